Context: an optimization exercise on an open-source flow, tuned for small area. The choices shown serve that exercise and are no tape-out recipe.
Function was checked by simulation only, so behaviour that the tests miss may differ from the original.
Order is by start time. A run may have started before the one above it ended, and the first run may already hold edits.
Some runs may be left out. An edit can pass the tests and still lose a function that they never use.
The clock port is modelled as an ideal driver, which makes a skipped or thinned clock tree look cheaper than it is; a real chip needs a root buffer or a tree.
Power figures rest on the tool's default switching activity, not on a simulated workload.

==> config.mk <==
export PLATFORM = sky130hd
export DESIGN_NAME = AXI_FIFO
export DESIGN_NICKNAME = AXI_FIFO
export VERILOG_FILES = /design/flow/design.v
export SDC_FILE = /design/flow/constraint.sdc
export NUM_CORES = 4
export LEC_CHECK = 0
export CAP_MARGIN = 20
export CORE_MARGIN = 2
export CORE_UTILIZATION = 40
export SLEW_MARGIN = 20
==> constraint.sdc <==
create_clock -name core_clock -period 5.0 [get_ports {Aclk}]
set_input_delay 1.0000 -clock core_clock [delete_from_list [all_inputs] [get_ports {Aclk}]]
set_output_delay 1.0000 -clock core_clock [all_outputs]
set_load 0.01 [all_outputs]
==> design.v <==
module AXI_FIFO(
	input wire Aclk,
	input wire Areset_n,
	input wire s_axis_tvalid,
	input wire s_axis_tlast,
	input wire [7:0] s_axis_tdata,
	input wire [1:0] s_axis_tkeep,
	output wire s_axis_tready,  
	input wire m_axis_tready,  
	output wire m_axis_tvalid,
	output wire m_axis_tlast,
	output wire [1:0] m_axis_tkeep,
	output wire [7:0] m_axis_tdata
);
reg mem_l[16];
reg [1:0] mem_k[16];
reg [7:0] mem_d[16];
reg [3:0] w_ptr;
reg [3:0] r_ptr;
reg [4:0] count;
wire full,empty;
wire wr_en,rd_en;
assign full = (count==5'd16) ? 1'b1 : 1'b0;
assign empty = (count==5'd0) ? 1'b1 : 1'b0;
assign s_axis_tready = !full;
assign wr_en = s_axis_tvalid && !full;
assign rd_en = m_axis_tready && !empty;
always_ff @(posedge Aclk or negedge Areset_n)
begin
	if(!Areset_n) begin
		w_ptr <= 4'd0;
		r_ptr <= 4'd0;
		count <= 5'd0;
		for(int i=0 ; i<16; i++) begin
				mem_d[i] <= 8'h00;
				mem_l[i] <= 1'b0;
				mem_k[i] <= 2'b00;
		end
	end
	else begin
		if (wr_en) begin
			mem_d[w_ptr] <= s_axis_tdata;
			mem_k[w_ptr] <= s_axis_tkeep;
			mem_l[w_ptr] <= s_axis_tlast;
			w_ptr <= w_ptr + 4'h1;
		end
		if (rd_en) begin 		 
			r_ptr <= r_ptr + 4'h1;	 
		end				 
		if (wr_en && !rd_en)
			count <= count + 5'h1;
		else if (rd_en && !wr_en)
			count <= count - 5'h1;
	end
end
assign m_axis_tdata = (m_axis_tvalid) ? mem_d[r_ptr] : 8'h00;
assign m_axis_tlast = (m_axis_tvalid) ? mem_l[r_ptr] : 1'b0;
assign m_axis_tkeep = (m_axis_tvalid) ? mem_k[r_ptr] : 2'b00;
assign m_axis_tvalid = (count > 0) ? 1'b1 : 1'b0;
endmodule
==> run.sh <==
#!/bin/bash
# synth_recipe.tcl (not shown) runs the flow's synth.tcl, then flattens the netlist and writes it again
# the make line also repeats each setting of config.mk as NAME=value (left out here)
make -C /OpenROAD-flow-scripts/flow DESIGN_CONFIG=/design/flow/config.mk WORK_HOME=/design/flow/orfs CLKGATE_MAP_FILE= SYNTH_SCRIPT=/design/flow/synth_recipe.tcl finish
==> reports/results.tsv, run 1 <==
metric	value	unit
outcome	timing/DRC/antenna clean	
drt_first_iter_violations	431	
cts_setup_buffers	0	
final.fill_count	1933	
timing.final.ws_setup	0.4935	ns
port_buffers	27	
drc	0	
drive_above_1_share	27.49	%
max-slew-margin-rel	34.19	%
die_h	154.1	um
synth_area	9015	sq um
pwr_density_cell	708.3	nW/um^2
critPathMaxFanout	30	
critPathKind	reg -> out	
setup_tns	0	ns
clock_skew	0.008864	ns
placed_cells_incl_taps	933	
report.final.setup_viol	0	
num_vias	5692	
timing_hold_violations_final	0	
power_frac_clock	19.7	%
seqPwrFrac	39.5	%
cts_made_buffers	17	
ys_ff_latch	189	
critical-path-slowest-cell	sky130_fd_sc_hd__a2111o_1	
max-clock-path-buffers	2	
antennaDiodeCount	0	
synth_sequential_area_ratio	52.46	%
preCtsSetupSlack	1.068	ns
antenna_left	0	
design.portCount	28	
antenna_found_initial	0	
finalMaxSlewViolations	0	
cp_data_arrival_time	3.51	ns
critical_path.cell_chain	inv_1 > ha_2 > a2111o_1 > o21ai_0 > a31oi_1 > clkdlybuf4s50_1	
finish.utilization	45.49	%
timing.critical_path.required	4.00	ns
wirelength	22560	um
htree_levels	4	
layout.nets	700	
drt_pre_antenna_iters	6	
yosysWarnings	4	
ir_drop	0.2883	mV
area.growth.synth_to_final	10.80	%
hold_path.class	reg -> reg	
rsz0062_at_grt	no	
timing.hold.ws	0.4879	ns
floorplan.initialDensity	41.05	%
first_pass_grt_wire_length	35940	um
dieArea	23750	sq um
synth-main-ff-cell	sky130_fd_sc_hd__dfrtp_1	
place_congestion	0.7885	
ys_types	48	
grt_remaining_overflow	0	
p_leak	4.286	nW
cts_tree	done	
count_of_flip_flops_with_a_built_in_enable_after_synthesis	0	
dp_hpwl	13940	um
holdBufCountCts	0	
intPower	4.543	mW
critical_path.endpoint_type	output port	
via_count_of_the_first_global_routing_pass	6043	
worst_setup_path_start_kind	flop	
clkSinkCount	189	
routed_via_count_divided_by_cell_count	5.905	
switching_pwr	2.532	mW
max_slew.worst_pin.slew	0.9871	ns
final_cell_count_no_fill	964	
rows	54	
cts.clk_slew.worst_paths	0.07	ns
die_w	154.1	um
layout_min_cycle_time	4.506	ns
design.core.area	21960	sq um
cp_slowest_stage_delay	0.76	ns
post-route-period-util	90.13	%
gr-usage-all-layers	19.99	%
combPwrFrac	40.8	%
synthesis.instances	673	
synthesis.area_per_instance	13.40	sq um
cts.root.buffer_cell	sky130_fd_sc_hd__clkbuf_16	
clkLatencyLatePin	0.42	ns
max_freq	221.9	MHz
async_s_r_ff_share_synth	100.0	%
max-cap-violations	0	
netSwitchingFraction	35.78	%
postCtsResizedCells	0	
postSynthNetCount	701	
largest_net_degree_at_the_start_of_global_routing	98	
post_drt_wl_per_cell	23.40	um
==> worst max-delay path: cells and delay by family, from the launching register on <==
| family | cells | cell delay, ns |
|---|---|---|
| buffers and inverters | 2 | 0.68 |
| AO/OA/AOI/OAI | 3 | 1.23 |
| adder cells (fa/ha/maj) | 1 | 0.74 |
| flip-flops | 1 | 0.41 |
==> final cells by class <==
cell class | count | area (sq um) | area share, %
Clock buffer | 21 | 460.4 | 4.610
Clock inverter | 10 | 137.6 | 1.378
Inverter | 7 | 26.28 | 0.2631
Multi-Input combinational cell | 414 | 3891 | 38.96
Sequential cell | 189 | 4731 | 47.36
Tap cell | 280 | 350.3 | 3.507
Timing Repair Buffer | 43 | 391.6 | 3.921
==> sequential cells by signal, indices dropped and copies added, names as in the netlist <==
register	count
mem_k	32
count	5
r_ptr	4
w_ptr	4
mem_l	16
mem_d	128
==> metal layers <==
metal	share of wire (%)	track usage (%)
met1	46	27.56
met2	48	31.95
met3	5.0	4.002
met4	1.7	6.231
met5	0	0
==> cell usage after synthesis, types with 2 or more instances <==
cell / instances / share of area (%)
sky130_fd_sc_hd__dfrtp_1: 189 / 52
sky130_fd_sc_hd__mux2_2: 101 / 13
sky130_fd_sc_hd__mux2_1: 60 / 7.5
sky130_fd_sc_hd__a22oi_1: 28 / 2.3
sky130_fd_sc_hd__nand2_1: 27 / 1.1
sky130_fd_sc_hd__a221oi_1: 24 / 2.3
sky130_fd_sc_hd__clkbuf_1: 23 / 0.96
sky130_fd_sc_hd__mux2_4: 20 / 3.3
sky130_fd_sc_hd__a21oi_1: 19 / 1.1
sky130_fd_sc_hd__a31oi_1: 15 / 1.0
sky130_fd_sc_hd__buf_2: 13 / 0.72
sky130_fd_sc_hd__ha_1: 12 / 1.7
sky130_fd_sc_hd__nand3_2: 12 / 1.3
sky130_fd_sc_hd__buf_6: 11 / 1.4
sky130_fd_sc_hd__o21ai_0: 11 / 0.61
sky130_fd_sc_hd__a22o_1: 9 / 0.87
sky130_fd_sc_hd__a311oi_1: 9 / 0.87
sky130_fd_sc_hd__buf_4: 9 / 0.75
sky130_fd_sc_hd__xnor2_1: 9 / 0.87
sky130_fd_sc_hd__inv_1: 7 / 0.29
sky130_fd_sc_hd__a32o_1: 6 / 0.67
sky130_fd_sc_hd__buf_1: 6 / 0.25
sky130_fd_sc_hd__nor2b_1: 5 / 0.35
sky130_fd_sc_hd__a211oi_1: 4 / 0.33
sky130_fd_sc_hd__nand3_1: 4 / 0.22
sky130_fd_sc_hd__nor2_1: 4 / 0.17
sky130_fd_sc_hd__o21ai_1: 4 / 0.22
sky130_fd_sc_hd__a222oi_1: 3 / 0.33
sky130_fd_sc_hd__nand4_1: 3 / 0.21
sky130_fd_sc_hd__nor3_1: 3 / 0.17
sky130_fd_sc_hd__a211o_1: 2 / 0.19
sky130_fd_sc_hd__a21o_1: 2 / 0.17
sky130_fd_sc_hd__a32oi_1: 2 / 0.19
sky130_fd_sc_hd__mux2i_1: 2 / 0.22
sky130_fd_sc_hd__nand4_2: 2 / 0.28
==> layout by cell type, fill, tap and decap left out, drive strengths merged, types with 3 or more instances in the layout <==
master	n
nand2	27
nor2	4
mux2	181
clkbuf	21
ha	12
a221oi	24
nor2b	5
nand3	16
a22o	9
clkinv	3
a22oi	28
a32o	6
buf	17
a311oi	9
a222oi	3
bufinv	3
inv	9
a211oi	4
nand4	5
o21ai	15
nor3	3
a21oi	19
a31oi	15
xnor2	9
dfrtp	189
clkdlybuf4s50	26
==> kinds of logic after synthesis <==
kind of cell               Yosys count  synth area share, %
DFF                                189                52.46
muxes                              184                23.91
AOI/OAI and AO/OA                  143                12.05
buffers and inverters               70                4.400
and+or+nand+nor                     64                4.317
adders and majority gates           13                1.888
xor gates and xnor gates            10               0.9716
==> power groups by stage <==
stage | registers [mW] | clock network [mW] | logic [mW]
after floorplan | 2.60 | 0 | 2.11
after global placement | 2.77 | 0 | 2.80
after detailed placement | 2.81 | 0 | 2.88
after CTS | 2.79 | 1.42 | 2.90
after global routing | 2.90 | 1.49 | 3.12
final | 2.79 | 1.39 | 2.89
==> worst paths after layout <==
check	start	endpoint	slack, ns	cells past startpoint
worst max-delay path	r_ptr[1]	m_axis_tdata[2]	0.49	6
worst min-delay path	mem_l[0]	mem_l[0]	0.49	1
min in group asynchronous	Areset_n	mem_d[14][2]	0.66	1
worst min register to register	mem_l[0]	mem_l[0]	0.49	1
worst max register to register	count[0]	count[4]	1.55	10
max in group asynchronous	Areset_n	mem_d[9][7]	3.28	2
==> metrics by stage <==
stage,total power [mW],instance area [sq um]
detailed placement,5.688,9390
global route,7.509,9988
global placement,5.569,9390
floorplan,4.713,9015
CTS,7.104,9988
finish,7.075,9988
==> run 2, diff against run 1 <==
==> design.v (replaced) <==
module AXI_FIFO(
	input wire Aclk,
	input wire Areset_n,
	input wire s_axis_tvalid,
	input wire s_axis_tlast,
	input wire [7:0] s_axis_tdata,
	input wire [1:0] s_axis_tkeep,
	output wire s_axis_tready,
	input wire m_axis_tready,
	output wire m_axis_tvalid,
	output wire m_axis_tlast,
	output wire [1:0] m_axis_tkeep,
	output wire [7:0] m_axis_tdata
);
reg [10:0] mem [0:15];
reg [4:0] p;             
wire empty = p[4];
wire full  = !p[4] && (p[3:0] == 4'hf);
wire wr_en = s_axis_tvalid && !full;
wire rd_en = m_axis_tready && !empty;
assign s_axis_tready = !full;
assign m_axis_tvalid = !empty;
always @(posedge Aclk) begin
	if (wr_en) begin
		mem[0] <= {s_axis_tlast, s_axis_tkeep, s_axis_tdata};
		for (int i = 1; i < 16; i++)
			mem[i] <= mem[i-1];
	end
end
always @(posedge Aclk or negedge Areset_n) begin
	if (!Areset_n)
		p <= 5'b11111;
	else if (wr_en && !rd_en)
		p <= p + 5'd1;
	else if (rd_en && !wr_en)
		p <= p - 5'd1;
end
wire [10:0] head = mem[p[3:0]];
assign {m_axis_tlast, m_axis_tkeep, m_axis_tdata} = head;
endmodule
==> reports/results.tsv, run 2 <==
metric	value	unit	change
cp_data_arrival_time	3.30	ns	-0.21 ns
synth.most_common_cell	sky130_fd_sc_hd__edfxtp_1		
timing_hold_violations_final	0		unchanged
largest_net_degree_at_the_start_of_global_routing	177		+81%
max-cap-violations	0		unchanged
rsz0062_at_grt	no		
ir_drop	0.3046	mV	+5.7%
design.core.area	17960	sq um	-18%
critPathMaxFanout	34		+13%
cts_made_buffers	17		unchanged
seq_area	5416	sq um	+14%
antennaDiodeCount	0		unchanged
rr_endpoint	p[4]		
worst_setup_path_start_kind	flop		
hold_path.class	reg -> reg		
cts_setup_buffers	0		unchanged
floorplan.initialDensity	40.69	%	-0.36 points
cts.root.buffer_cell	sky130_fd_sc_hd__clkbuf_16		
clkLatencyLatePin	0.43	ns	about the same
ff2ff_setup_slack	1.61	ns	+0.06 ns
clock_skew	0.008033	ns	-0.0008311 ns
first_pass_grt_wire_length	25370	um	-29%
drt_first_iter_violations	841		+95%
wirelength	16330	um	-28%
die_w	139.2	um	-9.7%
r2r_start	p[1]		
postSynthNetCount	478		-32%
timing.hold.worst.start	mem[10][6]		
synth_area_leaders	sky130_fd_sc_hd__edfxtp_1 72%, sky130_fd_sc_hd__mux2i_1 2.1%, sky130_fd_sc_hd__dfstp_2 1.8%, sky130_fd_sc_hd__a22oi_1 1.6%, sky130_fd_sc_hd__nand3_1 1.4%		
synthesis.instances	458		-32%
post_drt_wl_per_cell	22.43	um	-4.2%
max-clock-path-buffers	2		unchanged
setup_tns	0	ns	unchanged
postCtsResizedCells	0		unchanged
max_slew.worst_pin.slew	0.9733	ns	-0.01377 ns
num_vias	4286		-25%
gr-usage-all-layers	17.28	%	-2.7 points
synth_area	7310	sq um	-19%
final_cell_count_no_fill	728		-24%
placed_cells_incl_taps	696		-25%
synth_common_cells	176 x sky130_fd_sc_hd__edfxtp_1, 20 x sky130_fd_sc_hd__nand3_1, 19 x sky130_fd_sc_hd__a21oi_1, 19 x sky130_fd_sc_hd__nand2_1		
routed_via_count_divided_by_cell_count	5.887		-0.29%
layout_min_cycle_time	4.299	ns	-0.2076 ns
synthesis.area_per_instance	15.96	sq um	+19%
layout.nets	506		-28%
p_leak	2.813	nW	-34%
place_congestion	0.8968		+14%
outcome	timing/DRC/antenna clean		
critical_path.cell_chain	buf_4 > mux2_2 > a221o_1 > nand3_1 > a41oi_1 > clkdlybuf4s50_1		
dieArea	19370	sq um	-18%
yosys.area.top_type_share	72.30	%	+20 points
report.final.setup_viol	0		unchanged
antenna_found_initial	0		unchanged
postLayoutCellArea	8392	sq um	-16%
ys_types	52		+8.3%
area_of_combinational_cells_with_multiple_inputs	1710	sq um	-56%
synth_sequential_area_ratio	74.10	%	+22 points
dp_hpwl	10030	um	-28%
critical-path-slowest-cell	sky130_fd_sc_hd__dfstp_2		
rows	49		-9.3%
clkSinkCount	181		-4.2%
cp_slowest_stage_delay	1.00	ns	+0.24 ns
critical_path.endpoint_type	output port		
min_path_cells	0		-1
drc	0		unchanged
rr_worst_depth	12		+2
cts_tree	done		
crit_buf_inv	2		unchanged
top_regs	mem (176), p (5)		
registers.top_by_ff_count	mem		
holdBufCountCts	0		unchanged
drt_pre_antenna_iters	5		-1
preCtsSetupSlack	1.180	ns	+0.1120 ns
via_count_of_the_first_global_routing_pass	4086		-32%
most_frequent_standard_cell_in_the_layout_excluding_fill_and_tap_cells	sky130_fd_sc_hd__edfxtp_1		
async_s_r_ff_share_synth	2.762	%	-97 points
finish.utilization	46.72	%	+1.2 points
holdPathEnd	mem[11][6]		
cts.clk_slew.worst_paths	0.07	ns	about the same
critical-path-top-delay-family	flip-flops		
htree_levels	4		unchanged
ys_ff_latch	181		-4.2%
synth-main-ff-cell	sky130_fd_sc_hd__edfxtp_1		
final.fill_count	1523		-21%
antenna_left	0		unchanged
max_freq	232.6	MHz	+4.8%
drive_above_1_share	11.02	%	-16 points
count_of_flip_flops_with_a_built_in_enable_after_synthesis	176		+176
design.portCount	28		unchanged
port_buffers	27		unchanged
max-slew-margin-rel	35.11	%	+0.92 points
area.growth.synth_to_final	14.81	%	
finalMaxSlewViolations	0		unchanged
timing.hold.ws	0.4484	ns	-0.03946 ns
timing.final.ws_setup	0.7011	ns	+0.2076 ns
placedInstanceArea	7802	sq um	-17%
largest_register_ff_count	176		+38%
timing.critical_path.required	4.00	ns	about the same
die_h	139.2	um	-9.7%
pwr_density_cell	618.7	nW/um^2	-13%
leading_area_contributor_after_synthesis	sky130_fd_sc_hd__edfxtp_1		
yosysWarnings	2		-2
critPathKind	reg -> out		
top_library_cells_by_usage_in_the_layout_fill_and_taps_aside	176 x sky130_fd_sc_hd__edfxtp_1, 27 x sky130_fd_sc_hd__clkdlybuf4s50_1, 20 x sky130_fd_sc_hd__nand3_1, 19 x sky130_fd_sc_hd__nand2_1, 19 x sky130_fd_sc_hd__a21oi_1		
post-route-period-util	85.98	%	-4.2 points
grt_remaining_overflow	0		unchanged
totalPowerFinal	5.192	mW	-27%
[run 2: cell types whose count changed in the layout (fill, tap and decap cells not counted), moves of 16 or more]
cell                       delta
sky130_fd_sc_hd__mux2_4      -20
sky130_fd_sc_hd__a221oi_1    -20
sky130_fd_sc_hd__edfxtp_1   +176
sky130_fd_sc_hd__mux2_1      -60
sky130_fd_sc_hd__nand3_1     +16
sky130_fd_sc_hd__dfrtp_1    -188
sky130_fd_sc_hd__mux2_2      -93
[run 2: metal layers]
metal  up-vias  wire length, um  global-route usage [%]
met5         -                0                       0
met4         0              223                   6.114
met3        20             1102                   3.833
met2       218             7397                   24.55
met1      2166             7606                   26.21
li1       1882                -                       -
[run 2: area by class of cell]
type                    count  share of cell area [%]
flip-flops and latches    181                   64.54
clock inverters            14                   1.908
inverters                   5                  0.2236
clock buffers              18                   5.114
multi-input cells         244                   20.38
well taps                 229                   3.414
repair buffers             37                   4.413
[run 2: how the worst max path moves through the flow]
stage                              from  cells past startpoint               to  slack (ns)
after floorplan           s_axis_tvalid                      9             p[4]        0.18
after global placement             p[1]                      6  m_axis_tkeep[1]        1.20
after detailed placement           p[1]                      6  m_axis_tdata[5]        1.18
after CTS                          p[1]                      6  m_axis_tdata[5]        0.71
after global routing               p[1]                      6  m_axis_tdata[5]        0.51
final                              p[1]                      6  m_axis_tkeep[1]        0.70
[run 2: cell families (layout without fill, tap and decap cells)]
logic type	Yosys count	count (layout)	share of synthesized area, %
compound gates	107	107	10.42
fa+ha+maj	5	5	0.9586
xor+xnor	5	5	0.5991
buf+inv	33	74	2.533
flops	181	181	74.10
simple gates	101	101	7.172
mux	26	26	4.211
[run 2: where the power goes]
part / internal, mW / total, mW / switching, mW
Combinational: 0.757 / 1.68 / 0.927
Sequential: 1.92 / 2.16 / 0.243
Clock: 0.782 / 1.35 / 0.565
Total: 3.46 / 5.19 / 1.74
[run 2: worst register-to-register path: cells and delay by family (launching register included)]
kind | cells | cell delay [ns]
fa+ha+maj | 2 | 0.51
buf+inv | 2 | 0.50
xor+xnor | 2 | 0.28
simple gates | 4 | 0.68
flops | 1 | 1.00
compound gates | 2 | 0.36
==> run 3, diff against run 2 <==
==> design.v (replaced) <==
module AXI_FIFO(
	input wire Aclk,
	input wire Areset_n,
	input wire s_axis_tvalid,
	input wire s_axis_tlast,
	input wire [7:0] s_axis_tdata,
	input wire [1:0] s_axis_tkeep,
	output wire s_axis_tready,
	input wire m_axis_tready,
	output wire m_axis_tvalid,
	output wire m_axis_tlast,
	output wire [1:0] m_axis_tkeep,
	output wire [7:0] m_axis_tdata
);
reg [10:0] mem [0:15];
reg [4:0] c;
wire [4:0] c_nxt;
wire wr_en;
wire [15:0] sel;
fifo_ctrl u_ctrl (
	.c(c), .s_valid(s_axis_tvalid), .m_ready(m_axis_tready),
	.s_ready(s_axis_tready), .wr_en(wr_en), .c_nxt(c_nxt), .sel(sel));
assign m_axis_tvalid = c[4];
always @(posedge Aclk) begin
	if (wr_en) begin
		mem[0] <= {s_axis_tlast, s_axis_tkeep, s_axis_tdata};
		for (int i = 1; i < 16; i++)
			mem[i] <= mem[i-1];
	end
end
always @(posedge Aclk or negedge Areset_n) begin
	if (!Areset_n)
		c <= 5'd0;
	else
		c <= c_nxt;
end
wire [10:0] head;
genvar b;
generate
	for (b = 0; b < 11; b++) begin : g_mux
		wire [15:0] col;
		for (genvar i = 0; i < 16; i++) begin : g_col
			assign col[i] = mem[i][b];
		end
		fifo_mux16 u_mux (.d(col), .s(sel), .y(head[b]));
	end
endgenerate
assign {m_axis_tlast, m_axis_tkeep, m_axis_tdata} = head;
endmodule
module fifo_ctrl(
	input wire [4:0] c,
	input wire s_valid,
	input wire m_ready,
	output wire s_ready,
	output wire wr_en,
	output wire [4:0] c_nxt,
	output wire [15:0] sel
);
wire z, rd_en, en;
fifo_nor4  g_z   (.a(c[3:0]), .y(z));                  
fifo_nand2 g_rdy (.a(c[4]), .b(z), .y(s_ready));       
fifo_and2  g_wr  (.a(s_valid), .b(s_ready), .y(wr_en));
fifo_and2  g_rd  (.a(m_ready), .b(c[4]), .y(rd_en));
fifo_xor2  g_en  (.a(wr_en), .b(rd_en), .y(en));       
wire y0, y1n, y2, y3n, n1, t2, n3, t4;
fifo_xor2  g_y0  (.a(c[0]), .b(wr_en), .y(y0));
fifo_xnor2 g_y1  (.a(c[1]), .b(wr_en), .y(y1n));
fifo_xor2  g_y2  (.a(c[2]), .b(wr_en), .y(y2));
fifo_xnor2 g_y3  (.a(c[3]), .b(wr_en), .y(y3n));
fifo_nand2 g_n1  (.a(en), .b(y0), .y(n1));
fifo_nor2  g_t2  (.a(n1), .b(y1n), .y(t2));
fifo_nand2 g_n3  (.a(t2), .b(y2), .y(n3));
fifo_nor2  g_t4  (.a(n3), .b(y3n), .y(t4));
fifo_xor2  g_c0  (.a(c[0]), .b(en), .y(c_nxt[0]));
fifo_xnor2 g_c1  (.a(c[1]), .b(n1), .y(c_nxt[1]));
fifo_xor2  g_c2  (.a(c[2]), .b(t2), .y(c_nxt[2]));
fifo_xnor2 g_c3  (.a(c[3]), .b(n3), .y(c_nxt[3]));
fifo_xor2  g_c4  (.a(c[4]), .b(t4), .y(c_nxt[4]));
wire [3:0] ci;
wire [3:0] lo_n, hi_n;
genvar j;
generate
	for (j = 0; j < 4; j++) begin : g_inv
		fifo_inv g (.a(c[j]), .y(ci[j]));
	end
	for (j = 0; j < 4; j++) begin : g_pre
		fifo_nand2 gl (.a(j[1] ? c[1] : ci[1]), .b(j[0] ? c[0] : ci[0]), .y(lo_n[j]));
		fifo_nand2 gh (.a(j[1] ? c[3] : ci[3]), .b(j[0] ? c[2] : ci[2]), .y(hi_n[j]));
	end
	for (j = 0; j < 16; j++) begin : g_sel
		fifo_nor2 g (.a(lo_n[3 - (j % 4)]), .b(hi_n[3 - (j / 4)]), .y(sel[j]));
	end
endgenerate
endmodule
module fifo_mux16(input wire [15:0] d, input wire [15:0] s, output wire y);
wire [5:0] n;
wire m0, m1;
fifo_aoi222 g0 (.a(d[1:0]), .b(s[1:0]), .c(d[2]), .e(s[2]), .y(n[0]));
fifo_aoi222 g1 (.a(d[4:3]), .b(s[4:3]), .c(d[5]), .e(s[5]), .y(n[1]));
fifo_aoi222 g2 (.a(d[7:6]), .b(s[7:6]), .c(d[8]), .e(s[8]), .y(n[2]));
fifo_aoi222 g3 (.a(d[10:9]), .b(s[10:9]), .c(d[11]), .e(s[11]), .y(n[3]));
fifo_aoi222 g4 (.a(d[13:12]), .b(s[13:12]), .c(d[14]), .e(s[14]), .y(n[4]));
fifo_nand2  g5 (.a(d[15]), .b(s[15]), .y(n[5]));
fifo_nand3  g6 (.a(n[2:0]), .y(m0));
fifo_nand3  g7 (.a(n[5:3]), .y(m1));
fifo_or2    g8 (.a(m0), .b(m1), .y(y));
endmodule
module fifo_aoi222(input wire [1:0] a, input wire [1:0] b, input wire c, input wire e, output wire y);
assign y = !((a[0] & b[0]) | (a[1] & b[1]) | (c & e));
endmodule
module fifo_inv(input wire a, output wire y);
assign y = !a;
endmodule
module fifo_and2(input wire a, input wire b, output wire y);
assign y = a & b;
endmodule
module fifo_or2(input wire a, input wire b, output wire y);
assign y = a | b;
endmodule
module fifo_nand2(input wire a, input wire b, output wire y);
assign y = !(a & b);
endmodule
module fifo_nor2(input wire a, input wire b, output wire y);
assign y = !(a | b);
endmodule
module fifo_xor2(input wire a, input wire b, output wire y);
assign y = a ^ b;
endmodule
module fifo_xnor2(input wire a, input wire b, output wire y);
assign y = !(a ^ b);
endmodule
module fifo_nand3(input wire [2:0] a, output wire y);
assign y = !(&a);
endmodule
module fifo_nor4(input wire [3:0] a, output wire y);
assign y = !(|a);
endmodule
==> flow/run.sh (new file) <==
#!/bin/bash
set -euo pipefail
here=$(pwd)
export BUFFER_PORTS_ARGS="-buffer_cell sky130_fd_sc_hd__buf_1"
export CTS_ARGS="-sink_clustering_enable -repair_clock_nets -dont_use_dummy_load -buf_list sky130_fd_sc_hd__clkbuf_4"
export POST_CTS_TCL="$here/flow/post_cts.tcl"
export CLK_SLEW_SWAP_NS=0.105
bash standard.sh > flow_make.log 2>&1
==> flow/post_cts.tcl (new file) <==
estimate_parasitics -placement
set swapped 0
foreach inst [get_cells -hierarchical *] {
  if { [get_property $inst ref_name] ne "sky130_fd_sc_hd__clkbuf_4" } { continue }
  set worst 0.0
  set out [get_pins -of_objects $inst -filter "direction == output"]
  foreach p [get_pins -of_objects [get_nets -of_objects $out] -filter "direction == input"] {
    set s [get_property $p slew_max]
    if { $s > $worst } { set worst $s }
  }
  if { $worst > $::env(CLK_SLEW_SWAP_NS) } {
    puts "post_cts: [get_full_name $inst] worst sink slew $worst ns -> clkbuf_8"
    replace_cell $inst sky130_fd_sc_hd__clkbuf_8
    incr swapped
  }
}
puts "post_cts: swapped $swapped clock buffers"
if { $swapped > 0 } {
  detailed_placement
  check_placement -verbose
  estimate_parasitics -placement
}
==> standard.sh (new file) <==
#!/bin/bash
# synth_recipe.tcl (not shown) runs the flow's synth.tcl, then flattens the netlist and writes it again
# the make line also repeats each setting of config.mk as NAME=value (left out here)
make -C /OpenROAD-flow-scripts/flow DESIGN_CONFIG=/design/flow/config.mk WORK_HOME=/design/flow/orfs CLKGATE_MAP_FILE= SYNTH_SCRIPT=/design/flow/synth_recipe.tcl "${@:-finish}"
--- a/config.mk
+++ b/config.mk
@@ -8,4 +8,7 @@
 export CAP_MARGIN = 20
 export CORE_MARGIN = 2
-export CORE_UTILIZATION = 40
+export CORE_UTILIZATION = 60
+export CTS_BUF_LIST = sky130_fd_sc_hd__clkbuf_4
 export SLEW_MARGIN = 20
+export SYNTH_HIERARCHICAL = 1
+export SYNTH_MINIMUM_KEEP_SIZE = 0
removed: run.sh
==> reports/results.tsv, run 3 <==
metric	value	unit	change
placed_cells_incl_taps	491		-29%
intPower	2.481	mW	-28%
max_slew.worst_pin.slew	1.018	ns	+0.04442 ns
yosysWarnings	8		+6
gr-usage-all-layers	20.51	%	+3.2 points
final_cell_count_no_fill	508		-30%
seqPwrFrac	57.6	%	+16 points
gr-usage-met2	28.75	%	+4.2 points
max-slew-margin-rel	32.15	%	-3.0 points
design.portCount	28		unchanged
dieArea	11540	sq um	-40%
critPathMaxFanout	11		-68%
design.core.area	10370	sq um	-42%
pwr_density_cell	516.6	nW/um^2	-17%
critPathKind	reg -> out		
wirelength	11130	um	-32%
clkSinkCount	181		unchanged
registers.top_by_ff_count	mem		
place_congestion	0.7780		-13%
yosys.area.top_type_share	82.36	%	+10 points
combPwrFrac	24.0	%	-8.4 points
antenna_left	0		unchanged
largest_register_ff_count	176		unchanged
rsz0062_at_grt	no		
totalPowerFinal	3.566	mW	-31%
area.growth.synth_to_final	7.565	%	
finish.utilization	66.57	%	+20 points
ys_types	12		-77%
top_regs	mem (176), c (5)		
outcome	timing/DRC/antenna clean		
timing_hold_violations_final	0		unchanged
grt_use_met1	31.02	%	+4.8 points
synth.most_common_cell	sky130_fd_sc_hd__edfxtp_1		
num_vias	3337		-22%
post_drt_wl_per_cell	21.91	um	-2.3%
most_frequent_standard_cell_in_the_layout_excluding_fill_and_tap_cells	sky130_fd_sc_hd__edfxtp_1		
drc	0		unchanged
critical_path.endpoint_type	output port		
synth-main-ff-cell	sky130_fd_sc_hd__edfxtp_1		
hold_path.class	in -> async		
cp_data_arrival_time	2.58	ns	-0.72 ns
grt_most_used_layer	met1		
largest_net_degree_at_the_start_of_global_routing	84		-53%
max_freq	279.4	MHz	+20%
layout_min_cycle_time	3.579	ns	-0.7200 ns
setup_tns	0	ns	unchanged
clkLatencyLatePin	0.44	ns	about the same
leading_area_contributor_after_synthesis	sky130_fd_sc_hd__edfxtp_1		
routed_via_count_divided_by_cell_count	6.569		+12%
port_buffers	27		unchanged
final.fill_count	720		-53%
netSwitchingFraction	30.41	%	-3.0 points
die_h	107.4	um	-23%
post-route-period-util	71.58	%	-14 points
synthesis.instances	326		-29%
cts_tree	done		
first_pass_grt_wire_length	16910	um	-33%
power_frac_clock	18.5	%	-7.4 points
layout.nets	389		-23%
ir_drop	0.3050	mV	+0.12%
top_library_cells_by_usage_in_the_layout_fill_and_taps_aside	176 x sky130_fd_sc_hd__edfxtp_1, 55 x sky130_fd_sc_hd__a222oi_1, 27 x sky130_fd_sc_hd__buf_1, 22 x sky130_fd_sc_hd__nand2_1, 22 x sky130_fd_sc_hd__nand3_1		
synth_sequential_area_ratio	84.30	%	+10 points
count_of_flip_flops_with_a_built_in_enable_after_synthesis	176		unchanged
p_leak	2.297	nW	-18%
synth_common_cells	176 x sky130_fd_sc_hd__edfxtp_1, 55 x sky130_fd_sc_hd__a222oi_1, 22 x sky130_fd_sc_hd__nand2_1, 22 x sky130_fd_sc_hd__nand3_1, 18 x sky130_fd_sc_hd__nor2_1		
ys_ff_latch	181		unchanged
antenna_found_initial	0		unchanged
drive_above_1_share	5.645	%	-5.4 points
synth_area	6417	sq um	-12%
postSynthNetCount	341		-29%
async_s_r_ff_share_synth	2.762	%	unchanged
drt_first_iter_violations	591		-30%
groute.layer.met3.usage	5.145	%	+1.3 points
timing.critical_path.required	4.00	ns	about the same
drt_pre_antenna_iters	7		+2
report.final.setup_viol	0		unchanged
antennaDiodeCount	0		unchanged
dp_hpwl	6878	um	-31%
clock_skew	0.02949	ns	+0.02146 ns
rows	37		-24%
die_w	107.4	um	-23%
synth_area_leaders	sky130_fd_sc_hd__edfxtp_1 82%, sky130_fd_sc_hd__a222oi_1 8.6%, sky130_fd_sc_hd__dfrtp_1 1.9%, sky130_fd_sc_hd__nand3_1 1.7%, sky130_fd_sc_hd__nand2_1 1.3%		
finalMaxSlewViolations	0		unchanged
synthesis.area_per_instance	19.69	sq um	+23%
switching_pwr	1.085	mW	-38%
cts.clk_slew.worst_paths	0.09	ns	+0.02 ns
floorplan.initialDensity	61.88	%	+21 points
via_count_of_the_first_global_routing_pass	3109		-24%
worst_setup_path_start_kind	flop		
grt_remaining_overflow	0		unchanged
max-cap-violations	0		unchanged
==> run 3: path summary, 6_finish.rpt <==
kind,from,to,slack [ns],depth (start not counted)
max,c[3],m_axis_tdata[6],1.42,6
min,Areset_n,c[3],0.42,1
max reg2reg,c[3],mem[11][7],2.80,4
min reg2reg,mem[10][0],mem[11][0],0.43,0
max in group asynchronous,Areset_n,c[2],4.34,1
min in group core_clock,mem[10][0],mem[11][0],0.43,0
==> run 3: worst max-delay path, stage by stage, from the launching register on <==
cell and delay, ns:
sky130_fd_sc_hd__dfrtp_1 0.48, sky130_fd_sc_hd__nand2_1 0.15, sky130_fd_sc_hd__nor2_1 0.71, sky130_fd_sc_hd__a222oi_1 0.30, sky130_fd_sc_hd__nand3_1 0.23, sky130_fd_sc_hd__or2_1 0.13, sky130_fd_sc_hd__buf_1 0.15
==> run 3: final cells by class <==
class / instances / area (sq um) / area share [%]
Sequential cell: 181 / 5410 / 78.38
Clock buffer: 17 / 196.4 / 2.846
Inverter: 4 / 15.01 / 0.2175
Multi-Input combinational cell: 141 / 994.7 / 14.41
Tap cell: 136 / 170.2 / 2.465
Timing Repair Buffer: 29 / 116.4 / 1.686
==> run 3: logic make-up (layout without fill, tap and decap cells) <==
group	after synthesis	in the layout	share of synthesized area, %
and+or+nand+nor	76	76	5.518
AOI/OAI and AO/OA	55	55	8.579
DFF	181	181	84.30
xor gates and xnor gates	10	10	1.365
buffers and inverters	4	50	0.2339
==> run 3: power by group through the flow <==
stage	clock [mW]	sequential, mW	combinational, mW
after floorplan	0	2.05	0.569
after global placement	0	2.07	0.846
after detailed placement	0	2.08	0.854
after global routing	0.734	2.08	0.943
final	0.658	2.05	0.856
==> run 3: per-module statistics from Yosys, one instance, submodules excluded, a selection <==
| module | times used | cell area [sq um] |
|---|---|---|
| fifo_nor4 | 1 | 12.51 |
| fifo_inv | 4 | 3.754 |
| fifo_nand2 | 22 | 3.754 |
| fifo_xor2 | 6 | 8.758 |
| fifo_xnor2 | 4 | 8.758 |
| fifo_nor2 | 18 | 3.754 |
| fifo_aoi222 | 55 | 10.01 |
| fifo_and2 | 2 | 6.256 |
| AXI_FIFO | 1 | 5410 |
| fifo_nand3 | 22 | 5.005 |
==> run 3: per-layer routing <==
metal  routed length (um)  part of all wire, %
met5                    0                    0
met4                  137                  1.2
met3                  742                  6.7
met2                 5190                   47
met1                 5062                   45
==> run 3: per-stage QoR <==
step           setup WS (ns)  hold slack (ns)  cell area (sq um)
2_1_floorplan         0.7278           0.4260               6419
3_3_place_gp           1.929           0.4299               6706
3_5_place_dp           1.880           0.4341               6706
5_1_grt                1.192           0.4026               6903
6_report               1.421           0.4186               6903
==> run 4, diff against run 3 <==
==> run.sh (new file) <==
#!/bin/bash
# synth_recipe.tcl (not shown) runs the flow's synth.tcl, then flattens the netlist and writes it again
# the make line also repeats each setting of config.mk as NAME=value (left out here)
make -C /OpenROAD-flow-scripts/flow DESIGN_CONFIG=/design/flow/config.mk WORK_HOME=/design/flow/orfs CLKGATE_MAP_FILE= SYNTH_SCRIPT=/design/flow/synth_recipe.tcl finish
--- a/config.mk
+++ b/config.mk
@@ -9,5 +9,5 @@
 export CORE_MARGIN = 2
 export CORE_UTILIZATION = 60
-export CTS_BUF_LIST = sky130_fd_sc_hd__clkbuf_4
+export CTS_BUF_LIST = sky130_fd_sc_hd__clkbuf_8
 export SLEW_MARGIN = 20
 export SYNTH_HIERARCHICAL = 1
removed: flow/run.sh
removed: flow/post_cts.tcl
removed: standard.sh
==> reports/results.tsv, run 4 <==
metric	value	unit	change
combPwrFrac	25.6	%	+1.6 points
ys_types	12		unchanged
intPower	2.872	mW	+16%
clkSinkCount	181		unchanged
critical-path-top-delay-family	simple AND/OR/NAND/NOR gates		
outcome	timing/DRC/antenna clean		
worst_setup_path_start_kind	flop		
die_w	107.4	um	unchanged
synth.most_common_cell	sky130_fd_sc_hd__edfxtp_1		
largest_net_degree_at_the_start_of_global_routing	149		+77%
antennaDiodeCount	0		unchanged
max_slew.worst_pin.slew	1.052	ns	+0.03454 ns
max-slew-margin-rel	29.59	%	-2.6 points
finalMaxSlewViolations	0		unchanged
max-cap-violations	0		unchanged
pwr_density_cell	555.4	nW/um^2	+7.5%
dieArea	11540	sq um	unchanged
rows	37		unchanged
async_s_r_ff_share_synth	2.762	%	unchanged
cp_slowest_stage_delay	0.78	ns	+0.07 ns
seqPwrFrac	50.8	%	-6.8 points
clkLatencyLatePin	0.45	ns	about the same
critical_path.endpoint_type	output port		
cts_made_buffers	17		
power_frac_clock	23.6	%	+5.1 points
antenna_left	0		unchanged
critPathKind	reg -> out		
critPathMaxFanout	11		unchanged
hold_path.class	reg -> reg		
dp_hpwl	6663	um	-3.1%
synth-main-ff-cell	sky130_fd_sc_hd__edfxtp_1		
antenna_found_initial	0		unchanged
post-route-period-util	81.59	%	+10 points
most_frequent_standard_cell_in_the_layout_excluding_fill_and_tap_cells	sky130_fd_sc_hd__edfxtp_1		
p_leak	2.462	nW	+7.2%
critical-path-slowest-cell	sky130_fd_sc_hd__nor2_1		
leading_area_contributor_after_synthesis	sky130_fd_sc_hd__edfxtp_1		
yosysWarnings	8		unchanged
max_freq	245.1	MHz	-12%
top_regs	mem (176), c (5)		
cts_tree	done		
synthesis.instances	326		unchanged
cp_data_arrival_time	3.08	ns	+0.50 ns
htree_levels	4		
design.core.area	10370	sq um	unchanged
postLayoutCellArea	7263	sq um	+5.2%
netSwitchingFraction	28.81	%	-1.6 points
ys_ff_latch	181		unchanged
grt_remaining_overflow	0		unchanged
cts.root.buffer_cell	sky130_fd_sc_hd__clkbuf_8		
via_count_of_the_first_global_routing_pass	3236		+4.1%
count_of_flip_flops_with_a_built_in_enable_after_synthesis	176		unchanged
post_drt_wl_per_cell	21.88	um	-0.16%
num_vias	3403		+2.0%
crit_buf_inv	2		+1
placed_cells_incl_taps	490		-0.20%
timing.critical_path.required	4.00	ns	about the same
setup_tns	0	ns	unchanged
postSynthNetCount	341		unchanged
wirelength	11420	um	+2.6%
cts.clk_slew.worst_paths	0.08	ns	about the same
largest_register_ff_count	176		unchanged
drt_first_iter_violations	511		-14%
final_cell_count_no_fill	522		+2.8%
gr-usage-all-layers	21.41	%	+0.90 points
floorplan.initialDensity	61.88	%	unchanged
placedInstanceArea	6880	sq um	+2.6%
rsz0062_at_grt	no		
cts_setup_buffers	0		
timing_hold_violations_final	0		unchanged
synth_sequential_area_ratio	84.30	%	unchanged
place_congestion	0.8662		+11%
max-clock-path-buffers	2		
synth_area_leaders	sky130_fd_sc_hd__edfxtp_1 82%, sky130_fd_sc_hd__a222oi_1 8.6%, sky130_fd_sc_hd__dfrtp_1 1.9%, sky130_fd_sc_hd__nand3_1 1.7%, sky130_fd_sc_hd__nand2_1 1.3%		
die_h	107.4	um	unchanged
report.final.setup_viol	0		unchanged
design.portCount	28		unchanged
synth_area	6417	sq um	unchanged
postCtsResizedCells	0		
holdBufCountCts	0		
port_buffers	27		unchanged
registers.top_by_ff_count	mem		
synth_common_cells	176 x sky130_fd_sc_hd__edfxtp_1, 55 x sky130_fd_sc_hd__a222oi_1, 22 x sky130_fd_sc_hd__nand2_1, 22 x sky130_fd_sc_hd__nand3_1, 18 x sky130_fd_sc_hd__nor2_1		
switching_pwr	1.162	mW	+7.2%
first_pass_grt_wire_length	17620	um	+4.2%
drc	0		unchanged
ir_drop	0.2812	mV	-7.8%
critical_path.cell_chain	inv_1 > nand2_1 > nor2_1 > a222oi_1 > nand3_1 > or2_1 > clkdlybuf4s50_1		
timing.hold.ws	0.4544	ns	+0.03579 ns
layout_min_cycle_time	4.080	ns	+0.5007 ns
drt_pre_antenna_iters	12		+5
top_library_cells_by_usage_in_the_layout_fill_and_taps_aside	176 x sky130_fd_sc_hd__edfxtp_1, 55 x sky130_fd_sc_hd__a222oi_1, 27 x sky130_fd_sc_hd__clkdlybuf4s50_1, 22 x sky130_fd_sc_hd__nand2_1, 22 x sky130_fd_sc_hd__nand3_1		
layout.nets	388		-0.26%
clock_skew	0.008802	ns	-0.02069 ns
synthesis.area_per_instance	19.69	sq um	unchanged
routed_via_count_divided_by_cell_count	6.519		-0.76%
drive_above_1_share	7.254	%	+1.6 points
area.growth.synth_to_final	13.18	%	
yosys.area.top_type_share	82.36	%	unchanged
## run 4: cell counts after synthesis
No cell type changed its count.
## run 4: power groups by stage
stage	clock network, mW	logic, mW	registers (mW)
finish	0.954	1.03	2.05
global route	1.03	1.12	2.08
CTS	0.978	1.03	2.05
detailed placement	0	1.03	2.08
global placement	0	1.02	2.07
floorplan	0	0.569	2.05
## run 4: cell type report
type | instances | area [sq um]
clock buffer | 17 | 234.0
clock inverter | 15 | 148.9
fill | 688 | 3107
inverter | 4 | 15.01
multi-input combinational | 141 | 994.7
sequential | 181 | 5410
tap | 136 | 170.2
timing repair buffer | 28 | 290.3
## run 4: per-stage QoR
| stage | util [%] | power (mW) | setup slack [ns] |
|---|---|---|---|
| after detailed placement | 66.35 | 3.109 | 1.423 |
| after global routing | 70.04 | 4.224 | 0.7482 |
| after floorplan | - | 2.621 | 0.7278 |
| final | 70.04 | 4.034 | 0.9204 |
| after CTS | 70.04 | 4.061 | 0.8969 |
| after global placement | 66.35 | 3.091 | 1.467 |
## run 4: path summary, 6_finish.rpt
kind	from	endpoint	slack, ns	cells after the start
setup / recovery	c[1]	m_axis_tdata[6]	0.92	7
hold / removal	mem[2][3]	mem[3][3]	0.45	0
setup reg to reg	c[3]	mem[6][5]	2.78	4
hold reg to reg	mem[2][3]	mem[3][3]	0.45	0
max in group asynchronous	Areset_n	c[2]	4.04	1
min in group asynchronous	Areset_n	c[3]	0.77	1
## run 4: cell families (layout without fill, tap and decap cells)
kind of cell / after synthesis / after routing / share of synthesized area (%)
compound gates: 55 / 55 / 8.579
xor+xnor: 10 / 10 / 1.365
buf+inv: 4 / 64 / 0.2339
flops: 181 / 181 / 84.30
simple gates: 76 / 76 / 5.518
## run 4: modules after synthesis (local to each module, per instance), excerpt
module / cell area [sq um] / flops+latches
fifo_nor4: 12.51 / 0
fifo_nand3: 5.005 / 0
fifo_xnor2: 8.758 / 0
fifo_aoi222: 10.01 / 0
fifo_nor2: 3.754 / 0
fifo_and2: 6.256 / 0
AXI_FIFO: 5410 / 181
## run 4: layer usage
layer | vias up | share of wire, % | GRT usage (%)
li1 | 1506 | - | -
met1 | 1698 | 44 | 32.88
met2 | 185 | 46 | 28.62
met3 | 14 | 9.2 | 5.448
met4 | 0 | 1.3 | 10.99
met5 | - | 0 | 0
==> run 5, diff against run 4 <==
--- a/design.v
+++ b/design.v
@@ -57,7 +57,6 @@
 	output wire [15:0] sel
 );
-wire z, rd_en, en;
-fifo_nor4  g_z   (.a(c[3:0]), .y(z));                  
-fifo_nand2 g_rdy (.a(c[4]), .b(z), .y(s_ready));       
+wire rd_en, en;
+fifo_nand2 g_rdy (.a(c[4]), .b(sel[15]), .y(s_ready));  
 fifo_and2  g_wr  (.a(s_valid), .b(s_ready), .y(wr_en));
 fifo_and2  g_rd  (.a(m_ready), .b(c[4]), .y(rd_en));
@@ -94,5 +93,5 @@
 endmodule
 module fifo_mux16(input wire [15:0] d, input wire [15:0] s, output wire y);
-wire [5:0] n;
+wire [4:0] n;
 wire m0, m1;
 fifo_aoi222 g0 (.a(d[1:0]), .b(s[1:0]), .c(d[2]), .e(s[2]), .y(n[0]));
@@ -101,8 +100,10 @@
 fifo_aoi222 g3 (.a(d[10:9]), .b(s[10:9]), .c(d[11]), .e(s[11]), .y(n[3]));
 fifo_aoi222 g4 (.a(d[13:12]), .b(s[13:12]), .c(d[14]), .e(s[14]), .y(n[4]));
-fifo_nand2  g5 (.a(d[15]), .b(s[15]), .y(n[5]));
-fifo_nand3  g6 (.a(n[2:0]), .y(m0));
-fifo_nand3  g7 (.a(n[5:3]), .y(m1));
-fifo_or2    g8 (.a(m0), .b(m1), .y(y));
+fifo_nand3  g5 (.a(n[2:0]), .y(m0));
+fifo_nand2  g6 (.a(n[3]), .b(n[4]), .y(m1));
+fifo_ao211  g7 (.a(d[15]), .b(s[15]), .c(m0), .e(m1), .y(y));
+endmodule
+module fifo_ao211(input wire a, input wire b, input wire c, input wire e, output wire y);
+assign y = (a & b) | c | e;
 endmodule
 module fifo_aoi222(input wire [1:0] a, input wire [1:0] b, input wire c, input wire e, output wire y);
@@ -114,7 +115,4 @@
 module fifo_and2(input wire a, input wire b, output wire y);
 assign y = a & b;
-endmodule
-module fifo_or2(input wire a, input wire b, output wire y);
-assign y = a | b;
 endmodule
 module fifo_nand2(input wire a, input wire b, output wire y);
@@ -133,5 +131,2 @@
 assign y = !(&a);
 endmodule
-module fifo_nor4(input wire [3:0] a, output wire y);
-assign y = !(|a);
-endmodule
==> flow/run.sh (new file) <==
#!/bin/bash
set -euo pipefail
here=$(pwd)
export BUFFER_PORTS_ARGS="-buffer_cell sky130_fd_sc_hd__buf_1"
export CTS_ARGS="-sink_clustering_enable -repair_clock_nets -dont_use_dummy_load -buf_list sky130_fd_sc_hd__clkbuf_4"
export POST_CTS_TCL="$here/flow/post_cts.tcl"
export CLK_SLEW_SWAP_NS=0.115
bash standard.sh > flow_make.log 2>&1
==> flow/post_cts.tcl (new file) <==
estimate_parasitics -placement
set swapped 0
foreach inst [get_cells -hierarchical *] {
  if { [get_property $inst ref_name] ne "sky130_fd_sc_hd__clkbuf_4" } { continue }
  set worst 0.0
  set out [get_pins -of_objects $inst -filter "direction == output"]
  foreach p [get_pins -of_objects [get_nets -of_objects $out] -filter "direction == input"] {
    set s [get_property $p slew_max]
    if { $s > $worst } { set worst $s }
  }
  if { $worst > $::env(CLK_SLEW_SWAP_NS) } {
    puts "post_cts: [get_full_name $inst] worst sink slew $worst ns -> clkbuf_8"
    replace_cell $inst sky130_fd_sc_hd__clkbuf_8
    incr swapped
  }
}
puts "post_cts: swapped $swapped clock buffers"
if { $swapped > 0 } {
  detailed_placement
  check_placement -verbose
  estimate_parasitics -placement
}
==> standard.sh (new file) <==
#!/bin/bash
# synth_recipe.tcl (not shown) runs the flow's synth.tcl, then flattens the netlist and writes it again
# the make line also repeats each setting of config.mk as NAME=value (left out here)
make -C /OpenROAD-flow-scripts/flow DESIGN_CONFIG=/design/flow/config.mk WORK_HOME=/design/flow/orfs CLKGATE_MAP_FILE= SYNTH_SCRIPT=/design/flow/synth_recipe.tcl "${@:-finish}"
--- a/config.mk
+++ b/config.mk
@@ -9,5 +9,5 @@
 export CORE_MARGIN = 2
 export CORE_UTILIZATION = 60
-export CTS_BUF_LIST = sky130_fd_sc_hd__clkbuf_8
+export CTS_BUF_LIST = sky130_fd_sc_hd__clkbuf_4
 export SLEW_MARGIN = 20
 export SYNTH_HIERARCHICAL = 1
removed: run.sh
==> reports/results.tsv, run 5 <==
metric	value	unit	change
outcome	timing/DRC/antenna clean		
post_drt_wl_per_cell	21.74	um	-0.63%
largest_register_ff_count	176		unchanged
top_library_cells_by_usage_in_the_layout_fill_and_taps_aside	176 x sky130_fd_sc_hd__edfxtp_1, 55 x sky130_fd_sc_hd__a222oi_1, 27 x sky130_fd_sc_hd__buf_1, 22 x sky130_fd_sc_hd__nand2_1, 18 x sky130_fd_sc_hd__nor2_1		
die_w	107.1	um	-0.30%
wirelength	10760	um	-5.8%
synth_area_leaders	sky130_fd_sc_hd__edfxtp_1 83%, sky130_fd_sc_hd__a222oi_1 8.6%, sky130_fd_sc_hd__dfrtp_1 2.0%, sky130_fd_sc_hd__a211o_1 1.5%, sky130_fd_sc_hd__nand2_1 1.3%		
critical_path.cell_chain	inv_1 > nand2_1 > nor2_1 > a222oi_1 > nand3_1 > a211o_1 > buf_1		
die_h	107.1	um	-0.30%
registers.top_by_ff_count	mem		
setup_tns	0	ns	unchanged
hold_path.class	in -> async		
pwr_density_cell	522.2	nW/um^2	-6.0%
critical-path-slowest-cell	sky130_fd_sc_hd__nor2_1		
cts_tree	done		
clkSinkCount	181		unchanged
synth_common_cells	176 x sky130_fd_sc_hd__edfxtp_1, 55 x sky130_fd_sc_hd__a222oi_1, 22 x sky130_fd_sc_hd__nand2_1		
dieArea	11470	sq um	-0.60%
met3WireLength	853	um	-18%
sum_of_routed_wire_segments_on_met1	5079	um	+1.1%
async_s_r_ff_share_synth	2.762	%	unchanged
ys_ff_latch	181		unchanged
largest_net_degree_at_the_start_of_global_routing	162		+8.7%
ys_types	11		-1
layout.nets	376		-3.1%
count_of_flip_flops_with_a_built_in_enable_after_synthesis	176		unchanged
critPathKind	reg -> out		
clkLatencyLatePin	0.44	ns	about the same
report.final.setup_viol	0		unchanged
leading_area_contributor_after_synthesis	sky130_fd_sc_hd__edfxtp_1		
antenna_left	0		unchanged
layout_min_cycle_time	3.559	ns	-0.5202 ns
rsz0062_at_grt	no		
max-slew-margin-rel	26.74	%	-2.8 points
cts.clk_slew.worst_paths	0.10	ns	+0.02 ns
rr_worst_depth	11		+7
met2RoutedLength	4724	um	-9.2%
placed_cells_incl_taps	478		-2.4%
timing.hold.ws	0.4058	ns	-0.04863 ns
yosys.area.top_type_share	82.87	%	+0.52 points
timing_hold_violations_final	0		unchanged
post-route-period-util	71.19	%	-10 points
most_frequent_standard_cell_in_the_layout_excluding_fill_and_tap_cells	sky130_fd_sc_hd__edfxtp_1		
top_regs	mem (176), c (5)		
max_slew.worst_pin.slew	1.095	ns	+0.04251 ns
antenna_found_initial	0		unchanged
routed_via_count_divided_by_cell_count	6.598		+1.2%
gr-usage-all-layers	19.99	%	-1.4 points
via_count_of_the_first_global_routing_pass	3096		-4.3%
drc	0		unchanged
antennaDiodeCount	0		unchanged
synth.most_common_cell	sky130_fd_sc_hd__edfxtp_1		
postSynthNetCount	329		-3.5%
critPathMaxFanout	11		unchanged
grt_remaining_overflow	0		unchanged
dp_hpwl	6620	um	-0.65%
rows	37		unchanged
totalPowerFinal	3.573	mW	-11%
final.fill_count	701		+1.9%
r2r_start	c[0]		
synth_sequential_area_ratio	84.83	%	+0.53 points
area_of_combinational_cells_with_multiple_inputs	954.7	sq um	-4.0%
design.core.area	10320	sq um	-0.45%
first_pass_grt_wire_length	16730	um	-5.1%
floorplan.initialDensity	61.77	%	-0.11 points
timing.critical_path.required	4.00	ns	about the same
num_vias	3266		-4.0%
critical_path.endpoint_type	output port		
max_freq	280.9	MHz	+15%
synthesis.area_per_instance	20.31	sq um	+3.2%
synth-main-ff-cell	sky130_fd_sc_hd__edfxtp_1		
rr_endpoint	c[4]		
drt_first_iter_violations	575		+13%
worst_setup_path_start_kind	flop		
finalMaxSlewViolations	0		unchanged
synthesis.instances	314		-3.7%
ir_drop	0.2841	mV	+1.0%
seq_area	5410	sq um	unchanged
p_leak	2.330	nW	-5.4%
max-cap-violations	0		unchanged
cp_data_arrival_time	2.56	ns	-0.52 ns
highest_routing_layer_actually_used	met4		
drive_above_1_share	5.292	%	-2.0 points
clock_skew	0.03683	ns	+0.02803 ns
design.portCount	28		unchanged
place_congestion	0.8352		-3.6%
area.growth.synth_to_final	7.298	%	
yosysWarnings	8		unchanged
finish.utilization	66.28	%	-3.8 points
final_cell_count_no_fill	495		-5.2%
ff2ff_setup_slack	2.00	ns	-0.78 ns
synth_area	6377	sq um	-0.62%
port_buffers	27		unchanged
drt_pre_antenna_iters	10		-2
cp_slowest_stage_delay	0.69	ns	-0.09 ns
==> run 5: cell count changes in the layout (fill, tap and decap cells not counted), sizes merged <==
cell	before	now
or2	11	0
clkdlybuf4s50	27	0
nand3	22	11
a211o	0	11
clkinvlp	3	0
nor4	1	0
buf	1	28
bufinv	3	0
inv	8	4
clkinv	5	0
==> run 5: per-layer routing <==
| metal | vias up | global-route usage (%) |
|---|---|---|
| met5 | - | 0 |
| met4 | 0 | 8.720 |
| met3 | 9 | 5.471 |
| met2 | 161 | 26.54 |
| met1 | 1629 | 31.25 |
| li1 | 1467 | - |
==> run 5: Yosys stat by module, one instance, submodules excluded, excerpt <==
module | copies in the design | flip-flops and latches | cells | cell area [sq um]
AXI_FIFO | 1 | 181 | 181 | 5410
fifo_and2 | 2 | 0 | 1 | 6.256
fifo_inv | 4 | 0 | 1 | 3.754
fifo_nand2 | 22 | 0 | 1 | 3.754
fifo_nand3 | 11 | 0 | 1 | 5.005
fifo_xnor2 | 4 | 0 | 1 | 8.758
==> run 5: worst max-delay path by stage <==
stage                              from               to  slack [ns]  cells after the start
after floorplan           s_axis_tvalid             c[4]        0.73                      7
after global placement             c[1]     m_axis_tlast        2.00                      7
after detailed placement           c[1]  m_axis_tdata[6]        1.96                      7
after global routing               c[1]  m_axis_tdata[6]        1.30                      7
final                              c[1]  m_axis_tdata[6]        1.44                      7
==> run 5: critical path, delay by kind of cell, from the launching register on <==
family,cells,cell delay (ns)
compound gates,2,0.37
buf+inv,2,0.24
simple gates,3,1.06
flops,1,0.45
==> run 5: metrics by stage <==
stage	area [sq um]	setup WS, ns
2_1_floorplan	6379	0.7278
3_3_place_gp	6671	1.999
3_5_place_dp	6671	1.959
5_1_grt	6843	1.298
6_report	6843	1.441
==> run 5: area by class of cell <==
class,count,share of cell area [%]
multi-input cells,129,13.95
inverters,4,0.2194
well taps,136,2.487
flip-flops and latches,181,79.06
repair buffers,28,1.774
clock buffers,17,2.505
==> run 5: power breakdown <==
part           switching [mW]  internal (mW)  leakage, nW
logic                   0.570          0.315        0.456
clock network           0.409          0.218       0.0963
registers               0.121           1.94         1.78
==> run 5: logic make-up after synthesis <==
kind of cell    Yosys count  share of synthesized area [%]
buf+inv                   4                         0.2354
flops                   181                          84.83
xor+xnor                 10                          1.373
simple gates             53                          3.414
compound gates           66                          10.14
==> run 6, diff against run 5 <==
--- a/flow/run.sh
+++ b/flow/run.sh
@@ -1,3 +1,8 @@
 #!/bin/bash
+# The standard layout, with three changes to what the layout adds around the design:
+# the port buffers are buf_1 cells; CTS builds its tree from clkbuf_4 cells without
+# dummy loads; and after CTS, flow/post_cts.tcl regroups the flip-flops under
+# 12 leaf buffers by position and sizes each leaf to keep clock-pin slew in margin.
+# Each step's full log is in orfs/logs; make's own output is in flow_make.log here.
 set -euo pipefail
 here=$(pwd)
@@ -6,3 +11,5 @@
 export POST_CTS_TCL="$here/flow/post_cts.tcl"
 export CLK_SLEW_SWAP_NS=0.115
+export CLK_GROUPS=12
+export CLK_SIZES="4 8 16"
 bash standard.sh > flow_make.log 2>&1
==> flow/post_cts.tcl (replaced) <==
# After CTS: rebuild the leaf level of the clock tree and size its buffers.
#
# 1. The flip-flops are split into CLK_GROUPS groups by k-means on their
#    positions. Each group is driven by one of CTS's leaf buffers, moved to the
#    group's centroid and fed by the same root buffer as before; the leaf
#    buffers left over are removed.
# 2. Each leaf buffer gets the smallest of CLK_SIZES (clkbuf_N) whose
#    flip-flop clock pins stay under CLK_SLEW_SWAP_NS (placement estimate).
# The placement is then legalized again. If the tree is not a root buffer
# feeding leaf buffers, step 1 is skipped.
set block [ord::get_db_block]
set ngroups $::env(CLK_GROUPS)

proc is_clkbuf { inst } {
  return [string match "sky130_fd_sc_hd__clkbuf_*" [[$inst getMaster] getName]]
}
proc drives_flops { inst } {
  foreach s [[[$inst findITerm X] getNet] getITerms] {
    if { [[$s getMTerm] getName] eq "CLK" } { return 1 }
  }
  return 0
}

set leaves {}
foreach inst [$block getInsts] {
  if { [is_clkbuf $inst] && [drives_flops $inst] } { lappend leaves $inst }
}
set rootnets {}
foreach leaf $leaves {
  set n [[$leaf findITerm A] getNet]
  if { [lsearch -exact $rootnets $n] < 0 } { lappend rootnets $n }
}
set sinks {}
set ok [expr { [llength $rootnets] == 1 && [llength $leaves] >= $ngroups }]
foreach leaf $leaves {
  foreach s [[[$leaf findITerm X] getNet] getITerms] {
    if { [$s getIoType] ne "INPUT" } { continue }
    if { [[$s getMTerm] getName] ne "CLK" } { set ok 0 }
    set b [[$s getInst] getBBox]
    lappend sinks [list $s [expr {([$b xMin] + [$b xMax]) / 2.0}] [expr {([$b yMin] + [$b yMax]) / 2.0}]]
  }
}
puts "post_cts: [llength $leaves] leaf buffers, [llength $sinks] sinks, [llength $rootnets] root nets"

if { $ok } {
  set die [$block getDieArea]
  set side [expr {int(ceil(sqrt($ngroups)))}]
  set rows [expr {int(ceil(double($ngroups) / $side))}]
  set cx {}; set cy {}
  for {set g 0} {$g < $ngroups} {incr g} {
    lappend cx [expr {[$die xMin] + [$die dx] * (($g % $side) + 0.5) / $side}]
    lappend cy [expr {[$die yMin] + [$die dy] * (($g / $side) + 0.5) / $rows}]
  }
  for {set it 0} {$it < 50} {incr it} {
    set assign {}
    set sx [lrepeat $ngroups 0.0]; set sy [lrepeat $ngroups 0.0]; set sn [lrepeat $ngroups 0]
    foreach s $sinks {
      lassign $s t x y
      set best 0; set bd 1e30
      for {set g 0} {$g < $ngroups} {incr g} {
        set d [expr {abs($x - [lindex $cx $g]) + abs($y - [lindex $cy $g])}]
        if { $d < $bd } { set bd $d; set best $g }
      }
      lappend assign $best
      lset sx $best [expr {[lindex $sx $best] + $x}]
      lset sy $best [expr {[lindex $sy $best] + $y}]
      lset sn $best [expr {[lindex $sn $best] + 1}]
    }
    for {set g 0} {$g < $ngroups} {incr g} {
      if { [lindex $sn $g] > 0 } {
        lset cx $g [expr {[lindex $sx $g] / [lindex $sn $g]}]
        lset cy $g [expr {[lindex $sy $g] / [lindex $sn $g]}]
      }
    }
  }
  puts "post_cts: group sizes $sn"
  if { [lsearch -exact $sn 0] >= 0 } { set ok 0 }
}

if { $ok } {
  foreach s $sinks { [lindex $s 0] disconnect }
  set kept {}
  for {set g 0} {$g < [llength $leaves]} {incr g} {
    set leaf [lindex $leaves $g]
    if { $g < $ngroups } {
      set m [$leaf getMaster]
      $leaf setLocation [expr {int([lindex $cx $g] - [$m getWidth] / 2)}] [expr {int([lindex $cy $g] - [$m getHeight] / 2)}]
      $leaf setPlacementStatus PLACED
      lappend kept $leaf
    } else {
      set onet [[$leaf findITerm X] getNet]
      [$leaf findITerm A] disconnect
      [$leaf findITerm X] disconnect
      odb::dbInst_destroy $leaf
      odb::dbNet_destroy $onet
    }
  }
  set i 0
  foreach s $sinks {
    [lindex $s 0] connect [[[lindex $kept [lindex $assign $i]] findITerm X] getNet]
    incr i
  }
  set leaves $kept
  detailed_placement
  puts "post_cts: regrouped the flip-flops under $ngroups leaf buffers"
}

proc worst_sink_slew { inst } {
  set worst 0.0
  set out [get_pins -of_objects $inst -filter "direction == output"]
  foreach p [get_pins -of_objects [get_nets -of_objects $out] -filter "direction == input"] {
    set s [get_property $p slew_max]
    if { $s > $worst } { set worst $s }
  }
  return $worst
}
set limit $::env(CLK_SLEW_SWAP_NS)
foreach leaf $leaves {
  set inst [get_cells [$leaf getName]]
  set pick [lindex $::env(CLK_SIZES) end]
  foreach size $::env(CLK_SIZES) {
    replace_cell $inst sky130_fd_sc_hd__clkbuf_$size
    estimate_parasitics -placement
    set s [worst_sink_slew $inst]
    if { $s <= $limit } { set pick $size; break }
  }
  replace_cell $inst sky130_fd_sc_hd__clkbuf_$pick
  puts "post_cts: [$leaf getName] -> clkbuf_$pick (worst sink slew $s ns)"
}
detailed_placement
check_placement -verbose
estimate_parasitics -placement
==> reports/results.tsv, run 6 <==
metric	value	unit	change
outcome	timing/DRC/antenna clean		
synth.most_common_cell	sky130_fd_sc_hd__edfxtp_1		
cp_slowest_stage_delay	0.67	ns	-0.02 ns
design.portCount	28		unchanged
yosys.area_share.adder	0	%	unchanged
worst_setup_path_start_kind	flop		
synth_mux_area_share	0	%	unchanged
critical_path.endpoint_type	output port		
clkLatencyLatePin	0.54	ns	+0.10 ns
routed_via_count_divided_by_cell_count	6.664		+1.0%
critical-path-slowest-cell	sky130_fd_sc_hd__nor2_1		
p_leak	2.322	nW	-0.35%
grt_remaining_overflow	0		unchanged
top_regs	mem (176), c (5)		
first_pass_grt_wire_length	16550	um	-1.1%
num_vias	3272		+0.18%
cts.clk_slew.worst_paths	0.09	ns	about the same
max-slew-margin-rel	31.95	%	+5.2 points
ys_types	11		unchanged
synthesis.instances	314		unchanged
finish.utilization	66.23	%	about the same
critPathMaxFanout	11		unchanged
antenna_found_initial	0		unchanged
port_buffers	27		unchanged
largest_net_degree_at_the_start_of_global_routing	162		unchanged
post_drt_wl_per_cell	21.41	um	-1.5%
max_slew.worst_pin.slew	1.017	ns	-0.07773 ns
async_s_r_ff_share_synth	2.762	%	unchanged
post-route-period-util	72.62	%	+1.4 points
floorplan.initialDensity	61.77	%	unchanged
rsz0062_at_grt	no		
dieArea	11470	sq um	unchanged
gr-usage-all-layers	19.74	%	-0.24 points
synth_compound_gate_area_share	10.14	%	unchanged
synth_sequential_area_ratio	84.83	%	unchanged
die_w	107.1	um	unchanged
setup_tns	0	ns	unchanged
registers.top_by_ff_count	mem		
yosys.area.top_type_share	82.87	%	unchanged
synth_common_cells	176 x sky130_fd_sc_hd__edfxtp_1, 55 x sky130_fd_sc_hd__a222oi_1, 22 x sky130_fd_sc_hd__nand2_1		
synth-main-ff-cell	sky130_fd_sc_hd__edfxtp_1		
dominant_combinational_cell_family_by_area_after_synthesis	compound AO/OA/AOI/OAI gates		
yosys.area_share.simple	3.414	%	unchanged
drt_first_iter_violations	541		-5.9%
synth-xor-area-share	1.373	%	unchanged
layout.nets	372		-1.1%
antennaDiodeCount	0		unchanged
power_frac_clock	17.1	%	-0.4 points
postSynthNetCount	329		unchanged
intPower	2.467	mW	-0.23%
synthesis.area_per_instance	20.31	sq um	unchanged
drt_pre_antenna_iters	8		-2
seqPwrFrac	58.0	%	+0.3 points
design.core.area	10320	sq um	unchanged
rows	37		unchanged
switching_pwr	1.084	mW	-1.5%
leading_area_contributor_after_synthesis	sky130_fd_sc_hd__edfxtp_1		
synth_area	6377	sq um	unchanged
report.final.setup_viol	0		unchanged
finalMaxSlewViolations	0		unchanged
top_library_cells_by_usage_in_the_layout_fill_and_taps_aside	176 x sky130_fd_sc_hd__edfxtp_1, 55 x sky130_fd_sc_hd__a222oi_1, 27 x sky130_fd_sc_hd__buf_1, 22 x sky130_fd_sc_hd__nand2_1, 18 x sky130_fd_sc_hd__nor2_1		
critical_path.cell_chain	inv_1 > nand2_1 > nor2_1 > a222oi_1 > nand3_1 > a211o_1 > buf_1		
netSwitchingFraction	30.52	%	-0.28 points
most_frequent_standard_cell_in_the_layout_excluding_fill_and_tap_cells	sky130_fd_sc_hd__edfxtp_1		
synth_area_leaders	sky130_fd_sc_hd__edfxtp_1 83%, sky130_fd_sc_hd__a222oi_1 8.6%, sky130_fd_sc_hd__dfrtp_1 2.0%, sky130_fd_sc_hd__a211o_1 1.5%, sky130_fd_sc_hd__nand2_1 1.3%		
max_freq	275.4	MHz	-2.0%
hold_path.class	in -> async		
timing.critical_path.required	4.00	ns	about the same
drc	0		unchanged
critPathKind	reg -> out		
dp_hpwl	6620	um	unchanged
clkSinkCount	181		unchanged
largest_register_ff_count	176		unchanged
clock_skew	0.01939	ns	-0.01744 ns
ir_drop	0.2909	mV	+2.4%
yosysWarnings	8		unchanged
layout_min_cycle_time	3.631	ns	+0.07176 ns
place_congestion	0.8352		unchanged
antenna_left	0		unchanged
wirelength	10510	um	-2.3%
die_h	107.1	um	unchanged
pwr_density_cell	519.3	nW/um^2	-0.55%
ys_ff_latch	181		unchanged
max-cap-violations	0		unchanged
via_count_of_the_first_global_routing_pass	3091		-0.16%
cp_data_arrival_time	2.63	ns	+0.07 ns
timing_hold_violations_final	0		unchanged
area.growth.synth_to_final	7.220	%	about the same
combPwrFrac	24.9	%	about the same
drive_above_1_share	4.225	%	-1.1 points
count_of_flip_flops_with_a_built_in_enable_after_synthesis	176		unchanged
==> run 6: modules after synthesis, one instance, submodules excluded, excerpt <==
module | area, sq um | flip-flops and latches | times used | cells inside
AXI_FIFO | 5410 | 181 | 1 | 181
fifo_aoi222 | 10.01 | 0 | 55 | 1
fifo_xor2 | 8.758 | 0 | 6 | 1
fifo_xnor2 | 8.758 | 0 | 4 | 1
fifo_ao211 | 8.758 | 0 | 11 | 1
fifo_and2 | 6.256 | 0 | 2 | 1
fifo_nand3 | 5.005 | 0 | 11 | 1
fifo_nand2 | 3.754 | 0 | 22 | 1
fifo_nor2 | 3.754 | 0 | 18 | 1
==> run 6: power by group through the flow <==
stage / Combinational, mW / Clock (mW) / Sequential [mW]
after floorplan: 0.593 / 0 / 2.06
after global placement: 0.868 / 0 / 2.08
after detailed placement: 0.872 / 0 / 2.09
after global routing: 0.960 / 0.680 / 2.09
final: 0.883 / 0.607 / 2.06
==> run 6: layer usage <==
metal | wire [um] | up-vias | global-route usage [%]
met4 | 126 | 0 | 6.772
met1 | 4685 | 1637 | 29.67
li1 | - | 1458 | -
met5 | 0 | - | 0
met2 | 4615 | 166 | 27.12
met3 | 1086 | 11 | 7.052
==> run 6: final timing paths <==
kind	start	to	slack (ns)	cells past startpoint
min	Areset_n	c[4]	0.30	1
max in group asynchronous	Areset_n	c[2]	4.47	1
min in group core_clock	mem[7][4]	mem[8][4]	0.45	0
min reg2reg	mem[7][4]	mem[8][4]	0.45	0
max reg2reg	c[0]	c[4]	2.08	11
max	c[1]	m_axis_tdata[6]	1.37	7
==> run 6: cell type report <==
type | instances | area [sq um]
Tap cell | 136 | 170.2
Multi-Input combinational cell | 129 | 954.7
Inverter | 4 | 15.01
Sequential cell | 181 | 5410
Timing Repair Buffer | 28 | 121.4
Fill cell | 704 | 3486
Clock buffer | 13 | 166.4
==> run 6: kinds of logic (layout without fill, tap and decap cells) <==
kind of cell,Yosys count,after routing
buffers and inverters,4,45
AO/OA/AOI/OAI,66,66
XOR/XNOR,10,10
AND/OR/NAND/NOR,53,53
flip-flops,181,181
==> run 6: through the flow <==
| step | hold slack (ns) | worst slack, ns | cells | cell area (sq um) | total power, mW |
|---|---|---|---|---|---|
| finish | 0.3025 | 1.369 | 491 | 6838 | 3.551 |
| global route | 0.2727 | 1.175 | 491 | 6838 | 3.727 |
| detailed placement | 0.4336 | 1.959 | 478 | 6671 | 2.965 |
| global placement | 0.4287 | 1.999 | 478 | 6671 | 2.945 |
| floorplan | 0.4260 | 0.7278 | 314 | 6379 | 2.657 |
==> run 6: worst max-delay path: cells and delay by family (launching register included) <==
family                 cells  cell delay [ns]
buffers and inverters      2             0.24
and+or+nand+nor            3             1.03
AOI/OAI and AO/OA          2             0.37
DFF                        1             0.44

==> static timing again, ports no longer ideal <==
How much do the figures lean on ideal ports? The routed layouts below were timed once more, with nothing changed but the port constraints. Step 1 sets driving cells, clkbuf_16 on the clock port and buf_2 on the other inputs (assumed; they add their load-dependent delay and slew). Step 2 times the ports against the registers' clock, not the clock port: input delays grow and output delays shrink by t, the midpoint of the rising clock arrivals with the driver on. Slacks: ideal / step 1 / step 2; pairs: ideal / step 1.
run	t, ns	setup slack, ns	worst setup path after step 2	worst slew at a driven data input, ns	pins driven straight from the clock port
run 1	0.468	0.494 / 0.447 / 0.914	register to output	0.04	1
run 2	0.468	0.701 / 0.658 / 1.126	register to output	0.04	1
run 3	0.463	1.421 / 1.384 / 1.847	register to output	0.03	1
run 4	0.475	0.920 / 0.886 / 1.361	register to output	0.03	1
run 5	0.455	1.441 / 1.408 / 1.863	register to output	0.03	1
run 6	0.567	1.369 / 1.335 / 1.902	register to output	0.03	1
After both steps every run listed still meets setup and hold.
